What follows belongs to an exercise in optimizing a design on an open flow for small area, a short achievable clock period and few clock cycles per item; a production flow would make more cautious choices. RTL that was checked went through simulation tests only; none was proved equivalent to the original. Order is by start time. A run may have started before the one above it ended, and the first run may already hold edits. Some runs may be left out. An edit can pass the tests and still lose a function that they never use. For run 2, only the layout was checked, not whether the RTL still works.

===== flow/config.mk =====
export PLATFORM = sky130hd
export DESIGN_NAME = fpgaminer_top
export DESIGN_NICKNAME = fpgaminer_top
export VERILOG_FILES = /design/flow/design.v
export SDC_FILE = /design/flow/constraint.sdc
export NUM_CORES = 4
export LEC_CHECK = 0
export CAP_MARGIN = 20
export CORE_MARGIN = 2
export CORE_UTILIZATION = 45
export PLACE_DENSITY = 0.6
export SLEW_MARGIN = 20

===== flow/constraint.sdc =====
create_clock -name core_clock -period 12.0 [get_ports {clk}]
set_input_delay 2.4000 -clock core_clock [delete_from_list [all_inputs] [get_ports {clk}]]
set_output_delay 2.4000 -clock core_clock [all_outputs]
set_load 0.01 [all_outputs]

===== flow/design.v =====
`timescale 1ns/1ps
module e0 (x, y);
	input [31:0] x;
	output [31:0] y;
	assign y = {x[1:0],x[31:2]} ^ {x[12:0],x[31:13]} ^ {x[21:0],x[31:22]};
endmodule
module e1 (x, y);
	input [31:0] x;
	output [31:0] y;
	assign y = {x[5:0],x[31:6]} ^ {x[10:0],x[31:11]} ^ {x[24:0],x[31:25]};
endmodule
module ch (x, y, z, o);
	input [31:0] x, y, z;
	output [31:0] o;
	assign o = z ^ (x & (y ^ z));
endmodule
module maj (x, y, z, o);
	input [31:0] x, y, z;
	output [31:0] o;
	assign o = (x & y) | (z & (x | y));
endmodule
module s0 (x, y);
	input [31:0] x;
	output [31:0] y;
	assign y[31:29] = x[6:4] ^ x[17:15];
	assign y[28:0] = {x[3:0], x[31:7]} ^ {x[14:0],x[31:18]} ^ x[31:3];
endmodule
module s1 (x, y);
	input [31:0] x;
	output [31:0] y;
	assign y[31:22] = x[16:7] ^ x[18:9];
	assign y[21:0] = {x[6:0],x[31:17]} ^ {x[8:0],x[31:19]} ^ x[31:10];
endmodule
`timescale 1ns/1ps
module sha256_transform #(
	parameter LOOP = 6'd4
) (
	input clk,
	input feedback,
	input [5:0] cnt,
	input [255:0] rx_state,
	input [511:0] rx_input,
	output reg [255:0] tx_hash
);
	localparam Ks = {
		32'h428a2f98, 32'h71374491, 32'hb5c0fbcf, 32'he9b5dba5,
		32'h3956c25b, 32'h59f111f1, 32'h923f82a4, 32'hab1c5ed5,
		32'hd807aa98, 32'h12835b01, 32'h243185be, 32'h550c7dc3,
		32'h72be5d74, 32'h80deb1fe, 32'h9bdc06a7, 32'hc19bf174,
		32'he49b69c1, 32'hefbe4786, 32'h0fc19dc6, 32'h240ca1cc,
		32'h2de92c6f, 32'h4a7484aa, 32'h5cb0a9dc, 32'h76f988da,
		32'h983e5152, 32'ha831c66d, 32'hb00327c8, 32'hbf597fc7,
		32'hc6e00bf3, 32'hd5a79147, 32'h06ca6351, 32'h14292967,
		32'h27b70a85, 32'h2e1b2138, 32'h4d2c6dfc, 32'h53380d13,
		32'h650a7354, 32'h766a0abb, 32'h81c2c92e, 32'h92722c85,
		32'ha2bfe8a1, 32'ha81a664b, 32'hc24b8b70, 32'hc76c51a3,
		32'hd192e819, 32'hd6990624, 32'hf40e3585, 32'h106aa070,
		32'h19a4c116, 32'h1e376c08, 32'h2748774c, 32'h34b0bcb5,
		32'h391c0cb3, 32'h4ed8aa4a, 32'h5b9cca4f, 32'h682e6ff3,
		32'h748f82ee, 32'h78a5636f, 32'h84c87814, 32'h8cc70208,
		32'h90befffa, 32'ha4506ceb, 32'hbef9a3f7, 32'hc67178f2};
	genvar i;
	generate
		for (i = 0; i < 64/LOOP; i = i + 1) begin : HASHERS
			wire [511:0] W;
			wire [255:0] state;
			if(i == 0)
				sha256_digester U (
					.clk(clk),
					.k(Ks[32*(63-cnt) +: 32]),
					.rx_w(feedback ? W : rx_input),
					.rx_state(feedback ? state : rx_state),
					.tx_w(W),
					.tx_state(state)
				);
			else
				sha256_digester U (
					.clk(clk),
					.k(Ks[32*(63-LOOP*i-cnt) +: 32]),
					.rx_w(feedback ? W : HASHERS[i-1].W),
					.rx_state(feedback ? state : HASHERS[i-1].state),
					.tx_w(W),
					.tx_state(state)
				);
		end
	endgenerate
	always @ (posedge clk)
	begin
		if (!feedback)
		begin
			tx_hash[(((0)+1)*(32)-1):((0)*(32))] <= rx_state[(((0)+1)*(32)-1):((0)*(32))] + HASHERS[64/LOOP-6'd1].state[(((0)+1)*(32)-1):((0)*(32))];
			tx_hash[(((1)+1)*(32)-1):((1)*(32))] <= rx_state[(((1)+1)*(32)-1):((1)*(32))] + HASHERS[64/LOOP-6'd1].state[(((1)+1)*(32)-1):((1)*(32))];
			tx_hash[(((2)+1)*(32)-1):((2)*(32))] <= rx_state[(((2)+1)*(32)-1):((2)*(32))] + HASHERS[64/LOOP-6'd1].state[(((2)+1)*(32)-1):((2)*(32))];
			tx_hash[(((3)+1)*(32)-1):((3)*(32))] <= rx_state[(((3)+1)*(32)-1):((3)*(32))] + HASHERS[64/LOOP-6'd1].state[(((3)+1)*(32)-1):((3)*(32))];
			tx_hash[(((4)+1)*(32)-1):((4)*(32))] <= rx_state[(((4)+1)*(32)-1):((4)*(32))] + HASHERS[64/LOOP-6'd1].state[(((4)+1)*(32)-1):((4)*(32))];
			tx_hash[(((5)+1)*(32)-1):((5)*(32))] <= rx_state[(((5)+1)*(32)-1):((5)*(32))] + HASHERS[64/LOOP-6'd1].state[(((5)+1)*(32)-1):((5)*(32))];
			tx_hash[(((6)+1)*(32)-1):((6)*(32))] <= rx_state[(((6)+1)*(32)-1):((6)*(32))] + HASHERS[64/LOOP-6'd1].state[(((6)+1)*(32)-1):((6)*(32))];
			tx_hash[(((7)+1)*(32)-1):((7)*(32))] <= rx_state[(((7)+1)*(32)-1):((7)*(32))] + HASHERS[64/LOOP-6'd1].state[(((7)+1)*(32)-1):((7)*(32))];
		end
	end
endmodule
module sha256_digester (clk, k, rx_w, rx_state, tx_w, tx_state);
	input clk;
	input [31:0] k;
	input [511:0] rx_w;
	input [255:0] rx_state;
	output reg [511:0] tx_w;
	output reg [255:0] tx_state;
	wire [31:0] e0_w, e1_w, ch_w, maj_w, s0_w, s1_w;
	e0	e0_blk	(rx_state[(((0)+1)*(32)-1):((0)*(32))], e0_w);
	e1	e1_blk	(rx_state[(((4)+1)*(32)-1):((4)*(32))], e1_w);
	ch	ch_blk	(rx_state[(((4)+1)*(32)-1):((4)*(32))], rx_state[(((5)+1)*(32)-1):((5)*(32))], rx_state[(((6)+1)*(32)-1):((6)*(32))], ch_w);
	maj	maj_blk	(rx_state[(((0)+1)*(32)-1):((0)*(32))], rx_state[(((1)+1)*(32)-1):((1)*(32))], rx_state[(((2)+1)*(32)-1):((2)*(32))], maj_w);
	s0	s0_blk	(rx_w[63:32], s0_w);
	s1	s1_blk	(rx_w[479:448], s1_w);
	wire [31:0] t1 = rx_state[(((7)+1)*(32)-1):((7)*(32))] + e1_w + ch_w + rx_w[31:0] + k;
	wire [31:0] t2 = e0_w + maj_w;
	wire [31:0] new_w = s1_w + rx_w[319:288] + s0_w + rx_w[31:0];
	always @ (posedge clk)
	begin
		tx_w[511:480] <= new_w;
		tx_w[479:0] <= rx_w[511:32];
		tx_state[(((7)+1)*(32)-1):((7)*(32))] <= rx_state[(((6)+1)*(32)-1):((6)*(32))];
		tx_state[(((6)+1)*(32)-1):((6)*(32))] <= rx_state[(((5)+1)*(32)-1):((5)*(32))];
		tx_state[(((5)+1)*(32)-1):((5)*(32))] <= rx_state[(((4)+1)*(32)-1):((4)*(32))];
		tx_state[(((4)+1)*(32)-1):((4)*(32))] <= rx_state[(((3)+1)*(32)-1):((3)*(32))] + t1;
		tx_state[(((3)+1)*(32)-1):((3)*(32))] <= rx_state[(((2)+1)*(32)-1):((2)*(32))];
		tx_state[(((2)+1)*(32)-1):((2)*(32))] <= rx_state[(((1)+1)*(32)-1):((1)*(32))];
		tx_state[(((1)+1)*(32)-1):((1)*(32))] <= rx_state[(((0)+1)*(32)-1):((0)*(32))];
		tx_state[(((0)+1)*(32)-1):((0)*(32))] <= t1 + t2;
	end
endmodule
`timescale 1ns/1ps
module fpgaminer_top (clk, rst, midstate, data, mask, golden_nonce, golden_valid);
   parameter LOOP_LOG2 = 5;
   localparam [5:0] LOOP = (6'd1 << LOOP_LOG2);
   localparam [31:0] GOLDEN_NONCE_OFFSET = (32'd1 << (7 - LOOP_LOG2)) + 32'd1;
   input clk;
   input rst;
   input [255:0] midstate;
   input [95:0]  data;
   input [31:0]  mask;
   output reg [31:0] golden_nonce;
   output reg 	     golden_valid;
   reg [255:0] state;
   reg [511:0] data_r;
   reg [31:0]  nonce;
   wire        hash_clk = clk;
   wire [255:0] hash, hash2;
   reg [5:0] 	cnt;
   reg 		feedback;
   sha256_transform #(.LOOP(LOOP)) uut (
					.clk(hash_clk),
					.feedback(feedback),
					.cnt(cnt),
					.rx_state(state),
					.rx_input(data_r),
					.tx_hash(hash)
					);
   sha256_transform #(.LOOP(LOOP)) uut2 (
					 .clk(hash_clk),
					 .feedback(feedback),
					 .cnt(cnt),
					 .rx_state(256'h5be0cd191f83d9ab9b05688c510e527fa54ff53a3c6ef372bb67ae856a09e667),
					 .rx_input({256'h0000010000000000000000000000000000000000000000000000000080000000, hash}),
					 .tx_hash(hash2)
					 );
   reg [255:0] 	midstate_buf, data_buf;
   reg [31:0] 	mask_buf;
   reg 		is_golden_ticket;
   reg 		feedback_d1;
   reg [2:0] 	primed;
   wire [5:0] 	cnt_next;
   wire [31:0] 	nonce_next;
   wire 	feedback_next;
   wire 	reset = rst;
   assign cnt_next =  reset ? 6'd0 : (LOOP == 1) ? 6'd0 : (cnt + 6'd1) & (LOOP-1);
   assign feedback_next = (LOOP == 1) ? 1'b0 : (cnt_next != {(LOOP_LOG2){1'b0}});
   assign nonce_next =
		      reset ? 32'd0 :
		      feedback_next ? nonce : (nonce + 32'd1);
   always @ (posedge hash_clk)
     begin
	midstate_buf <= midstate;
	data_buf <= {160'd0, data};
	mask_buf <= mask;
	cnt <= cnt_next;
	feedback <= feedback_next;
	feedback_d1 <= feedback;
	state <= midstate_buf;
	data_r <= {384'h000002800000000000000000000000000000000000000000000000000000000000000000000000000000000080000000, nonce_next, data_buf[95:0]};
	nonce <= nonce_next;
	if (reset)
	  primed <= 3'd0;
	else if (!feedback_d1 && primed != 3'd6)
	  primed <= primed + 3'd1;
	is_golden_ticket <= ((hash2[255:224] & mask_buf) == 32'h00000000) && !feedback_d1 && (primed == 3'd6) && !reset;
	if(is_golden_ticket)
	  begin
	     if (LOOP == 1)
	       golden_nonce <= nonce - 32'd131;
	     else if (LOOP == 2)
	       golden_nonce <= nonce - 32'd66;
	     else
	       golden_nonce <= nonce - GOLDEN_NONCE_OFFSET;
	  end
	golden_valid <= is_golden_ticket && !reset;
     end
endmodule

===== flow/run.sh =====
#!/bin/bash
# synth_recipe.tcl (not shown) runs the flow's synth.tcl, then flattens the netlist and writes it again
# the make line also repeats each setting of config.mk as NAME=value (left out here)
make -C /OpenROAD-flow-scripts/flow DESIGN_CONFIG=/design/flow/config.mk WORK_HOME=/design/flow/orfs CLKGATE_MAP_FILE= SYNTH_SCRIPT=/design/flow/synth_recipe.tcl finish

==> summary.txt, run 1 <==
Placed design
  – Routability cong.: 1.01
  – Hpwl dp: 556000 µm
  – Port Buf Inserts: 418

Synth
  – Synth cell types: 111
  – Syn Nets: 18.9k
  – Post-synthesis compound-gate area fraction: 7.29%
  – Post-synthesis sequential area ratio: 45.8%
  – Flip-flop and latch count after synthesis: 4172
  – Post-Synth Adder-Cell Area: 13.2%
  – Mux cell area share after synthesis: 13.2%
  – Async set or reset register ratio after synthesis: 0%
  – Synth warn: 3
  – Mean area per synthesized cell: 11.1 µm²
  – Post-synth EDFFs: 320
  – Synth Cell Area: 0.189 mm²
  – Post-Syn Instances: 17.0k
  – Synth Area in Simple Gates: 7.66%
  – Post-Synth XOR/XNOR Area: 8.18%
  – Post-synth top flop: dfxtp_1
  – Largest family of logic cells by synthesized area: multiplexers

Setup path
  – Worst-path fanout max: 21
  – Crit Path Category: flop to flop
  – Slowest CP cell: a21oi_1
  – CP Capture Type: flop
  – Reg2Reg Launch Point: cnt[0]$_DFF_P_
  – Crit. Startpoint: cnt[0]$_DFF_P_
  – Peak per-stage delay on the critical path: 0.91 ns
  – Worst endpoint required time: 12.91 ns
  – Crit path launch type: flop
  – Worst EP arrival: 11.53 ns

Floorplan
  – IO Count: 419
  – Starting Density: 45.1%
  – CORE AREA: 0.420 mm²
  – Die W: 652 µm
  – DIE AREA: 0.426 mm²
  – Row cnt: 238
  – DIE HEIGHT: 652 µm

Timing
  – Rel. slew slack: 15.8%
  – Fin crit share: 88.5%
  – Setup TNS: 0 ns
  – Period minus WS final: 10.62 ns
  – Final count of pins violating max slew: 0
  – Worst clock skew: 0.0754 ns
  – F_max: 94.1 MHz
  – RSZ-0062 raised after global routing: false
  – Count of final setup violators: 0
  – Slew @ Worst Pin: 1.23 ns
  – Final Hold Fails: 0

Clocking
  – CTS buffer count: 433
  – Worst skew pair latency: 1.03 ns
  – CTS resizes: 0
  – CTS tree: done
  – Sink Count: 4172
  – H-Tree Depth: 5
  – Clock-pin slew on the worst setup and hold paths: 0.07 ns
  – Setup bufs post-CTS: 0
  – Clock Tree Buf Depth: 4
  – Hold Buf Count CTS: 0
  – CTS root buffer: clkbuf_16

Global route
  – Met1 Usage GRT: 41.3%
  – Largest net degree at the start of global routing: 193
  – Grt met3 use: 4.25%
  – First-pass GRT wire length: 927000 µm
  – Vias in the first global route: 122k
  – All-Layer GR Usage: 31.0%
  – GR peak layer: met2
  – GRT met2 Usage: 47.8%
  – Grt ovf: 0
  – Initial antenna violation count: 55

Finish
  – Area Growth Syn to Fin: 14.4%
  – Layout net count: 19.6k
  – Most frequent cells in the layout: 3847 x dfxtp_1, 1673 x inv_1, 1649 x mux2_2
  – Most common cell after layout, fill and taps aside: dfxtp_1
  – Final Core Density: 51.6%
  – Layout cell share with drive strength beyond 1: 15.9%
  – Fill cell count: 37.5k

Outcome
  – Outcome: timing/DRC/antenna clean

Job
  – Max-cap violation count: 0

Route
  – 1st-pass router iterations: 6
  – Final WL: 677000 µm
  – DRT iter0 DRCs: 11.3k
  – Routed wire per std cell: 28.6 µm
  – DRC Markers: 0
  – Vias: 125k
  – Detail Route Antenna Nets: 0
  – Via density: 5.27

Hold path
  – HP Start: midstate_buf[177]$_DFF_P_
  – Hold WC Path Type: flop to flop
-- cell usage after synthesis, drive strengths merged, types with 80 or more instances --
library cell | number | area (µm²)
inv | 1676 | 6290
nor2b | 98 | 613
a21o | 288 | 2160
and2 | 753 | 4710
nand2 | 620 | 2330
xor2 | 276 | 2420
o21bai | 80 | 601
nand3 | 136 | 693
nor3 | 118 | 596
o21a | 142 | 1070
nor2 | 668 | 2510
a21oi | 662 | 3320
clkbuf | 271 | 1020
xnor2 | 1471 | 12900
ha | 778 | 9730
mux2 | 1649 | 18600
buf | 270 | 1300
mux2i | 647 | 6480
o21ai | 412 | 2070
dfxtp | 3852 | 77100
edfxtp | 320 | 9610
fa | 729 | 14600
nand2b | 224 | 1400
-- worst max-delay path, delay by kind of cell, from the launching register on --
kind,cells,cell delay (ns)
DFF,1,0.30
xor gates and xnor gates,2,0.81
adders and majority gates,8,3.35
and+or+nand+nor,1,0.11
buffers and inverters,6,0.80
AOI/OAI and AO/OA,19,5.14
-- area by class of cell --
type,count,area [µm²],share of cell area (%)
antenna,74,185,0.0855
clock buffer,605,12500,5.77
clock inverter,205,2730,1.26
inverter,1677,6300,2.91
multi-input combinational,10600,94100,43.5
sequential,4172,86700,40.1
tap,5520,6910,3.19
timing repair buffer,781,7070,3.27
-- sequential cells by signal, summed over array words and instances (netlist names), 3 cells and up --
register                         flops
cnt                                  5
midstate_buf                       256
uut.tx_hash                        256
primed                               3
mask_buf                            32
uut2.HASHERS.genblk1.U.tx_w       1024
uut.HASHERS.genblk1.U.tx_state     512
uut.HASHERS.genblk1.U.tx_w        1024
golden_nonce                        32
state                              256
data_buf                            96
uut2.tx_hash                        32
nonce                               31
data_r                              97
uut2.HASHERS.genblk1.U.tx_state    512
-- stage by stage --
| step | hold WS [ns] | cells | area, µm² | setup WS (ns) |
|---|---|---|---|---|
| after floorplan | 0.310 | 17000 | 189000 | 0.222 |
| after global placement | 0.310 | 22800 | 201000 | 1.52 |
| after detailed placement | 0.312 | 22800 | 201000 | 1.62 |
| after CTS | 0.293 | 23600 | 216000 | 1.56 |
| after global routing | 0.292 | 23600 | 216000 | 0.995 |
| final | 0.298 | 23700 | 217000 | 1.38 |
-- final timing paths --
check	cells after the start	endpoint	slack [ns]
worst min register to register	0	state[177]$_DFF_P_	0.30
worst max-delay path	36	uut.HASHERS[0].genblk1.U.tx_state[156]$_DFF_P_	1.38
worst min-delay path	0	state[177]$_DFF_P_	0.30
worst max register to register	36	uut.HASHERS[0].genblk1.U.tx_state[156]$_DFF_P_	1.38
-- cells by family after synthesis --
group,after synthesis
XOR/XNOR,1755
AND/OR/NAND/NOR,2861
AO/OA/AOI/OAI,2136
adder cells (fa/ha/maj),1580
buffers and inverters,2218
multiplexers,2297
flip-flops,4172
-- layer usage --
| layer | share of wire [%] | vias up | routed length [µm] |
|---|---|---|---|
| met3 | 5.9 | 1083 | 39800 |
| met2 | 44 | 4260 | 295000 |
| met4 | 7.3 | 8 | 49600 |
| met5 | 0.0069 | - | 47 |
| met1 | 43 | 61200 | 292000 |
| li1 | - | 58100 | - |
Testbench counts, summed over its fixed seeds: cycles 202,928, items 6,145.
Power of run 1 is left out: the tool's default activity adds up to more than one toggle a clock period on the data nets, which glitch-free logic cannot reach.
==> inputs of run 2 (changes only) <==
==> flow/design.v (replaced) <==
`timescale 1ns/1ps
module e0 (x, y);
	input [31:0] x;
	output [31:0] y;
	assign y = {x[1:0],x[31:2]} ^ {x[12:0],x[31:13]} ^ {x[21:0],x[31:22]};
endmodule
module e1 (x, y);
	input [31:0] x;
	output [31:0] y;
	assign y = {x[5:0],x[31:6]} ^ {x[10:0],x[31:11]} ^ {x[24:0],x[31:25]};
endmodule
module ch (x, y, z, o);
	input [31:0] x, y, z;
	output [31:0] o;
	assign o = z ^ (x & (y ^ z));
endmodule
module maj (x, y, z, o);
	input [31:0] x, y, z;
	output [31:0] o;
	assign o = (x & y) | (z & (x | y));
endmodule
module s0 (x, y);
	input [31:0] x;
	output [31:0] y;
	assign y[31:29] = x[6:4] ^ x[17:15];
	assign y[28:0] = {x[3:0], x[31:7]} ^ {x[14:0],x[31:18]} ^ x[31:3];
endmodule
module s1 (x, y);
	input [31:0] x;
	output [31:0] y;
	assign y[31:22] = x[16:7] ^ x[18:9];
	assign y[21:0] = {x[6:0],x[31:17]} ^ {x[8:0],x[31:19]} ^ x[31:10];
endmodule
module csa32 (x, y, z, s, c);
	input [31:0] x, y, z;
	output [31:0] s, c;
	wire [31:0] m = (x & y) | (z & (x | y));
	assign s = x ^ y ^ z;
	assign c = {m[30:0], 1'b0};
endmodule
module add32 (a, b, y);
	input [31:0] a, b;
	output [31:0] y;
	wire [31:0] p0 = a ^ b;
	wire [31:0] g0 = a & b;
	wire [31:0] g1 = g0 | (p0 & {g0[30:0], 1'b0});
	wire [31:0] p1 = p0 & {p0[30:0], 1'b0};
	wire [31:0] g2 = g1 | (p1 & {g1[29:0], 2'b0});
	wire [31:0] p2 = p1 & {p1[29:0], 2'b0};
	wire [31:0] g3 = g2 | (p2 & {g2[27:0], 4'b0});
	wire [31:0] p3 = p2 & {p2[27:0], 4'b0};
	wire [31:0] g4 = g3 | (p3 & {g3[23:0], 8'b0});
	wire [31:0] p4 = p3 & {p3[23:0], 8'b0};
	wire [31:0] g5 = g4 | (p4 & {g4[15:0], 16'b0});
	assign y = p0 ^ {g5[30:0], 1'b0};
endmodule
`timescale 1ns/1ps
module sha256_transform (
	input             clk,
	input             rst,
	input      [255:0] midstate,
	input      [95:0]  data,
	output     [31:0]  h7,        
	output reg         s127,      
	output     [31:0]  nonce      
);
	localparam [31:0] IV0 = 32'h6a09e667, IV1 = 32'hbb67ae85, IV2 = 32'h3c6ef372, IV3 = 32'ha54ff53a,
	                  IV4 = 32'h510e527f, IV5 = 32'h9b05688c, IV6 = 32'h1f83d9ab, IV7 = 32'h5be0cd19;
	reg [6:0]  st;
	reg [31:0] A, B, C, E, F, G;
	reg [31:0] PS, PC, QS, QC;
	reg [31:0] X [0:15];
	reg [31:0] msel;
	reg [31:0] nonce_w;
	wire [31:0] mid [0:7];
	genvar gi;
	generate
		for (gi = 0; gi < 8; gi = gi + 1) begin : MID
			assign mid[gi] = midstate[32*gi +: 32];
		end
	endgenerate
	reg [31:0] kc;
	always @* begin
		case (st)
			7'd0: kc = 32'h71374491;
			7'd1: kc = 32'hb5c0fbcf;
			7'd2: kc = 32'he9b5dba5;
			7'd3: kc = 32'h3956c25b;
			7'd4: kc = 32'h59f111f1;
			7'd5: kc = 32'h923f82a4;
			7'd6: kc = 32'hab1c5ed5;
			7'd7: kc = 32'hd807aa98;
			7'd8: kc = 32'h12835b01;
			7'd9: kc = 32'h243185be;
			7'd10: kc = 32'h550c7dc3;
			7'd11: kc = 32'h72be5d74;
			7'd12: kc = 32'h80deb1fe;
			7'd13: kc = 32'h9bdc06a7;
			7'd14: kc = 32'hc19bf174;
			7'd15: kc = 32'he49b69c1;
			7'd16: kc = 32'hefbe4786;
			7'd17: kc = 32'h0fc19dc6;
			7'd18: kc = 32'h240ca1cc;
			7'd19: kc = 32'h2de92c6f;
			7'd20: kc = 32'h4a7484aa;
			7'd21: kc = 32'h5cb0a9dc;
			7'd22: kc = 32'h76f988da;
			7'd23: kc = 32'h983e5152;
			7'd24: kc = 32'ha831c66d;
			7'd25: kc = 32'hb00327c8;
			7'd26: kc = 32'hbf597fc7;
			7'd27: kc = 32'hc6e00bf3;
			7'd28: kc = 32'hd5a79147;
			7'd29: kc = 32'h06ca6351;
			7'd30: kc = 32'h14292967;
			7'd31: kc = 32'h27b70a85;
			7'd32: kc = 32'h2e1b2138;
			7'd33: kc = 32'h4d2c6dfc;
			7'd34: kc = 32'h53380d13;
			7'd35: kc = 32'h650a7354;
			7'd36: kc = 32'h766a0abb;
			7'd37: kc = 32'h81c2c92e;
			7'd38: kc = 32'h92722c85;
			7'd39: kc = 32'ha2bfe8a1;
			7'd40: kc = 32'ha81a664b;
			7'd41: kc = 32'hc24b8b70;
			7'd42: kc = 32'hc76c51a3;
			7'd43: kc = 32'hd192e819;
			7'd44: kc = 32'hd6990624;
			7'd45: kc = 32'hf40e3585;
			7'd46: kc = 32'h106aa070;
			7'd47: kc = 32'h19a4c116;
			7'd48: kc = 32'h1e376c08;
			7'd49: kc = 32'h2748774c;
			7'd50: kc = 32'h34b0bcb5;
			7'd51: kc = 32'h391c0cb3;
			7'd52: kc = 32'h4ed8aa4a;
			7'd53: kc = 32'h5b9cca4f;
			7'd54: kc = 32'h682e6ff3;
			7'd55: kc = 32'h748f82ee;
			7'd56: kc = 32'h78a5636f;
			7'd57: kc = 32'h84c87814;
			7'd58: kc = 32'h8cc70208;
			7'd59: kc = 32'h90befffa;
			7'd60: kc = 32'ha4506ceb;
			7'd61: kc = 32'hbef9a3f7;
			7'd62: kc = 32'hc67178f2;
			7'd63: kc = 32'h00000000;
			7'd64: kc = 32'h00000000;
			7'd65: kc = 32'h428a2f98;
			7'd66: kc = 32'h71374491;
			7'd67: kc = 32'hb5c0fbcf;
			7'd68: kc = 32'he9b5dba5;
			7'd69: kc = 32'h3956c25b;
			7'd70: kc = 32'h59f111f1;
			7'd71: kc = 32'h923f82a4;
			7'd72: kc = 32'hab1c5ed5;
			7'd73: kc = 32'hd807aa98;
			7'd74: kc = 32'h12835b01;
			7'd75: kc = 32'h243185be;
			7'd76: kc = 32'h550c7dc3;
			7'd77: kc = 32'h72be5d74;
			7'd78: kc = 32'h80deb1fe;
			7'd79: kc = 32'h9bdc06a7;
			7'd80: kc = 32'hc19bf174;
			7'd81: kc = 32'he49b69c1;
			7'd82: kc = 32'hefbe4786;
			7'd83: kc = 32'h0fc19dc6;
			7'd84: kc = 32'h240ca1cc;
			7'd85: kc = 32'h2de92c6f;
			7'd86: kc = 32'h4a7484aa;
			7'd87: kc = 32'h5cb0a9dc;
			7'd88: kc = 32'h76f988da;
			7'd89: kc = 32'h983e5152;
			7'd90: kc = 32'ha831c66d;
			7'd91: kc = 32'hb00327c8;
			7'd92: kc = 32'hbf597fc7;
			7'd93: kc = 32'hc6e00bf3;
			7'd94: kc = 32'hd5a79147;
			7'd95: kc = 32'h06ca6351;
			7'd96: kc = 32'h14292967;
			7'd97: kc = 32'h27b70a85;
			7'd98: kc = 32'h2e1b2138;
			7'd99: kc = 32'h4d2c6dfc;
			7'd100: kc = 32'h53380d13;
			7'd101: kc = 32'h650a7354;
			7'd102: kc = 32'h766a0abb;
			7'd103: kc = 32'h81c2c92e;
			7'd104: kc = 32'h92722c85;
			7'd105: kc = 32'ha2bfe8a1;
			7'd106: kc = 32'ha81a664b;
			7'd107: kc = 32'hc24b8b70;
			7'd108: kc = 32'hc76c51a3;
			7'd109: kc = 32'hd192e819;
			7'd110: kc = 32'hd6990624;
			7'd111: kc = 32'hf40e3585;
			7'd112: kc = 32'h106aa070;
			7'd113: kc = 32'h19a4c116;
			7'd114: kc = 32'h1e376c08;
			7'd115: kc = 32'h2748774c;
			7'd116: kc = 32'h34b0bcb5;
			7'd117: kc = 32'h391c0cb3;
			7'd118: kc = 32'h4ed8aa4a;
			7'd119: kc = 32'h5b9cca4f;
			7'd120: kc = 32'h682e6ff3;
			7'd121: kc = 32'h748f82ee;
			7'd122: kc = 32'h78a5636f;
			7'd123: kc = 32'h84c87814;
			7'd124: kc = 32'h8cc70208;
			7'd125: kc = 32'hec9fcd13;
			7'd126: kc = 32'h00000000;
			7'd127: kc = 32'h428a2f98;
			default: kc = 32'h0;
		endcase
	end
	wire [6:0] nst = st + 7'd1;
	wire [6:0] nxt = rst ? 7'd123 : nst;    
	reg s0, s63, s64, s65, s65x, s126, sld, smm, smm1, smm3;
	reg xy, xd0, xd1, xd2, xn, k31, k280, k100;
	always @(posedge clk) begin
		s0   <= nxt == 7'd0;
		s63  <= nxt == 7'd63;
		s64  <= nxt == 7'd64;
		s65  <= nxt == 7'd65;
		s65x <= nxt == 7'd65;
		s126 <= nxt == 7'd126;
		s127 <= nxt == 7'd127;
		sld  <= nxt[6:2] == 5'b11111;               
		smm  <= nxt[6:3] == 4'b1000;                
		smm1 <= nxt[6:3] == 4'b1000;
		smm3 <= nxt[6:3] == 4'b1000;
		xy   <= (nxt >= 7'd14 && nxt <= 7'd71) || (nxt >= 7'd80 && nxt <= 7'd125);
		xd2  <= nxt == 7'd0;
		xn   <= nxt == 7'd1;
		k31  <= nxt == 7'd2 || nxt == 7'd72;
		k280 <= nxt == 7'd13;
		k100 <= nxt == 7'd79;
		xd0  <= nxt == 7'd126;
		xd1  <= nxt == 7'd127;
	end
	wire [31:0] S0, S1, CH, MJ;
	e0  e0_blk  (A, S0);
	e1  e1_blk  (E, S1);
	ch  ch_blk  (E, F, G, CH);
	maj maj_blk (A, B, C, MJ);
	wire [31:0] ra_s1, ra_c1, rb_s1, rb_c1, ra_s2, ra_c2, ra_s3, ra_c3;
	csa32 ra1 (S0, S1, CH, ra_s1, ra_c1);
	csa32 rb1 (PS, PC, MJ, rb_s1, rb_c1);
	csa32 ra2 (ra_s1, ra_c1, rb_s1, ra_s2, ra_c2);
	csa32 ra3 (ra_s2, ra_c2, rb_c1, ra_s3, ra_c3);
	wire [31:0] re_s1, re_c1, re_s2, re_c2;
	csa32 re1 (QS, QC, S1, re_s1, re_c1);
	csa32 re2 (re_s1, re_c1, CH, re_s2, re_c2);
	wire [31:0] a_next, e_next;
	add32 ra (ra_s3, ra_c3, a_next);
	add32 re (re_s2, re_c2, e_next);
	assign h7 = E;
	assign nonce = nonce_w;
	wire [31:0] Gp = s65x ? IV7 : G;
	wire [31:0] Cp = s65x ? IV3 : C;
	wire [31:0] p_s, p_c, q_s, q_c;
	csa32 pq1 (Gp, kc, X[0], p_s, p_c);
	csa32 pq2 (p_s, p_c, Cp, q_s, q_c);
	wire [31:0] ws0, ws1;
	s0 s0_blk (X[14], ws0);
	s1 s1_blk (X[1], ws1);
	wire [31:0] op1 = smm1 ? 32'd0 : ws1;
	wire [31:0] op2 = smm ? msel : X[6];
	wire [31:0] op3 = smm3 ? 32'd0 : ws0;
	wire [31:0] op4 = X[15];
	wire [31:0] y_s1, y_c1, y_s2, y_c2, Y;
	csa32 y1 (op4, op2, op3, y_s1, y_c1);
	csa32 y2 (y_s1, y_c1, op1, y_s2, y_c2);
	add32 ya (y_s2, y_c2, Y);
	wire [31:0] x0_next = ({32{xy}} & Y) | ({32{xd0}} & data[31:0]) | ({32{xd1}} & data[63:32]) |
	                      ({32{xd2}} & data[95:64]) | ({32{xn}} & nonce_w) |
	                      {k31, 21'd0, k280, k100, k280, 7'd0};
	wire [2:0] midx = nst[5] ? {1'b0, ~nst[1:0]} : nst[2:0];
	integer i;
	always @(posedge clk) begin
		st <= nxt;
		if (rst)
			nonce_w <= 32'hffffffff;
		else if (s0)
			nonce_w <= nonce_w + 32'd1;
		msel <= mid[midx];
		A <= sld ? msel : s65 ? IV0 : a_next;
		B <= s65 ? IV1 : A;
		C <= s65 ? IV2 : B;
		E <= s127 ? mid[4] : s65 ? IV4 : e_next;
		F <= s126 ? mid[6] : s127 ? mid[5] : s65 ? IV5 : E;
		G <= s126 ? mid[7] : s65 ? IV6 : F;
		PS <= p_s;
		PC <= p_c;
		QS <= q_s;
		QC <= q_c;
		X[0] <= x0_next;
		for (i = 1; i < 16; i = i + 1)
			X[i] <= X[i-1];
		if (s63)
			X[15] <= a_next;
		if (s64)
			X[15] <= B;
		if (s63) begin
			X[12] <= C;
			X[8]  <= G;
		end
		if (s64) begin
			X[14] <= C;
			X[10] <= G;
		end
		if (s65) begin
			X[12] <= G;
			X[13] <= F;
		end
	end
endmodule
`timescale 1ns/1ps
module fpgaminer_top (clk, rst, midstate, data, mask, golden_nonce, golden_valid);
   input clk;
   input rst;
   input [255:0] midstate;
   input [95:0]  data;
   input [31:0]  mask;
   output [31:0] golden_nonce;
   output reg 	 golden_valid;
   wire [31:0] 	 h7;
   wire 	 s127;
   wire [31:0] 	 nonce;
   sha256_transform uut (
			 .clk(clk),
			 .rst(rst),
			 .midstate(midstate),
			 .data(data),
			 .h7(h7),
			 .s127(s127),
			 .nonce(nonce)
			 );
   reg 		 primed;
   always @(posedge clk) begin
      if (rst)
	primed <= 1'b0;
      else if (s127)
	primed <= 1'b1;
      golden_valid <= !rst && primed && s127 && ((h7 & mask) == 32'd0);
   end
   assign golden_nonce = nonce;
endmodule
==> run 2 against run 1 <==
Net effect:
- non-clock buffer count shrank 294
- clock skew shrank 0.021 ns
- routed wire length shrank 69%
- die area shrank 74%
- sequential cell count shrank 3224
- global-route usage grew 6.2 points
==> summary.txt, run 2 <==
Finish
  – Design area: 0.0582 mm² (-73%)
  – Reg with most FFs: uut.X
  – Most frequent cells in the layout: 941 x dfxtp_1, 484 x inv_1, 418 x clkdlybuf4s50_1
  – Layout cell share with drive strength beyond 1: 8.41% (-7.5 points)
  – Most common cell after layout, fill and taps aside: dfxtp_1
  – Max FFs per register: 512
  – Layout net count: 6298 (-68%)
  – Fill cell count: 10.1k (-73%)
  – Area Growth Syn to Fin: 17.5%
  – Finished Layout Cells: 6986 (-70%)
  – Final Core Density: 53.4% (+1.8 points)

Synth
  – Flip-flop and latch count after synthesis: 948 (-77%)
  – Top post-synthesis cells by area: dfxtp_1 38%, fa_1 12%, xnor2_1 4.6%, o21ai_0 3.7%, inv_1 3.7%
  – Post-synth top area share: 38.3% (-2.4 points)
  – Mean area per synthesized cell: 9.45 µm² (-15%)
  – Synth warn: 4 (+1)
  – Yosys top cell by area: dfxtp_1
  – Most frequent cell after synthesis: dfxtp_1
  – Post-synth EDFFs: 0 (-100%)
  – Post-synth top flop: dfxtp_1
  – Syn Nets: 6056 (-68%)
  – Post-Syn Instances: 5244 (-69%)
  – Synth cell types: 87 (-22%)
  – Synth Cell Area: 0.0495 mm² (-74%)
  – Synth cell count leaders: 948 x dfxtp_1, 484 x inv_1, 400 x nand2_1, 370 x o21ai_0, 306 x fa_1
  – Async set or reset register ratio after synthesis: 0% (unchanged)
  – Post-synthesis sequential area ratio: 38.3% (-7.5 points)

Outcome
  – Outcome: timing/DRC/antenna clean

Route
  – Via density: 5.91 (+12%)
  – 1st-pass router iterations: 8 (+2)
  – Final WL: 212000 µm (-69%)
  – Vias: 41.3k (-67%)
  – Detail Route Antenna Nets: 0 (unchanged)
  – DRT iter0 DRCs: 4618 (-59%)
  – DRC Markers: 0 (unchanged)
  – Routed wire per std cell: 30.4 µm (+6.2%)

Global route
  – First-pass GRT wire length: 300000 µm (-68%)
  – Initial antenna violation count: 16 (-71%)
  – Largest net degree at the start of global routing: 179 (-7.3%)
  – Vias in the first global route: 40.1k (-67%)
  – All-Layer GR Usage: 37.2% (+6.2 points)
  – Grt ovf: 0 (unchanged)

Setup path
  – Worst-path fanout max: 29 (+38%)
  – Worst-path cell chain: clkdlybuf4s50_1 > buf_4 > nor2_1 > inv_1 > ha_1 > buf_4 > nand2_1 > buf_4 > nand4_1 > o41ai_1 > o311ai_0 > o21ai_0
  – WP depth: 12 (-67%)
  – Critical R2R Capture: uut.X[15][28]$_DFF_P_
  – Reg2Reg Launch Point: uut.E[27]$_DFF_P_
  – Worst EP arrival: 7.08 ns (-4.45 ns)
  – Buf+Inv Stages, Crit Path: 5 (-1)
  – Most used cell, CP: buf_4
  – Slowest CP cell: nor2_1
  – Cell family with most CP delay: buffers and inverters
  – CP Capture Type: flop
  – Reg2reg path depth: 18 (-50%)
  – Peak per-stage delay on the critical path: 0.79 ns (-0.12 ns)
  – R2r setup slk: 5.69 ns (+4.31 ns)
  – Crit path launch type: input pin
  – Worst endpoint required time: 12.50 ns (-0.41 ns)
  – Crit Path Category: input pin to flop

Timing
  – F_max: 152 MHz (+61%)
  – Slew @ Worst Pin: 1.23 ns (+0.00157 ns)
  – Final count of pins violating max slew: 0 (unchanged)
  – Count of final setup violators: 0 (unchanged)
  – Worst clock skew: 0.0540 ns (-0.0214 ns)
  – Period minus WS final: 6.58 ns (-4.04 ns)
  – Fin crit share: 54.8% (-34 points)
  – Rel. slew slack: 17.7% (+1.9 points)
  – Setup TNS: 0 ns (unchanged)
  – Final Hold Fails: 0 (unchanged)
  – RSZ-0062 raised after global routing: false

Floorplan
  – Row cnt: 121 (-49%)
  – IO Count: 419 (unchanged)
  – DIE AREA: 0.113 mm² (-74%)
  – Die W: 336 µm (-49%)
  – CORE AREA: 0.109 mm² (-74%)
  – DIE HEIGHT: 336 µm (-49%)
  – Starting Density: 45.4% (+0.34 points)

Clocking
  – CTS root buffer: clkbuf_16
  – Setup bufs post-CTS: 0 (unchanged)
  – CTS resizes: 0 (unchanged)
  – CTS tree: done
  – CTS buffer count: 99 (-77%)
  – Sink Count: 948 (-77%)
  – Clock-pin slew on the worst setup and hold paths: 0.07 ns (about the same)
  – Clock Tree Buf Depth: 3 (-1)
  – H-Tree Depth: 3 (-2)
  – Worst skew pair latency: 0.72 ns (-0.31 ns)
  – Hold Buf Count CTS: 0 (unchanged)

Placed design
  – Placed cell area: 0.0548 mm² (-73%)
  – Port Buf Inserts: 418 (unchanged)
  – Hpwl dp: 163000 µm (-71%)
  – Post-Place Cells: 6798 (-70%)
  – Routability cong.: 1.03 (+1.8%)

Job
  – Max-cap violation count: 0 (unchanged)

Hold path
  – Hold WC Path Type: flop to flop
  – HP Start: uut.X[2][21]$_DFF_P_
  – Cell depth of the worst hold path: 0 (unchanged)
  – Hold EP: uut.X[3][21]$_DFF_P_
-- run 2: stage by stage --
| step | hold slack [ns] | setup WS (ns) |
|---|---|---|
| after floorplan | 0.310 | 6.92 |
| after global placement | 0.310 | 4.98 |
| after detailed placement | 0.312 | 4.96 |
| after CTS | 0.311 | 5.67 |
| after global routing | 0.314 | 5.44 |
| final | 0.313 | 5.42 |
-- run 2: final cells by class --
class / count / area [µm²] / area share (%)
antenna: 10 / 25.0 / 0.0430
clock buffer: 127 / 2760 / 4.75
clock inverter: 50 / 658 / 1.13
inverter: 489 / 1840 / 3.16
multi-input combinational: 3461 / 27400 / 47.1
sequential: 948 / 19000 / 32.6
tap: 1414 / 1770 / 3.04
timing repair buffer: 487 / 4720 / 8.12
-- run 2: per-layer routing --
layer	wire length, µm	part of all wire (%)	GRT usage [%]	up-vias
met5	23	0.011	0	-
met2	87400	41	53.6	2160
met3	21000	9.9	8.89	445
met1	92700	44	52.4	20300
li1	-	-	-	18400
met4	11100	5.2	17.2	4
-- run 2: cell families after synthesis --
logic type | synth area share [%]
compound gates | 16.6
simple gates | 11.1
flops | 38.3
buf+inv | 6.50
fa+ha+maj | 15.6
xor+xnor | 6.40
mux | 5.48
-- run 2: worst max-delay path by stage --
stage / from / end / slack (ns)
final: rst / uut.pq1.y[20]$_DFF_P_ / 5.42
after detailed placement: rst / uut.pq1.y[20]$_DFF_P_ / 4.96
after CTS: rst / uut.pq1.y[20]$_DFF_P_ / 5.67
after floorplan: rst / uut.pq1.y[8]$_DFF_P_ / 6.92
after global placement: rst / uut.pq1.y[20]$_DFF_P_ / 4.98
after global routing: rst / uut.pq1.y[20]$_DFF_P_ / 5.44
Power of run 2 is left out for the same reason.
==> inputs of run 3 (changes only) <==
==> flow/design.v (replaced) <==
`timescale 1ns/1ps
module e0 (x, y);
	input [31:0] x;
	output [31:0] y;
	assign y = {x[1:0],x[31:2]} ^ {x[12:0],x[31:13]} ^ {x[21:0],x[31:22]};
endmodule
module e1 (x, y);
	input [31:0] x;
	output [31:0] y;
	assign y = {x[5:0],x[31:6]} ^ {x[10:0],x[31:11]} ^ {x[24:0],x[31:25]};
endmodule
module ch (x, y, z, o);
	input [31:0] x, y, z;
	output [31:0] o;
	assign o = z ^ (x & (y ^ z));
endmodule
module maj (x, y, z, o);
	input [31:0] x, y, z;
	output [31:0] o;
	assign o = (x & y) | (z & (x | y));
endmodule
module s0 (x, y);
	input [31:0] x;
	output [31:0] y;
	assign y[31:29] = x[6:4] ^ x[17:15];
	assign y[28:0] = {x[3:0], x[31:7]} ^ {x[14:0],x[31:18]} ^ x[31:3];
endmodule
module s1 (x, y);
	input [31:0] x;
	output [31:0] y;
	assign y[31:22] = x[16:7] ^ x[18:9];
	assign y[21:0] = {x[6:0],x[31:17]} ^ {x[8:0],x[31:19]} ^ x[31:10];
endmodule
module csa32 (x, y, z, s, c);
	input [31:0] x, y, z;
	output [31:0] s, c;
	wire [31:0] m = (x & y) | (z & (x | y));
	assign s = x ^ y ^ z;
	assign c = {m[30:0], 1'b0};
endmodule
module add32 (a, b, y);
	input [31:0] a, b;
	output [31:0] y;
	wire [31:0] p0 = a ^ b;
	wire [31:0] g0 = a & b;
	wire [31:0] g1 = g0 | (p0 & {g0[30:0], 1'b0});
	wire [31:0] p1 = p0 & {p0[30:0], 1'b0};
	wire [31:0] g2 = g1 | (p1 & {g1[29:0], 2'b0});
	wire [31:0] p2 = p1 & {p1[29:0], 2'b0};
	wire [31:0] g3 = g2 | (p2 & {g2[27:0], 4'b0});
	wire [31:0] p3 = p2 & {p2[27:0], 4'b0};
	wire [31:0] g4 = g3 | (p3 & {g3[23:0], 8'b0});
	wire [31:0] p4 = p3 & {p3[23:0], 8'b0};
	wire [31:0] g5 = g4 | (p4 & {g4[15:0], 16'b0});
	assign y = p0 ^ {g5[30:0], 1'b0};
endmodule
`timescale 1ns/1ps
module sha256_transform (
	input             clk,
	input             rst,
	input      [255:0] midstate,
	input      [95:0]  data,
	output     [31:0]  h7,        
	output reg         s127,      
	output     [31:0]  nonce      
);
	localparam [31:0] IV0 = 32'h6a09e667, IV1 = 32'hbb67ae85, IV2 = 32'h3c6ef372, IV3 = 32'ha54ff53a,
	                  IV4 = 32'h510e527f, IV5 = 32'h9b05688c, IV6 = 32'h1f83d9ab, IV7 = 32'h5be0cd19;
	reg [6:0]  st;
	reg [31:0] A, B, C, D, E, F, G;
	reg [31:0] PS, PC;
	reg [31:0] X [0:15];
	reg [31:0] msel;
	reg [31:0] nonce_w;
	wire [31:0] mid [0:7];
	genvar gi;
	generate
		for (gi = 0; gi < 8; gi = gi + 1) begin : MID
			assign mid[gi] = midstate[32*gi +: 32];
		end
	endgenerate
	wire [6:0] nst = st + 7'd1;
	wire [6:0] nxt = rst ? 7'd123 : nst;    
	reg [31:0] kc;
	always @(posedge clk) begin
		case (nst)
			7'd0: kc <= 32'h71374491;
			7'd1: kc <= 32'hb5c0fbcf;
			7'd2: kc <= 32'he9b5dba5;
			7'd3: kc <= 32'h3956c25b;
			7'd4: kc <= 32'h59f111f1;
			7'd5: kc <= 32'h923f82a4;
			7'd6: kc <= 32'hab1c5ed5;
			7'd7: kc <= 32'hd807aa98;
			7'd8: kc <= 32'h12835b01;
			7'd9: kc <= 32'h243185be;
			7'd10: kc <= 32'h550c7dc3;
			7'd11: kc <= 32'h72be5d74;
			7'd12: kc <= 32'h80deb1fe;
			7'd13: kc <= 32'h9bdc06a7;
			7'd14: kc <= 32'hc19bf174;
			7'd15: kc <= 32'he49b69c1;
			7'd16: kc <= 32'hefbe4786;
			7'd17: kc <= 32'h0fc19dc6;
			7'd18: kc <= 32'h240ca1cc;
			7'd19: kc <= 32'h2de92c6f;
			7'd20: kc <= 32'h4a7484aa;
			7'd21: kc <= 32'h5cb0a9dc;
			7'd22: kc <= 32'h76f988da;
			7'd23: kc <= 32'h983e5152;
			7'd24: kc <= 32'ha831c66d;
			7'd25: kc <= 32'hb00327c8;
			7'd26: kc <= 32'hbf597fc7;
			7'd27: kc <= 32'hc6e00bf3;
			7'd28: kc <= 32'hd5a79147;
			7'd29: kc <= 32'h06ca6351;
			7'd30: kc <= 32'h14292967;
			7'd31: kc <= 32'h27b70a85;
			7'd32: kc <= 32'h2e1b2138;
			7'd33: kc <= 32'h4d2c6dfc;
			7'd34: kc <= 32'h53380d13;
			7'd35: kc <= 32'h650a7354;
			7'd36: kc <= 32'h766a0abb;
			7'd37: kc <= 32'h81c2c92e;
			7'd38: kc <= 32'h92722c85;
			7'd39: kc <= 32'ha2bfe8a1;
			7'd40: kc <= 32'ha81a664b;
			7'd41: kc <= 32'hc24b8b70;
			7'd42: kc <= 32'hc76c51a3;
			7'd43: kc <= 32'hd192e819;
			7'd44: kc <= 32'hd6990624;
			7'd45: kc <= 32'hf40e3585;
			7'd46: kc <= 32'h106aa070;
			7'd47: kc <= 32'h19a4c116;
			7'd48: kc <= 32'h1e376c08;
			7'd49: kc <= 32'h2748774c;
			7'd50: kc <= 32'h34b0bcb5;
			7'd51: kc <= 32'h391c0cb3;
			7'd52: kc <= 32'h4ed8aa4a;
			7'd53: kc <= 32'h5b9cca4f;
			7'd54: kc <= 32'h682e6ff3;
			7'd55: kc <= 32'h748f82ee;
			7'd56: kc <= 32'h78a5636f;
			7'd57: kc <= 32'h84c87814;
			7'd58: kc <= 32'h8cc70208;
			7'd59: kc <= 32'h90befffa;
			7'd60: kc <= 32'ha4506ceb;
			7'd61: kc <= 32'hbef9a3f7;
			7'd62: kc <= 32'hc67178f2;
			7'd63: kc <= 32'h00000000;
			7'd64: kc <= 32'h00000000;
			7'd65: kc <= 32'h428a2f98;
			7'd66: kc <= 32'h71374491;
			7'd67: kc <= 32'hb5c0fbcf;
			7'd68: kc <= 32'he9b5dba5;
			7'd69: kc <= 32'h3956c25b;
			7'd70: kc <= 32'h59f111f1;
			7'd71: kc <= 32'h923f82a4;
			7'd72: kc <= 32'hab1c5ed5;
			7'd73: kc <= 32'hd807aa98;
			7'd74: kc <= 32'h12835b01;
			7'd75: kc <= 32'h243185be;
			7'd76: kc <= 32'h550c7dc3;
			7'd77: kc <= 32'h72be5d74;
			7'd78: kc <= 32'h80deb1fe;
			7'd79: kc <= 32'h9bdc06a7;
			7'd80: kc <= 32'hc19bf174;
			7'd81: kc <= 32'he49b69c1;
			7'd82: kc <= 32'hefbe4786;
			7'd83: kc <= 32'h0fc19dc6;
			7'd84: kc <= 32'h240ca1cc;
			7'd85: kc <= 32'h2de92c6f;
			7'd86: kc <= 32'h4a7484aa;
			7'd87: kc <= 32'h5cb0a9dc;
			7'd88: kc <= 32'h76f988da;
			7'd89: kc <= 32'h983e5152;
			7'd90: kc <= 32'ha831c66d;
			7'd91: kc <= 32'hb00327c8;
			7'd92: kc <= 32'hbf597fc7;
			7'd93: kc <= 32'hc6e00bf3;
			7'd94: kc <= 32'hd5a79147;
			7'd95: kc <= 32'h06ca6351;
			7'd96: kc <= 32'h14292967;
			7'd97: kc <= 32'h27b70a85;
			7'd98: kc <= 32'h2e1b2138;
			7'd99: kc <= 32'h4d2c6dfc;
			7'd100: kc <= 32'h53380d13;
			7'd101: kc <= 32'h650a7354;
			7'd102: kc <= 32'h766a0abb;
			7'd103: kc <= 32'h81c2c92e;
			7'd104: kc <= 32'h92722c85;
			7'd105: kc <= 32'ha2bfe8a1;
			7'd106: kc <= 32'ha81a664b;
			7'd107: kc <= 32'hc24b8b70;
			7'd108: kc <= 32'hc76c51a3;
			7'd109: kc <= 32'hd192e819;
			7'd110: kc <= 32'hd6990624;
			7'd111: kc <= 32'hf40e3585;
			7'd112: kc <= 32'h106aa070;
			7'd113: kc <= 32'h19a4c116;
			7'd114: kc <= 32'h1e376c08;
			7'd115: kc <= 32'h2748774c;
			7'd116: kc <= 32'h34b0bcb5;
			7'd117: kc <= 32'h391c0cb3;
			7'd118: kc <= 32'h4ed8aa4a;
			7'd119: kc <= 32'h5b9cca4f;
			7'd120: kc <= 32'h682e6ff3;
			7'd121: kc <= 32'h748f82ee;
			7'd122: kc <= 32'h78a5636f;
			7'd123: kc <= 32'h84c87814;
			7'd124: kc <= 32'h8cc70208;
			7'd125: kc <= 32'hec9fcd13;
			7'd126: kc <= 32'h00000000;
			7'd127: kc <= 32'h428a2f98;
			default: kc <= 32'h0;
		endcase
	end
	reg s0, s63, s64, s65, s65x, s126, sld, smm, smm1, smm3;
	reg xy, xd0, xd1, xd2, xn, k31, k280, k100;
	always @(posedge clk) begin
		s0   <= !rst && (nst == 7'd0);
		s63  <= !rst && (nst == 7'd63);
		s64  <= !rst && (nst == 7'd64);
		s65  <= !rst && (nst == 7'd65);
		s65x <= !rst && (nst == 7'd64 || nst == 7'd65);
		s126 <= !rst && (nst == 7'd126);
		s127 <= !rst && (nst == 7'd127);
		sld  <= !rst && (nst[6:2] == 5'b11111);               
		smm  <= !rst && (nst[6:3] == 4'b1000);                
		smm1 <= !rst && (nst >= 7'd63 && nst <= 7'd71);
		smm3 <= !rst && (nst >= 7'd64 && nst <= 7'd72);
		xy   <= !rst && ((nst >= 7'd14 && nst <= 7'd71) || (nst >= 7'd80 && nst <= 7'd125));
		xd2  <= !rst && (nst == 7'd0);
		xn   <= !rst && (nst == 7'd1);
		k31  <= !rst && (nst == 7'd2 || nst == 7'd72);
		k280 <= !rst && (nst == 7'd13);
		k100 <= !rst && (nst == 7'd79);
		xd0  <= !rst && (nst == 7'd126);
		xd1  <= !rst && (nst == 7'd127);
	end
	wire [31:0] S0, S1, CH, MJ;
	e0  e0_blk  (A, S0);
	e1  e1_blk  (E, S1);
	ch  ch_blk  (E, F, G, CH);
	maj maj_blk (A, B, C, MJ);
	wire [31:0] ra_s1, ra_c1, rb_s1, rb_c1, ra_s2, ra_c2, ra_s3, ra_c3;
	csa32 ra1 (S0, S1, CH, ra_s1, ra_c1);
	csa32 rb1 (PS, PC, MJ, rb_s1, rb_c1);
	csa32 ra2 (ra_s1, ra_c1, rb_s1, ra_s2, ra_c2);
	csa32 ra3 (ra_s2, ra_c2, rb_c1, ra_s3, ra_c3);
	wire [31:0] re_s0, re_c0, re_s1, re_c1, re_s2, re_c2;
	csa32 re0 (PS, PC, D, re_s0, re_c0);
	csa32 re1 (re_s0, re_c0, S1, re_s1, re_c1);
	csa32 re2 (re_s1, re_c1, CH, re_s2, re_c2);
	wire [31:0] a_next, e_next;
	add32 ra (ra_s3, ra_c3, a_next);
	add32 re (re_s2, re_c2, e_next);
	assign h7 = E;
	assign nonce = nonce_w;
	wire [31:0] Gp = s65x ? IV7 : G;
	wire [31:0] p_s, p_c;
	csa32 pq1 (Gp, kc, X[0], p_s, p_c);
	wire [31:0] ws0, ws1;
	s0 s0_blk (X[14], ws0);
	s1 s1_blk (X[1], ws1);
	wire [31:0] op1 = smm1 ? 32'd0 : ws1;
	wire [31:0] op2 = smm ? msel : X[6];
	wire [31:0] op3 = smm3 ? 32'd0 : ws0;
	wire [31:0] op4 = X[15];
	wire [31:0] y_s1, y_c1, y_s2, y_c2, Y;
	csa32 y1 (op4, op2, op3, y_s1, y_c1);
	csa32 y2 (y_s1, y_c1, op1, y_s2, y_c2);
	add32 ya (y_s2, y_c2, Y);
	wire [31:0] x0_next = ({32{xy}} & Y) | ({32{xd0}} & data[31:0]) | ({32{xd1}} & data[63:32]) |
	                      ({32{xd2}} & data[95:64]) | ({32{xn}} & nonce_w) |
	                      {k31, 21'd0, k280, k100, k280, 7'd0};
	wire [2:0] midx = nst[5] ? {1'b0, ~nst[1:0]} : nst[2:0];
	integer i;
	always @(posedge clk) begin
		st <= nxt;
		if (rst)
			nonce_w <= 32'hffffffff;
		else if (s0)
			nonce_w <= nonce_w + 32'd1;
		msel <= mid[midx];
		A <= sld ? msel : s65 ? IV0 : a_next;
		B <= s65 ? IV1 : A;
		C <= s65 ? IV2 : B;
		D <= s65 ? IV3 : C;
		E <= s127 ? mid[4] : s65 ? IV4 : e_next;
		F <= s126 ? mid[6] : s127 ? mid[5] : s65 ? IV5 : E;
		G <= s126 ? mid[7] : s65 ? IV6 : F;
		PS <= p_s;
		PC <= p_c;
		X[0] <= x0_next;
		for (i = 1; i < 16; i = i + 1)
			X[i] <= X[i-1];
		if (s63)
			X[15] <= a_next;
		if (s64)
			X[15] <= B;
		if (s63) begin
			X[12] <= C;
			X[8]  <= G;
		end
		if (s64) begin
			X[14] <= C;
			X[10] <= G;
		end
		if (s65) begin
			X[12] <= G;
			X[13] <= F;
		end
	end
endmodule
`timescale 1ns/1ps
module fpgaminer_top (clk, rst, midstate, data, mask, golden_nonce, golden_valid);
   input clk;
   input rst;
   input [255:0] midstate;
   input [95:0]  data;
   input [31:0]  mask;
   output [31:0] golden_nonce;
   output reg 	 golden_valid;
   wire [31:0] 	 h7;
   wire 	 s127;
   wire [31:0] 	 nonce;
   sha256_transform uut (
			 .clk(clk),
			 .rst(rst),
			 .midstate(midstate),
			 .data(data),
			 .h7(h7),
			 .s127(s127),
			 .nonce(nonce)
			 );
   reg 		 primed;
   always @(posedge clk) begin
      if (rst)
	primed <= 1'b0;
      else if (s127)
	primed <= 1'b1;
      golden_valid <= !rst && primed && s127 && ((h7 & mask) == 32'd0);
   end
   assign golden_nonce = nonce;
endmodule
--- a/flow/config.mk
+++ b/flow/config.mk
@@ -6,7 +6,9 @@
 export NUM_CORES = 4
 export LEC_CHECK = 0
+export ABC_AREA = 0
 export CAP_MARGIN = 20
 export CORE_MARGIN = 2
-export CORE_UTILIZATION = 45
-export PLACE_DENSITY = 0.6
+export CORE_UTILIZATION = 60
+export PLACE_DENSITY = 0.7
+export SETUP_SLACK_MARGIN = 5
 export SLEW_MARGIN = 20
==> run 3 against run 2 <==
Net effect:
- first-iteration DRC count up 33%
- final area down 1.7%
- die area down 25%
- non-clock buffer count down 4
- utilization up 17 points
- critical endpoint is now uut.A[24]$_DFF_P_
- highest routed layer unchanged
==> summary.txt, run 3 <==
Floorplan
  – DIE HEIGHT: 290 µm (-14%)
  – Row cnt: 104 (-14%)
  – DIE AREA: 0.0842 mm² (-25%)
  – Starting Density: 60.8% (+15 points)
  – IO Count: 419 (unchanged)
  – CORE AREA: 0.0808 mm² (-26%)
  – Die W: 290 µm (-14%)

Setup path
  – Slowest CP cell: dfxtp_1
  – Peak per-stage delay on the critical path: 0.77 ns (-0.02 ns)
  – Worst-path fanout max: 6 (-79%)
  – Crit Path Category: flop to flop
  – CP Capture Type: flop
  – Worst endpoint required time: 12.56 ns (+0.06 ns)
  – Crit path launch type: flop
  – Worst-path cell chain: xnor2_1 > xor2_1 > fa_1 > inv_1 > fa_1 > inv_1 > fa_1 > inv_1 > ha_1 > inv_1 > fa_1 > nor2b_1 > o31a_1 > o211ai_1 > a21boi_0 > a21oi_1 > o21ba_2 > xor2_1 > o31ai_1
  – Worst EP arrival: 6.05 ns (-1.03 ns)

Synth
  – Top post-synthesis cells by area: dfxtp_1 37%, fa_1 12%, xnor2_1 4.6%, o21ai_0 3.4%, inv_1 3.2%
  – Flip-flop and latch count after synthesis: 920 (-3.0%)
  – Post-synth top area share: 37.5% (-0.84 points)
  – Synth cell types: 98 (+13%)
  – Synth warn: 4 (unchanged)
  – Yosys top cell by area: dfxtp_1
  – Synth cell count leaders: 920 x dfxtp_1, 419 x inv_1, 397 x nand2_1, 337 x o21ai_0, 306 x fa_1
  – Async set or reset register ratio after synthesis: 0% (unchanged)
  – Post-synth EDFFs: 0 (unchanged)
  – Post-Syn Instances: 5163 (-1.5%)
  – Post-synthesis sequential area ratio: 37.5% (-0.84 points)
  – Post-synth top flop: dfxtp_1
  – Syn Nets: 5976 (-1.3%)
  – Synth Cell Area: 0.0491 mm² (-0.79%)
  – Mean area per synthesized cell: 9.52 µm² (+0.77%)
  – Most frequent cell after synthesis: dfxtp_1

Clocking
  – Setup bufs post-CTS: 0 (unchanged)
  – Sink Count: 920 (-3.0%)
  – Worst skew pair latency: 0.71 ns (about the same)
  – Hold Buf Count CTS: 0 (unchanged)
  – CTS root buffer: clkbuf_16
  – CTS tree: done
  – CTS buffer count: 94 (-5.1%)
  – CTS resizes: 0 (unchanged)
  – Clock Tree Buf Depth: 3 (unchanged)
  – Clock-pin slew on the worst setup and hold paths: 0.07 ns (about the same)
  – H-Tree Depth: 3 (unchanged)

Timing
  – Final Hold Fails: 0 (unchanged)
  – Setup TNS: 0 ns (unchanged)
  – RSZ-0062 raised after global routing: false
  – Slew @ Worst Pin: 1.20 ns (-0.0331 ns)
  – Fin Hold WS: 0.289 ns (-0.0236 ns)
  – Count of final setup violators: 0 (unchanged)
  – Fin crit share: 45.7% (-9.2 points)
  – Rel. slew slack: 20.2% (+2.5 points)
  – Worst clock skew: 0.0626 ns (+0.00860 ns)
  – Final count of pins violating max slew: 0 (unchanged)
  – Period minus WS final: 5.48 ns (-1.10 ns)
  – F_max: 182 MHz (+20%)

Global route
  – Vias in the first global route: 42.8k (+6.7%)
  – Initial antenna violation count: 14 (-2)
  – All-Layer GR Usage: 48.5% (+11 points)
  – Grt ovf: 0 (unchanged)
  – Largest net degree at the start of global routing: 87 (-51%)
  – First-pass GRT wire length: 298000 µm (-0.65%)

Placed design
  – Routability cong.: 1.09 (+6.3%)
  – Port Buf Inserts: 418 (unchanged)
  – Hpwl dp: 157000 µm (-3.8%)
  – Post-Place Cells: 6380 (-6.1%)

Route
  – Top Metal Used: met5
  – Routed met3 length: 32600 µm (+55%)
  – DRC Markers: 0 (unchanged)
  – Routed met2 length: 83800 µm (-4.1%)
  – Detail Route Antenna Nets: 0 (unchanged)
  – 1st-pass router iterations: 7 (-1)
  – Vias: 43.8k (+6.1%)
  – Final WL: 209000 µm (-1.6%)
  – Via density: 6.67 (+13%)
  – WL met1: 76400 µm (-18%)
  – DRT iter0 DRCs: 6138 (+33%)
  – Routed wire per std cell: 31.8 µm (+4.8%)

Finish
  – Reg with most FFs: uut.X
  – Most frequent cells in the layout: 912 x dfxtp_1, 419 x inv_1, 417 x clkdlybuf4s50_1
  – Final Core Density: 70.8% (+17 points)
  – Layout net count: 6229 (-1.1%)
  – Most common cell after layout, fill and taps aside: dfxtp_1
  – Area Growth Syn to Fin: 16.4%
  – Finished Layout Cells: 6562 (-6.1%)
  – Max FFs per register: 512 (unchanged)
  – Layout cell share with drive strength beyond 1: 8.83% (+0.42 points)

Outcome
  – Outcome: timing/DRC/antenna clean

Hold path
  – Hold WC Path Type: flop to flop

Job
  – Max-cap violation count: 0 (unchanged)
## run 3: cell types whose count changed in the layout (fill, tap and decap cells not counted), sizes merged, moves of 28 or more
cell | before | now
a22o | 42 | 70
o21ai | 379 | 349
nand3 | 93 | 122
inv | 493 | 425
and3 | 51 | 23
dfxtp | 948 | 920
## run 3: metrics by stage
stage	setup WS, ns	cell area (µm²)
4_1_cts	6.64	57200
6_report	6.52	57200
3_3_place_gp	6.78	54000
3_5_place_dp	6.71	54000
2_1_floorplan	7.28	49100
5_1_grt	6.32	57200
## run 3: final timing paths
| path | startpoint | slack, ns | endpoint | depth (start not counted) |
|---|---|---|---|---|
| setup / recovery | uut.E[26]$_DFF_P_ | 6.52 | uut.A[24]$_DFF_P_ | 19 |
| hold / removal | uut.X[10][16]$_DFF_P_ | 0.29 | uut.X[11][16]$_DFF_P_ | 0 |
| setup reg to reg | uut.E[26]$_DFF_P_ | 6.52 | uut.A[24]$_DFF_P_ | 19 |
| hold reg to reg | uut.X[10][16]$_DFF_P_ | 0.29 | uut.X[11][16]$_DFF_P_ | 0 |
## run 3: cell families after synthesis
kind of cell	Yosys count	share of synthesized area [%]
AOI/OAI and AO/OA	1215	16.6
xor gates and xnor gates	354	6.45
adders and majority gates	435	15.7
buffers and inverters	748	5.90
DFF	920	37.5
muxes	251	5.51
and+or+nand+nor	1240	12.4
## run 3: layout make-up
| type | instances | area, µm² |
|---|---|---|
| inverters | 422 | 1580 |
| well taps | 1060 | 1330 |
| fillers | 5906 | 23600 |
| clock inverters | 48 | 606 |
| diodes | 12 | 30.0 |
| flip-flops and latches | 920 | 18400 |
| clock buffers | 122 | 2570 |
| multi-input cells | 3495 | 28000 |
| repair buffers | 483 | 4670 |
## run 3: metal layers
metal	vias up	GRT usage, %
li1	18300	-
met1	21000	62.2
met2	3635	67.6
met3	832	19.4
met4	14	31.0
met5	-	0
## run 3: worst max-delay path: cells and delay by family (launching register included)
| kind | cells | cell delay (ns) |
|---|---|---|
| DFF | 1 | 0.77 |
| adders and majority gates | 5 | 1.98 |
| buffers and inverters | 4 | 0.30 |
| and+or+nand+nor | 1 | 0.17 |
| xor gates and xnor gates | 3 | 0.53 |
| AOI/OAI and AO/OA | 6 | 1.60 |
Testbench counts for the RTL of run 3, summed over its fixed seeds: cycles 786,800, items 6,145.
Power of run 3 is left out for the same reason.
==> inputs of run 4 (changes only) <==
--- a/flow/config.mk
+++ b/flow/config.mk
@@ -6,9 +6,9 @@
 export NUM_CORES = 4
 export LEC_CHECK = 0
-export ABC_AREA = 0
+export ABC_AREA = 1
 export CAP_MARGIN = 20
 export CORE_MARGIN = 2
-export CORE_UTILIZATION = 60
-export PLACE_DENSITY = 0.7
+export CORE_UTILIZATION = 45
+export PLACE_DENSITY = 0.6
 export SETUP_SLACK_MARGIN = 5
 export SLEW_MARGIN = 20
==> run 4 against run 3 <==
Net effect:
- still clean on timing, DRC and antenna
- global-route usage down 3.6 points
- sequential share of layout area fell by 1.1 points
- clock skew fell by 0.023 ns
- worst hold slack gained 0.025 ns
- final area is 3.5% higher
- final cell count is 30% higher
- worst setup slack gained 0.17 ns
==> summary.txt, run 4 <==
Synth
  – Synth Cell Area: 0.0504 mm² (+2.6%)
  – Mean area per synthesized cell: 7.60 µm² (-20%)
  – Async set or reset register ratio after synthesis: 0% (unchanged)
  – Syn Nets: 7448 (+25%)
  – Post-synth EDFFs: 0 (unchanged)
  – Post-Syn Instances: 6635 (+29%)
  – Top post-synthesis cells by area: dfxtp_1 37%, fa_1 12%, nand2_1 11%, inv_1 7.9%, o21ai_0 6.1%
  – Yosys top cell by area: dfxtp_1
  – Synth cell count leaders: 1428 x nand2_1, 1067 x inv_1, 920 x dfxtp_1, 610 x o21ai_0, 436 x nor2_1
  – Most frequent cell after synthesis: nand2_1
  – Post-synthesis sequential area ratio: 36.5% (-0.95 points)
  – Post-synth top flop: dfxtp_1
  – Synth warn: 4 (unchanged)
  – Flip-flop and latch count after synthesis: 920 (unchanged)
  – Post-synth top area share: 36.5% (-0.95 points)
  – Synth cell types: 57 (-42%)

Floorplan
  – Starting Density: 45.4% (-15 points)
  – DIE HEIGHT: 339 µm (+17%)
  – CORE AREA: 0.111 mm² (+37%)
  – IO Count: 419 (unchanged)
  – DIE AREA: 0.115 mm² (+36%)
  – Die W: 339 µm (+17%)
  – Row cnt: 122 (+17%)

Finish
  – Max FFs per register: 512 (unchanged)
  – Most common cell after layout, fill and taps aside: nand2_1
  – Most frequent cells in the layout: 1428 x nand2_1, 1065 x inv_1, 913 x dfxtp_1
  – Layout net count: 7761 (+25%)
  – Fill cell count: 10.6k (+80%)
  – Multi-input gate area: 0.0269 mm² (-4.0%)
  – Register Area: 0.0184 mm² (about the same)
  – Area Growth Syn to Fin: 17.4%
  – Reg with most FFs: uut.X
  – Layout cell share with drive strength beyond 1: 4.63% (-4.2 points)

Timing
  – Period minus WS final: 5.31 ns (-0.170 ns)
  – Final count of pins violating max slew: 0 (unchanged)
  – F_max: 188 MHz (+3.2%)
  – Fin crit share: 44.3% (-1.4 points)
  – Count of final setup violators: 0 (unchanged)
  – Setup TNS: 0 ns (unchanged)
  – Rel. slew slack: 17.7% (-2.6 points)
  – Final Hold Fails: 0 (unchanged)
  – Worst clock skew: 0.0397 ns (-0.0229 ns)
  – RSZ-0062 raised after global routing: false
  – Slew @ Worst Pin: 1.22 ns (+0.0254 ns)

Hold path
  – HP Start: uut.X[4][5]$_DFF_P_
  – Hold WC Path Type: flop to flop
  – Cell depth of the worst hold path: 0 (unchanged)
  – Hold EP: uut.X[5][5]$_DFF_P_

Setup path
  – R2r setup slk: 6.69 ns (+0.17 ns)
  – Peak per-stage delay on the critical path: 0.97 ns (+0.20 ns)
  – Reg2reg path depth: 14 (-5)
  – Worst-path fanout max: 6 (unchanged)
  – CP Capture Type: flop
  – Crit path launch type: flop
  – Crit Path Category: flop to flop
  – Worst endpoint required time: 12.52 ns (-0.04 ns)
  – Reg2Reg Launch Point: uut.E[6]$_DFF_P_
  – Critical R2R Capture: uut.X[15][15]$_DFF_P_
  – Worst EP arrival: 5.83 ns (-0.22 ns)
  – Slowest CP cell: o21ai_0
  – Worst-path cell chain: o21ai_0 > fa_1 > fa_1 > inv_1 > fa_1 > ha_1 > a21oi_1 > nand3_1 > nand2_1 > nand2_1 > xnor2_1 > nand2_1 > o211ai_1 > o21ai_0

Global route
  – Vias in the first global route: 47.9k (+12%)
  – Initial antenna violation count: 24 (+10)
  – First-pass GRT wire length: 362000 µm (+22%)
  – Grt ovf: 0 (unchanged)
  – All-Layer GR Usage: 44.9% (-3.6 points)
  – Largest net degree at the start of global routing: 96 (+10%)

Clocking
  – Clock-pin slew on the worst setup and hold paths: 0.07 ns (about the same)
  – H-Tree Depth: 3 (unchanged)
  – Sink Count: 920 (unchanged)
  – Clock Tree Buf Depth: 3 (unchanged)
  – CTS root buffer: clkbuf_16
  – CTS resizes: 0 (unchanged)
  – CTS tree: done
  – Worst skew pair latency: 0.73 ns (+0.02 ns)
  – CTS buffer count: 93 (-1.1%)
  – Setup bufs post-CTS: 0 (unchanged)
  – Hold Buf Count CTS: 0 (unchanged)

Route
  – DRC Markers: 0 (unchanged)
  – Via density: 5.88 (-12%)
  – DRT iter0 DRCs: 7281 (+19%)
  – Vias: 50.1k (+15%)
  – Final WL: 264000 µm (+27%)
  – 1st-pass router iterations: 8 (+1)
  – Detail Route Antenna Nets: 0 (unchanged)
  – Routed wire per std cell: 31.0 µm (-2.6%)

Placed design
  – Routability cong.: 1.11 (+1.4%)
  – Hpwl dp: 215000 µm (+37%)
  – Port Buf Inserts: 418 (unchanged)

Outcome
  – Outcome: timing/DRC/antenna clean

Job
  – Max-cap violation count: 0 (unchanged)
## run 4: cell type report
cell class	instances	area share [%]
multi-input cells	4371	45.4
clock inverters	51	1.12
repair buffers	476	7.84
flip-flops and latches	920	31.1
diodes	10	0.0423
clock buffers	122	4.43
well taps	1488	3.15
inverters	1086	6.91
## run 4: how the worst max path moves through the flow
stage	from	endpoint	slack, ns	depth (start not counted)
4_1_cts	uut.E[2]$_DFF_P_	uut.X[15][18]$_DFF_P_	6.90	17
3_3_place_gp	uut.E[6]$_DFF_P_	uut.X[15][15]$_DFF_P_	6.89	14
5_1_grt	uut.E[6]$_DFF_P_	uut.X[15][15]$_DFF_P_	6.66	14
3_5_place_dp	uut.E[2]$_DFF_P_	uut.X[15][18]$_DFF_P_	6.88	17
2_1_floorplan	uut.E[13]$_DFF_P_	uut.X[15][22]$_DFF_P_	7.87	23
6_report	uut.E[6]$_DFF_P_	uut.X[15][15]$_DFF_P_	6.69	14
## run 4: metrics by stage
stage / setup WS (ns) / cell area (µm²) / util (%) / instances / hold WS, ns
after global routing: 6.66 / 59200 / 53.3 / 8514 / 0.329
after global placement: 6.89 / 55800 / 50.3 / 8340 / 0.310
after CTS: 6.90 / 59100 / 53.3 / 8513 / 0.311
after floorplan: 7.87 / 50400 / - / 6635 / 0.310
final: 6.69 / 59200 / 53.3 / 8524 / 0.314
after detailed placement: 6.88 / 55800 / 50.3 / 8340 / 0.312
## run 4: cells by family after synthesis
| kind of cell | after synthesis | synth area share [%] |
|---|---|---|
| flip-flops | 920 | 36.5 |
| buffers and inverters | 1344 | 10.3 |
| multiplexers | 14 | 0.280 |
| AND/OR/NAND/NOR | 2477 | 20.5 |
| XOR/XNOR | 207 | 3.63 |
| adder cells (fa/ha/maj) | 427 | 15.2 |
| AO/OA/AOI/OAI | 1246 | 13.6 |
## run 4: worst max-delay path, delay by kind of cell (launching register included)
family                     cells  cell delay, ns
buffers and inverters          1            0.05
DFF                            1            0.48
xor gates and xnor gates       1            0.42
adders and majority gates      4            1.85
and+or+nand+nor                4            0.74
AOI/OAI and AO/OA              4            1.59
## run 4: layer usage
layer / global-route usage (%) / up-vias / share of wire, %
li1: - / 21700 / -
met1: 55.7 / 23900 / 37
met2: 66.5 / 3588 / 42
met3: 11.7 / 909 / 11
met4: 34.5 / 22 / 9.6
met5: 0 / - / 0.056
Power of run 4 is left out for the same reason.

## static timing again, ports no longer ideal
In the flow no input, the clock included, has a driving cell. The finished layouts below were timed again as built, in two steps.
Step 1: set_driving_cell puts a clkbuf_16 on clk and a buf_2 on each other input, an assumption about the parent block.
Step 2 moves the port delays by t, midway between the first and last clock arrival at a register: inputs arrive t later, outputs are due t later. That takes back most of the time a late clock gives input paths.
Slacks: ideal ports / drivers / drivers and shift; pairs: ideal ports / drivers.
| run | shift t [ns] | slack for setup (ns) | hold slack, ns | latest minus earliest clock arrival (ns) |
|---|---|---|---|---|
| run 1 | 1.125 | 1.377 / 1.377 / 1.377 | 0.298 / 0.298 / 0.298 | 0.084 / 0.085 |
| run 2 | 0.774 | 5.420 / 5.478 / 4.704 | 0.313 / 0.313 / 0.313 | 0.056 / 0.056 |
| run 3 | 0.752 | 6.519 / 6.519 / 6.519 | 0.289 / 0.289 / 0.289 | 0.064 / 0.064 |
| run 4 | 0.786 | 6.688 / 6.688 / 6.688 | 0.314 / 0.314 / 0.314 | 0.043 / 0.043 |
After both steps every run listed still meets setup and hold. The setup slack of run 2, which loses most, moves by +0.058 ns with the drivers and by -0.716 ns with both steps.
